Context: an optimization exercise on an open-source flow, tuned for small area. The choices shown serve that exercise and are no tape-out recipe.
Only simulation tests tie the RTL to the original design; equivalence was not proved.
Order is by start time. A run may have started before the one above it ended, and the first run may already hold edits.
Not every run is shown, and edits may drop behaviour that the tests do not exercise.
No driver is modelled on the clock port, so clocking that relies on it looks cheaper here than on a real chip.
Power is estimated from default activity; no workload was simulated.

## flow/config.mk

```make
export PLATFORM = sky130hd
export DESIGN_NAME = m_spi
export DESIGN_NICKNAME = m_spi
export VERILOG_FILES = /design/flow/design.v
export SDC_FILE = /design/flow/constraint.sdc
export NUM_CORES = 4
export LEC_CHECK = 0
export CAP_MARGIN = 20
export CORE_MARGIN = 2
export CORE_UTILIZATION = 40
export SLEW_MARGIN = 20
```

## flow/constraint.sdc

```tcl
create_clock -name core_clock -period 5.0 [get_ports {user_clk}]
set_input_delay 1.0000 -clock core_clock [delete_from_list [all_inputs] [get_ports {user_clk}]]
set_output_delay 1.0000 -clock core_clock [all_outputs]
set_load 0.01 [all_outputs]
```

## flow/run.sh

```bash
#!/bin/bash
# synth_recipe.tcl (not shown) runs the flow's synth.tcl, then flattens the netlist and writes it again
# the make line also repeats each setting of config.mk as NAME=value (left out here)
make -C /OpenROAD-flow-scripts/flow DESIGN_CONFIG=/design/flow/config.mk WORK_HOME=/design/flow/orfs CLKGATE_MAP_FILE= SYNTH_SCRIPT=/design/flow/synth_recipe.tcl finish
```

## flow/design.v

```verilog
module m_spi # (
    parameter   [31:00]         USER_CLK_RATE    = 32'd100_000_000  ,  
    parameter   [31:00]         SPI_CLK_RATE     = 32'd2_500_000    ,  
    parameter   [00:00]         MCS_VALID_LEVEL  = 0                , 
    parameter   [01:00]         SCK_MODE         = 2'b01            , 
    parameter   [15:00]         AWIDTH           = 16               , 
    parameter   [15:00]         DWIDTH           = 8                  
) ( 
    input                       user_clk                            ,  
    input                       user_rst                            ,  
    input                       i_rd_evt                            ,  
    input                       i_wr_evt                            ,  
    input       [DWIDTH-1:0]    i_wr_data                           ,  
    input       [AWIDTH-1:0]    i_addr                              ,  
    output reg                  o_rd_evt                            ,  
    output reg  [DWIDTH-1:0]    o_rd_data                           ,  
    output reg                  o_rw_done_evt                       ,  
    output reg                  mcs                                 ,  
    output reg                  sclk                                ,  
    output reg                  mosi                                ,  
    input                       miso                                   
);
    localparam  SCK_DIV         = USER_CLK_RATE/SPI_CLK_RATE/2  ;
    localparam  PAYLOAD_WIDTH   = AWIDTH + DWIDTH + 1           ;
    localparam  IDLE            = 3'b001                        ;
    localparam  BUSY            = 3'b010                        ;
    localparam  MASTER_OUT      = 3'b100                        ;
    reg         [04:00]             c_state                     ;
    reg         [04:00]             n_state                     ;
    reg         [PAYLOAD_WIDTH-1:0] tx_payload                  ;
    reg                             rd_en                       ;
    reg         [31:00]             cnt_mbusy                   ;
    reg         [31:00]             cnt_bit                     ;
    reg                             rw_mode                     ;  
    reg                             read_evt                    ;
    reg         [PAYLOAD_WIDTH-1:0] rx_payload                  ;
    always@(posedge user_clk or posedge user_rst) begin
        if(user_rst) begin
            c_state <=  IDLE;
        end else begin
            c_state <=  n_state;
        end
    end
    always@(*) begin
        case(c_state)
        IDLE       :
        begin
            if(i_wr_evt || i_rd_evt) begin
                n_state = BUSY;
            end else begin
                n_state = IDLE;
            end
        end
        BUSY        :
        begin
            if( (cnt_mbusy == (SCK_DIV - 1)) && (cnt_bit == (PAYLOAD_WIDTH - 1)) && (sclk == SCK_MODE[0])) begin
                n_state = MASTER_OUT;
            end else begin
                n_state = BUSY;
            end
        end
        MASTER_OUT :
        begin
            n_state = IDLE;
        end
        default:n_state = IDLE;
        endcase
    end
    always@(posedge user_clk or posedge user_rst) begin
        if(user_rst) begin
            tx_payload    <= 'h0;
            rd_en         <= 'd0;
            cnt_mbusy     <= 'h0;
            cnt_bit       <= 'h0;
            rw_mode       <= 'b0;
            read_evt      <= 'b0;
            rx_payload    <= 'h0;
            o_rd_evt      <= 'b0;
            o_rd_data     <= 'h0;
            o_rw_done_evt <= 'b0;
            mcs           <= 'b0;
            sclk          <= 'b0;
            mosi          <= 'b0;
        end else begin
            read_evt      <= 0;
            o_rd_evt      <= read_evt;
            o_rw_done_evt <= 0;
            case(c_state)
            IDLE        : 
            begin
                mcs     <= ~MCS_VALID_LEVEL;
                sclk    <=  SCK_MODE[1];
                cnt_bit <= 0;
                if(i_wr_evt) begin
                    tx_payload <= {1'b0,i_addr,i_wr_data};
                    mosi       <= 1'b0;  
                    if(MCS_VALID_LEVEL) begin
                        mcs <= 1;
                    end else begin
                        mcs <= 0; 
                    end
                    if(SCK_MODE[0]) begin  
                        sclk <= 0;
                    end else begin  
                        sclk <= 1; 
                    end
                end
                if(i_rd_evt) begin
                    rw_mode    <= 1;
                    tx_payload <= {1'b1,i_addr,{DWIDTH{1'b0}}};
                    mosi       <= 1'b1;  
                    if(SCK_MODE[0]) begin
                        sclk <= 0;
                    end else begin
                        sclk <= 1;
                    end
                end
            end
            BUSY : 
            begin
                mcs <= MCS_VALID_LEVEL; 
                if(cnt_mbusy == (SCK_DIV - 1)) begin
                    cnt_mbusy <= 'h0;
                end else begin
                    cnt_mbusy <= cnt_mbusy + 1; 
                end
                if (cnt_mbusy == (SCK_DIV - 1)) begin
                    sclk <=  ~sclk;
                    if(sclk == SCK_MODE[0]) begin
                        if(cnt_bit == (PAYLOAD_WIDTH - 1)) begin
                            cnt_bit <=  0;
                            mcs     <= ~MCS_VALID_LEVEL;
                            sclk    <=  SCK_MODE[1];
                        end else begin
                            cnt_bit <=  cnt_bit + 1; 
                        end
                    end
                    if(sclk == SCK_MODE[0]) begin 
                        mosi       <= tx_payload[PAYLOAD_WIDTH-1]; 
                    end else begin
                        tx_payload <= {tx_payload[PAYLOAD_WIDTH-2:0],1'b0};
                    end
                end
                if (rw_mode) begin
                    if (cnt_mbusy == (SCK_DIV - 2)) begin
                        rd_en   <=  ~rd_en;
                    end
                end
                if(cnt_mbusy == 0 && rd_en) begin 
                    rx_payload <= {rx_payload[PAYLOAD_WIDTH-2:0],miso}; 
                end
            end
            MASTER_OUT  : 
            begin
                mcs     <= ~MCS_VALID_LEVEL;
                sclk    <=  SCK_MODE[1];
                rw_mode <=  0;
                o_rw_done_evt <= 1;
                if(rw_mode) begin
                    read_evt  <= 1;
                    o_rd_data <= rx_payload[DWIDTH-1:0];
                end
            end
            default:
            begin
                tx_payload <= 'h0;
                rd_en      <= 'd0;
                cnt_mbusy  <= 'h0;
                cnt_bit    <= 'h0;
                rw_mode    <= 'b0;
                read_evt   <= 'b0;
                o_rd_evt   <= 'b0;
                o_rd_data  <= 'h0;
                mcs        <= 'b0;
                sclk       <= 'b0;
                mosi       <= 'b0;
            end
            endcase 
        end
    end 
endmodule
```

==> results of run 1 <==
cells by family (layout without fill, tap and decap cells):
| kind of cell | count (synthesis) | count (layout) | share of synthesized area |
|---|---|---|---|
| and+or+nand+nor | 269 | 269 | 0.2278 |
| xor gates and xnor gates | 13 | 13 | 0.01763 |
| DFF | 116 | 116 | 0.4496 |
| AOI/OAI and AO/OA | 165 | 165 | 0.1879 |
| muxes | 37 | 37 | 0.06374 |
| buffers and inverters | 66 | 94 | 0.04359 |
| adders and majority gates | 5 | 5 | 0.009686 |
power breakdown:
group / total, mW / internal (mW) / switching [mW]
Sequential: 1.13 / 1.04 / 0.0900
Combinational: 0.827 / 0.327 / 0.501
Clock: 1.12 / 0.718 / 0.400
Total: 3.08 / 2.09 / 0.991
placed cells by master, fill, tap and decap left out, types with 11 or more instances in the layout:
cell             synthesis  layout
clkbuf_16                0      17
and3_1                  22      22
nand3_1                 32      32
and4_1                  13      13
nand4_1                 14      14
nor3_1                  19      17
nand2_1                 62      62
o21ai_0                 30      29
a31oi_1                 29      29
nor4_1                  25      24
clkdlybuf4s50_1          0      41
a22o_1                  32      32
inv_1                   16      15
a21oi_1                 13      12
mux2_2                  33      33
nor2_1                  36      36
xnor2_1                 11      11
dfrtp_1                115     115
cell type report:
class	instances	area, sq um	share of cell area
Multi-Input combinational cell	489	3298	0.4360
Sequential cell	116	2904	0.3839
Timing Repair Buffer	50	490.5	0.06484
Clock buffer	22	484.2	0.06401
Tap cell	216	270.3	0.03573
Inverter	16	62.56	0.008270
Clock inverter	6	55.05	0.007278
metrics by stage:
| step | cells | hold slack [ps] | util |
|---|---|---|---|
| floorplan | 671 | 433.4 | - |
| global placement | 886 | 449.6 | 0.4434 |
| detailed placement | 886 | 440.1 | 0.4434 |
| CTS | 914 | 453.1 | 0.4775 |
| global route | 915 | 496.4 | 0.4779 |
| finish | 915 | 452.3 | 0.4779 |
sequential cells by signal, summed over array words and instances (netlist names):
name and count:
c_state 3, cnt_bit 32, cnt_mbusy 32, mcs 1, mosi 1, o_rd_data 8
o_rd_evt 1, o_rw_done_evt 1, rd_en 1, read_evt 1, rw_mode 1, rx_payload 8
sclk 1, tx_payload 25
per-layer routing:
metal	global-route usage	vias to the layer above
met5	0	-
met4	0.07947	0
met3	0.03774	25
met2	0.2978	171
met1	0.2731	2674
li1	-	2592
path summary, 6_finish.rpt:
path                               start             to  slack (ps)  cells after the start
max reg2reg                cnt_mbusy[12]  cnt_mbusy[15]        1880                      5
min in group asynchronous       user_rst  tx_payload[0]        1080                      3
max                        cnt_mbusy[12]  cnt_mbusy[15]        1880                      5
max in group asynchronous       user_rst  cnt_mbusy[19]        3430                      3
min                             read_evt       o_rd_evt         450                      1
min reg2reg                     read_evt       o_rd_evt         450                      1
worst max-delay path: stages, from the launching register on:
cell     delay [ps]
dfrtp_1         440
nor4_2          380
nand4_1         340
or4_1           890
a21oi_1         790
nor2_1          120
==> out/summary.log, run 1 <==
qor: critical_path.cp-start-kind flop
qor: clock_tree.cts_max_path_bufs 2
qor: power_and_ir_drop.power_leakage 3.196 nW
qor: route.dr_wl_met2 7233 um
qor: timing.timing.final.hold_violations 0
qor: timing.tightestPinTransition 1044 ps
qor: grt.number_of_antenna_violations_at_the_first_check_in_global_routing 0
qor: route.route.met3.wl 783 um
qor: critical_path.worst-endpoint-required 5260 ps
qor: route.route.detailed.wl_per_inst 17.31 um
qor: clock_tree.cts_hold_buffers 0
qor: synthesis.syn_avg_cell_area 9.625 sq um
qor: power_and_ir_drop.post-layout-total-power 3.077 mW
qor: timing.max_slew_violations 0
qor: synthesis.netlist_top_cells_count dfrtp_1, nand2_1, clkbuf_1
qor: grt.grt_util_all_layers 0.1949
qor: clock_tree.tritoncts yes
qor: synthesis.synth_warnings 1
qor: place.post-place-ws 1938 ps
qor: min_path.hold_path.class flop to flop
qor: synthesis.synthDominantCellAreaShare 0.4456
qor: route.drtPass1Iterations 5
qor: job.max_cap_viols 0
qor: route.drt-initial-drc-count 413
qor: place.placement.cell_area 7018 sq um
qor: route.detail_route.wirelength.met1 7545 um
qor: die.core_area 15830 sq um
qor: route.antenna_left 0
qor: timing.fmax 320.2 MHz
qor: route.vias_per_cell 5.969
qor: clock_tree.number_of_setup_buffers_added_after_cts 0
qor: timing.report.final.setup_viol 0
qor: grt.grt_pass1_vias 5240
qor: synthesis.async_reset_ff_frac 1.000
qor: die.dieHeight 131.1 um
qor: place.port_buffers 41
qor: route.top_layer_used met4
qor: timing.finalWorstSetupSlack 1877 ps
qor: synthesis.fraction_of_the_yosys_area_taken_by_sequential_cells 0.4496
qor: timing.post-route-period-util 0.6247
qor: run_status.outcome timing/DRC/antenna clean
qor: clock_tree.cts_inserted_buffers 17
qor: timing.grt_setup_unrepaired false
qor: synthesis.yosys.cell_types.count 61
qor: layout.drive_above_1_share 0.1259
qor: synthesis.mappedNetlistNets 705
qor: layout.antennaDiodeCount 0
qor: place.gp_congestion 0.8173
qor: timing.finClkSkew 4.470 ps
qor: synthesis.synth.most_common_cell dfrtp_1
qor: clock_tree.htree_num_levels 4
qor: die.die_w 131.1 um
qor: power_and_ir_drop.worst_vdd_rail_ir_drop 0.0002731 V
qor: synthesis.synth_cells 671
qor: clock_tree.clkSlewWorstSetupHoldPaths 50 ps
qor: grt.grt_pass1_wl 26280 um
qor: critical_path.critical_path_arrival 3380 ps
qor: die.floorplan.initialDensity 0.4081
qor: clock_tree.clock-root-buffer clkbuf_16
qor: clock_tree.clock-sinks 116
qor: synthesis.synth_edf_count 0
qor: route.detailroute.via_count 5462
qor: route.routed_wirelength 15840 um
qor: die.top_ports 42
qor: layout.final_nets 724
qor: grt.overflow 0
qor: power_and_ir_drop.power_density 406.8 nW/um^2
qor: synthesis.synth.cell_area 6459 sq um
qor: timing.max_slew_margin 0.3001
qor: die.placementRows 46
qor: place.dp.final_hpwl 10550 um
qor: timing.final_period_minus_worst_setup_slack 3123 ps
qor: synthesis.synth_flop_cell dfrtp_1
qor: layout.final.fill_count 1471
qor: synthesis.synth.top_cells.by_area dfrtp_1, mux2_2, a22o_1
qor: clock_tree.cts_repair_resized_insts 0
qor: critical_path.worst_setup_path_end_kind flop
qor: timing.finalSetupTns 0 ps
qor: critical_path.cp_max_fo 16
qor: layout.synthToLayoutAreaGrowth 17.13%
qor: route.drc_errors 0
qor: grt.grt_start_max_net_pins 117
qor: clock_tree.clock_latency 410 ps
qor: critical_path.critPathKind flop to flop
qor: layout.post-route-cell-area 7565 sq um
qor: die.design.die.area 17180 sq um
qor: synthesis.number_of_synthesized_register_bits 116
qor: synthesis.synth_largest_area_cell dfrtp_1
==> inputs of run 2 (changes only) <==
==> flow/design.v (replaced) <==
module m_spi # (
    parameter   [31:00]         USER_CLK_RATE    = 32'd100_000_000  ,
    parameter   [31:00]         SPI_CLK_RATE     = 32'd2_500_000    ,
    parameter   [00:00]         MCS_VALID_LEVEL  = 0                ,
    parameter   [01:00]         SCK_MODE         = 2'b01            ,
    parameter   [15:00]         AWIDTH           = 16               ,
    parameter   [15:00]         DWIDTH           = 8
) (
    input                       user_clk                            ,
    input                       user_rst                            ,
    input                       i_rd_evt                            ,
    input                       i_wr_evt                            ,
    input       [DWIDTH-1:0]    i_wr_data                           ,
    input       [AWIDTH-1:0]    i_addr                              ,
    output reg                  o_rd_evt                            ,
    output reg  [DWIDTH-1:0]    o_rd_data                           ,
    output reg                  o_rw_done_evt                       ,
    output reg                  mcs                                 ,
    output reg                  sclk                                ,
    output reg                  mosi                                ,
    input                       miso
);
    reg                 busy     ;  
    reg     [4:0]       cnt_div  ;  
    reg     [4:0]       cnt_bit  ;  
    reg                 rw_mode  ;  
    reg     [23:0]      sreg     ;  
    wire    idle     = ~busy;
    wire    half_end = busy & (cnt_div == 5'd19);
    wire    fall     = half_end & sclk;
    wire    closing  = busy & cnt_bit[4] & cnt_bit[3] & cnt_bit[0];    
    wire    sample   = busy & sclk & (cnt_div == 5'd0) & (cnt_bit != 5'd0);
    wire    req      = i_wr_evt | i_rd_evt;
    always @(posedge user_clk) begin
        if (idle) begin
            cnt_div <= 5'd0;
            cnt_bit <= 5'd0;
            rw_mode <= i_rd_evt;
            sreg    <= {i_addr, i_wr_data};
        end else begin
            cnt_div <= (cnt_div == 5'd19) ? 5'd0 : cnt_div + 5'd1;
            if (fall)
                cnt_bit <= cnt_bit + 5'd1;
            if (sample)
                sreg <= {sreg[22:0], miso};
        end
    end
    always @(posedge user_clk or posedge user_rst) begin
        if (user_rst) begin
            busy          <= 1'b0;
            sclk          <= 1'b0;
            mcs           <= 1'b0;
            mosi          <= 1'b0;
            o_rw_done_evt <= 1'b0;
            o_rd_evt      <= 1'b0;
            o_rd_data     <= 8'h0;
        end else begin
            busy          <= idle ? req : ~closing;
            sclk          <= sclk ^ half_end;
            mcs           <= idle ? ~i_wr_evt : (cnt_bit[4] & cnt_bit[3] & (cnt_bit[0] | fall));
            if (idle)
                mosi <= i_rd_evt;
            else if (fall)
                mosi <= sreg[23] & ~(cnt_bit[4] & (rw_mode | cnt_bit[3]));
            o_rw_done_evt <= closing;
            o_rd_evt      <= o_rw_done_evt & rw_mode;
            if (closing & rw_mode)
                o_rd_data <= sreg[7:0];
        end
    end
endmodule
==> run 2 against run 1 <==
Still clean on timing, DRC and antenna. Non-clock buffer count fell by 8. Register-to-register slack improved by 1300 ps. Synthesized cell count decreased by 79%. Final area fell by 64%. Clock-buffer cell count shrank 15. Combinational power down 81%. Critical path type is now flop to primary output.
==> out/summary.log, run 2 <==
qor: run_status.outcome timing/DRC/antenna clean
qor: layout.synthToLayoutAreaGrowth 27.96%
qor: route.routed_wirelength 3640 um [-77%]
qor: layout.post-route-cell-area 2691 sq um [-64%]
qor: critical_path.cp_max_fo 3 [-13]
qor: die.design.die.area 5855 sq um [-66%]
qor: critical_path.cp_slowest_stage_delay 550 ps [-340 ps]
qor: die.die_w 76.52 um [-42%]
qor: grt.grt_pass1_vias 1333 [-75%]
qor: layout.largestRegisters sreg: 24 flops, o_rd_data: 8 flops
qor: timing.max_slew_margin 0.4874 [+0.1873]
qor: layout.layout.cells.most_common_list clkdlybuf4s50_1, edfxtp_1, mux2_2
qor: clock_tree.htree_num_levels 2 [-2]
qor: route.route.met3.wl 184 um [-77%]
qor: synthesis.synth.cell_area 2103 sq um [-67%]
qor: synthesis.async_reset_ff_frac 0.2857 [-0.7143]
qor: place.port_buffers 41 [unchanged]
qor: synthesis.synthDominantCellAreaShare 0.3569 [-0.08863]
qor: timing.finalWorstSetupSlack 2752 ps [+875.5 ps]
qor: route.route.detailed.wl_per_inst 14.05 um [-19%]
qor: critical_path.cp-start-kind flop
qor: critical_path.path_delay_family buffers and inverters
qor: synthesis.yosys.cell_types.count 32 [-48%]
qor: timing.timing.final.hold_violations 0 [unchanged]
qor: power_and_ir_drop.post-layout-total-power 0.9215 mW [-70%]
qor: layout.regMostFlops sreg
qor: route.drtPass1Iterations 4 [-1]
qor: clock_tree.cts_inserted_buffers 5 [-12]
qor: grt.grt_start_max_net_pins 33 [-72%]
qor: route.antenna_left 0 [unchanged]
qor: timing.finClkSkew 7.659 ps [+3.189 ps]
qor: synthesis.number_of_synthesized_register_bits 49 [-58%]
qor: timing.report.final.setup_viol 0 [unchanged]
qor: synthesis.mappedNetlistNets 178 [-75%]
qor: critical_path.critical_path_arrival 1250 ps [-2130 ps]
qor: route.drt-initial-drc-count 42 [-90%]
qor: clock_tree.number_of_setup_buffers_added_after_cts 0 [unchanged]
qor: die.dieHeight 76.52 um [-42%]
qor: place.gp_congestion 0.6770 [-17%]
qor: synthesis.synth_flop_cell edfxtp_1
qor: power_and_ir_drop.power_leakage 1.050 nW [-67%]
qor: synthesis.synth_warnings 1 [unchanged]
qor: critical_path.critPathKind flop to primary output
qor: critical_path.worst-endpoint-required 4000 ps [-1260 ps]
qor: clock_tree.tritoncts yes
qor: timing.tightestPinTransition 766.0 ps [-278.1 ps]
qor: layout.final.fill_count 445 [-70%]
qor: clock_tree.cts_hold_buffers 0 [unchanged]
qor: die.placementRows 26 [-43%]
qor: synthesis.fraction_of_the_yosys_area_taken_by_sequential_cells 0.6187 [+0.1690]
qor: grt.number_of_antenna_violations_at_the_first_check_in_global_routing 0 [unchanged]
qor: timing.finalSetupTns 0 ps [unchanged]
qor: layout.number_of_flip_flops_under_the_largest_register_name 24
qor: timing.grt_setup_unrepaired false
qor: clock_tree.cts_max_path_bufs 2 [unchanged]
qor: die.floorplan.initialDensity 0.4144 [+0.006384]
qor: clock_tree.clkSlewWorstSetupHoldPaths 90 ps [+40 ps]
qor: power_and_ir_drop.worst_vdd_rail_ir_drop 0.0001709 V [-37%]
qor: place.post-place-ws 3039 ps [+1101 ps]
qor: route.top_layer_used met4
qor: critical_path.path_buf_inv 1 [+1]
qor: route.detailroute.via_count 1242 [-77%]
qor: clock_tree.clock-root-buffer clkbuf_8
qor: timing.post-route-period-util 0.4496 [-0.1751]
qor: synthesis.synth_cells 144 [-79%]
qor: layout.antennaDiodeCount 0 [unchanged]
qor: place.dp.final_hpwl 2621 um [-75%]
qor: grt.overflow 0 [unchanged]
qor: critical_path.worst_setup_path_end_kind primary output
qor: route.vias_per_cell 4.795 [-20%]
qor: synthesis.synth_largest_area_cell edfxtp_1
qor: layout.final_nets 222 [-69%]
qor: synthesis.synth.top_cells.by_area edfxtp_1, dfrtp_1, mux2_2
qor: timing.fmax 444.9 MHz [+39%]
qor: min_path.hold_path.class flop to flop
qor: layout.layout_commonest_cell clkdlybuf4s50_1
qor: die.top_ports 42 [unchanged]
qor: clock_tree.cts_repair_resized_insts 0 [unchanged]
qor: grt.grt_pass1_wl 6051 um [-77%]
qor: layout.drive_above_1_share 0.2275 [+0.1016]
qor: die.core_area 5075 sq um [-68%]
qor: synthesis.syn_avg_cell_area 14.61 sq um [+52%]
qor: timing.final_period_minus_worst_setup_slack 2248 ps [-875.5 ps]
qor: synthesis.synth.most_common_cell edfxtp_1
qor: route.detail_route.wirelength.met1 1595 um [-79%]
qor: clock_tree.clock_latency 290 ps [-120 ps]
qor: grt.grt_util_all_layers 0.1317 [-0.06325]
qor: place.placement.cell_area 2590 sq um [-63%]
qor: job.max_cap_viols 0 [unchanged]
qor: route.drc_errors 0 [unchanged]
qor: synthesis.synth_edf_count 25 [+25]
qor: critical_path.critPathSlowestCell clkdlybuf4s50_1
qor: synthesis.netlist_top_cells_count edfxtp_1, mux2_2, dfrtp_1
qor: layout.final_core_util 0.5303 [+0.05238]
qor: clock_tree.clock-sinks 49 [-58%]
qor: critical_path.critical_path.cell_chain clkdlybuf4s50_1
qor: route.dr_wl_met2 1806 um [-75%]
qor: timing.max_slew_violations 0 [unchanged]
qor: power_and_ir_drop.power_density 342.4 nW/um^2 [-16%]
run 2: changes by cell type in the layout (fill, tap and decap cells not counted), sizes merged, moves of 25 or more:
| cell | previous run | this run |
|---|---|---|
| a31oi | 29 | 2 |
| nor4 | 28 | 0 |
| edfxtp | 0 | 25 |
| nand2 | 62 | 2 |
| nor2 | 36 | 11 |
| a22o | 32 | 0 |
| dfrtp | 115 | 14 |
| o21ai | 30 | 4 |
| nand3 | 32 | 2 |
run 2: area by class of cell:
cell class                      instances  area [sq um]  area share
Sequential cell                        49          1301      0.4835
Clock inverter                          1         3.754    0.001395
Multi-Input combinational cell         83         757.0      0.2813
Inverter                                7         26.28    0.009763
Tap cell                               70         87.58     0.03254
Timing Repair Buffer                   42         417.9      0.1553
Clock buffer                            7         97.59     0.03626
run 2: through the flow:
stage / hold slack [ps] / cells
5_1_grt: 519.9 / 259
3_5_place_dp: 489.0 / 251
2_1_floorplan: 477.9 / 144
3_3_place_gp: 464.6 / 251
6_report: 504.2 / 259
4_1_cts: 500.2 / 259
run 2: final timing paths:
| path | start | endpoint | slack [ps] | depth (start not counted) |
|---|---|---|---|---|
| setup / recovery | sclk | sclk | 2750 | 1 |
| max in group asynchronous | user_rst | o_rd_data[1] | 3580 | 2 |
| hold reg to reg | sreg[0] | o_rd_data[0] | 500 | 1 |
| hold / removal | sreg[0] | o_rd_data[0] | 500 | 1 |
| min in group asynchronous | user_rst | o_rw_done_evt | 1050 | 2 |
| setup reg to reg | cnt_bit[0] | sreg[12] | 3140 | 4 |
run 2: metal layers:
layer  global-route usage  vias up
met3              0.04028        6
li1                     -      603
met2               0.2310       35
met1               0.1509      598
met4              0.04909        0
met5                    0        -
run 2: logic make-up (layout without fill, tap and decap cells):
kind of cell / after synthesis / after routing / synth area share
AO/OA/AOI/OAI: 9 / 9 / 0.02439
XOR/XNOR: 5 / 5 / 0.02082
adder cells (fa/ha/maj): 5 / 5 / 0.02974
buffers and inverters: 12 / 57 / 0.02676
flip-flops: 49 / 49 / 0.6187
multiplexers: 33 / 33 / 0.1904
AND/OR/NAND/NOR: 31 / 31 / 0.08923
run 2: power by group:
group | leakage (nW) | switching [mW] | internal [mW]
combinational | 0.504 | 0.0702 | 0.0845
clock | 0.0510 | 0.124 | 0.128
sequential | 0.496 | 0.0458 | 0.470
==> inputs of run 3 (changes only) <==
--- a/flow/design.v
+++ b/flow/design.v
@@ -16,3 +16,3 @@
     output reg  [DWIDTH-1:0]    o_rd_data                           ,
-    output reg                  o_rw_done_evt                       ,
+    output                      o_rw_done_evt                       ,
     output reg                  mcs                                 ,
@@ -24,5 +24,7 @@
     reg     [4:0]       cnt_div  ;  
-    reg     [4:0]       cnt_bit  ;  
+    reg     [4:1]       cnt_bit_h;  
+    reg                 cnt_bit_l;  
     reg                 rw_mode  ;  
     reg     [23:0]      sreg     ;  
+    wire    [4:0]       cnt_bit  = {cnt_bit_h, cnt_bit_l};
     wire    idle     = ~busy;
@@ -30,19 +32,22 @@
     wire    fall     = half_end & sclk;
-    wire    closing  = busy & cnt_bit[4] & cnt_bit[3] & cnt_bit[0];    
+    wire    at_end   = cnt_bit[4] & cnt_bit[3] & cnt_bit[0];     
+    wire    closing  = busy & at_end;
     wire    sample   = busy & sclk & (cnt_div == 5'd0) & (cnt_bit != 5'd0);
     wire    req      = i_wr_evt | i_rd_evt;
+    wire    [4:0] cnt_bit_nx = idle ? 5'd0 : cnt_bit + {4'd0, fall};
+    assign  o_rw_done_evt = idle & at_end;
     always @(posedge user_clk) begin
+        cnt_bit_h <= cnt_bit_nx[4:1];
         if (idle) begin
             cnt_div <= 5'd0;
-            cnt_bit <= 5'd0;
             rw_mode <= i_rd_evt;
-            sreg    <= {i_addr, i_wr_data};
         end else begin
             cnt_div <= (cnt_div == 5'd19) ? 5'd0 : cnt_div + 5'd1;
-            if (fall)
-                cnt_bit <= cnt_bit + 5'd1;
-            if (sample)
-                sreg <= {sreg[22:0], miso};
         end
     end
+    wire    hold = busy & ~sample;
+    always @(posedge user_clk)
+        sreg <= ({24{idle}} & {i_addr, i_wr_data})
+              | ({24{sample}} & {sreg[22:0], miso})
+              | ({24{hold}} & sreg);
     always @(posedge user_clk or posedge user_rst) begin
@@ -50,2 +55,3 @@
             busy          <= 1'b0;
+            cnt_bit_l     <= 1'b0;
             sclk          <= 1'b0;
@@ -53,3 +59,2 @@
             mosi          <= 1'b0;
-            o_rw_done_evt <= 1'b0;
             o_rd_evt      <= 1'b0;
@@ -57,3 +62,4 @@
         end else begin
-            busy          <= idle ? req : ~closing;
+            busy          <= idle ? req : ~at_end;
+            cnt_bit_l     <= cnt_bit_nx[0];
             sclk          <= sclk ^ half_end;
@@ -64,3 +70,2 @@
                 mosi <= sreg[23] & ~(cnt_bit[4] & (rw_mode | cnt_bit[3]));
-            o_rw_done_evt <= closing;
             o_rd_evt      <= o_rw_done_evt & rw_mode;
==> flow/flow/run.sh (new file) <==
#!/bin/bash
# Layout flow: the standard ORFS flow (standard.sh) with two changes that only affect
# cell area:
#  * synthesis uses the standard synthesis script, except that ABC maps the combinational
#    logic with an area-oriented script (flow/abc_area.script); flip-flop mapping
#    (dfflibmap) and everything else is unchanged, so the registers are the same;
#  * ports are buffered with sky130_fd_sc_hd__buf_1 instead of the default buffer.
set -euo pipefail
here=$(pwd)
sed 's#log_cmd abc {\*}\$abc_args#log_cmd abc {*}[lreplace $abc_args 1 1 '"$here"'/flow/abc_area.script]#' \
    "$FLOW_HOME/scripts/synth.tcl" > "$here/area_synth_core.tcl"
grep -q 'abc_area.script' "$here/area_synth_core.tcl"
sed "s#\$::env(SCRIPTS_DIR)/synth.tcl#$here/area_synth_core.tcl#" synth_recipe.tcl > "$here/area_synth.tcl"
grep -q 'area_synth_core.tcl' "$here/area_synth.tcl"
bash standard.sh SYNTH_SCRIPT="$here/area_synth.tcl" \
    "BUFFER_PORTS_ARGS=-buffer_cell sky130_fd_sc_hd__buf_1" \
    finish > "$here/flow_make.log" 2>&1
test -f out/final.def
==> flow/flow/abc_area.script (new file) <==
strash
dch
amap
==> flow/standard.sh (new file) <==
#!/bin/bash
# synth_recipe.tcl (not shown) runs the flow's synth.tcl, then flattens the netlist and writes it again
# the make line also repeats each setting of config.mk as NAME=value (left out here)
make -C /OpenROAD-flow-scripts/flow DESIGN_CONFIG=/design/flow/config.mk WORK_HOME=/design/flow/orfs CLKGATE_MAP_FILE= SYNTH_SCRIPT=/design/flow/synth_recipe.tcl "${@:-finish}"
removed: flow/run.sh
==> run 3 against run 2 <==
Maximum frequency fell by 16%. Sequential share of layout area rose by 0.65 points. First-iteration DRC count rose to 4.4 times the previous value. Worst hold slack got worse by 39 ps. Via count rose by 13%. Utilization fell by 3.9 points. Synthesized cell count rose by 15%. Critical path depth rose by 8. Critical path type is now flop to flop.
==> out/summary.log, run 3 <==
qor: run_status.outcome timing/DRC/antenna clean
qor: timing.grt_setup_unrepaired false
qor: power_and_ir_drop.worst_vdd_rail_ir_drop 0.0002108 V [+23%]
qor: die.die_w 70.88 um [-7.4%]
qor: critical_path.r2r_end cnt_bit_h[4]
qor: layout.antennaDiodeCount 0 [unchanged]
qor: route.drt-initial-drc-count 185 [+340%]
qor: timing.finalSetupTns 0 ps [unchanged]
qor: route.drc_errors 0 [unchanged]
qor: place.place.detailed.instances 260 [+3.6%]
qor: synthesis.synth_warnings 1 [unchanged]
qor: critical_path.worst-r2r-setup-slack 2320 ps [-820 ps]
qor: route.routed_wirelength 3486 um [-4.2%]
qor: min_path.hold_path.startpoint sreg[9]
qor: critical_path.crit_end cnt_bit_h[4]
qor: grt.grt_pass1_wl 5975 um [-1.3%]
qor: timing.fmax 372.7 MHz [-16%]
qor: clock_tree.clkSlewWorstSetupHoldPaths 90 ps [about the same]
qor: route.vias_per_cell 5.216 [+8.8%]
qor: clock_tree.clock-root-buffer clkbuf_8
qor: synthesis.synth.top_cells.by_area dfxtp_1, dfrtp_1, a222oi_1
qor: timing.max_slew_violations 0 [unchanged]
qor: timing.post-route-period-util 0.5366 [+0.08704]
qor: route.detail_route.wirelength.met1 1685 um [+5.6%]
qor: clock_tree.tritoncts yes
qor: clock_tree.clock-sinks 48 [-2.0%]
qor: route.top_layer_used met4
qor: job.max_cap_viols 0 [unchanged]
qor: clock_tree.clock_latency 300 ps [about the same]
qor: timing.max_slew_margin 0.3656 [-0.1218]
qor: grt.grt_pass1_vias 1319 [-1.1%]
qor: route.detailroute.via_count 1398 [+13%]
qor: layout.post_layout_nonfiller_instances 268 [+3.5%]
qor: critical_path.cp-start-kind flop
qor: timing.finClkSkew 7.655 ps [-0.003640 ps]
qor: synthesis.netlist_top_cells_count clkinv_1, dfxtp_1, a222oi_1
qor: timing.final_period_minus_worst_setup_slack 2683 ps [+435.2 ps]
qor: die.top_ports 42 [unchanged]
qor: layout.final_nets 250 [+13%]
qor: critical_path.worst_setup_path_end_kind flop
qor: timing.report.final.setup_viol 0 [unchanged]
qor: place.dp.final_hpwl 2400 um [-8.4%]
qor: synthesis.synthDominantCellAreaShare 0.3692 [+0.01230]
qor: layout.drive_above_1_share 0.05093 [-0.1766]
qor: power_and_ir_drop.power_density 454.9 nW/um^2 [+33%]
qor: place.gp_congestion 0.7587 [+12%]
qor: layout.largestRegisters sreg: 24 flops, o_rd_data: 8 flops, cnt_div: 5 flops
qor: route.dr_wl_met2 1543 um [-15%]
qor: clock_tree.cts_inserted_buffers 5 [unchanged]
qor: layout.regMostFlops sreg
qor: critical_path.cp-startpoint busy
qor: clock_tree.cts_hold_buffers 0 [unchanged]
qor: critical_path.worst-r2r-cell-count 9 [+5]
qor: route.route.met3.wl 225 um [+22%]
qor: place.port_buffers 41 [unchanged]
qor: critical_path.cp_common_cell ha_1
qor: synthesis.synth.cell_area 1789 sq um [-15%]
qor: synthesis.syn_avg_cell_area 10.84 sq um [-26%]
qor: grt.overflow 0 [unchanged]
qor: die.placementRows 24 [-7.7%]
qor: grt.grt_start_max_net_pins 38 [+15%]
qor: critical_path.worst-endpoint-required 5190 ps [+1190 ps]
qor: critical_path.critical_path_arrival 2880 ps [+1630 ps]
qor: synthesis.synth.most_common_cell clkinv_1
qor: layout.layout.cells.most_common_list buf_1, clkinv_1, dfxtp_1
qor: clock_tree.cts_max_path_bufs 2 [unchanged]
qor: route.antenna_left 0 [unchanged]
qor: synthesis.yosys.cell_types.count 21 [-34%]
qor: die.design.die.area 5024 sq um [-14%]
qor: critical_path.cp_max_fo 37 [+34]
qor: critical_path.critical_path.cell_chain clkinv_1 > nor2b_1 > ha_1 > ha_1 > ha_1 > nand2_1 > nor2_1 > nor2_1 > a211oi_1
qor: synthesis.mappedNetlistNets 200 [+12%]
qor: die.core_area 4324 sq um [-15%]
qor: die.floorplan.initialDensity 0.4138 [-0.0006745]
qor: synthesis.number_of_synthesized_register_bits 48 [-2.0%]
qor: layout.final.fill_count 412 [-7.4%]
qor: synthesis.async_reset_ff_frac 0.2917 [+0.005952]
qor: route.route.detailed.wl_per_inst 13.01 um [-7.4%]
qor: synthesis.synth_flop_cell dfxtp_1
qor: grt.number_of_antenna_violations_at_the_first_check_in_global_routing 0 [unchanged]
qor: layout.synthToLayoutAreaGrowth 18.74%
qor: timing.timing.final.hold_violations 0 [unchanged]
qor: critical_path.critPathSlowestCell clkinv_1
qor: clock_tree.cts_repair_resized_insts 0 [unchanged]
qor: synthesis.synth_largest_area_cell dfxtp_1
qor: critical_path.cp_slowest_stage_delay 750 ps [+200 ps]
qor: clock_tree.number_of_setup_buffers_added_after_cts 0 [unchanged]
qor: layout.layout_commonest_cell buf_1
qor: die.dieHeight 70.88 um [-7.4%]
qor: layout.number_of_flip_flops_under_the_largest_register_name 24 [unchanged]
qor: min_path.hold_path.class flop to flop
qor: grt.grt_util_all_layers 0.1485 [+0.01685]
qor: clock_tree.htree_num_levels 2 [unchanged]
qor: synthesis.fraction_of_the_yosys_area_taken_by_sequential_cells 0.5818 [-0.03686]
qor: route.drtPass1Iterations 8 [+4]
qor: timing.tightestPinTransition 945.8 ps [+179.7 ps]
qor: critical_path.r2r-start busy
qor: synthesis.synth_cells 165 [+15%]
qor: power_and_ir_drop.power_leakage 0.8653 nW [-18%]
qor: critical_path.critPathKind flop to flop
qor: synthesis.synth_edf_count 1 [-96%]
## run 3: kinds of logic (layout without fill, tap and decap cells)
logic type | Yosys count | count (layout) | synth area share
buffers and inverters | 37 | 88 | 0.07762
AOI/OAI and AO/OA | 44 | 44 | 0.2203
and+or+nand+nor | 30 | 30 | 0.07832
DFF | 48 | 48 | 0.5818
adders and majority gates | 6 | 6 | 0.04196
## run 3: through the flow
step	util	worst slack [ps]	area, sq um	hold slack (ps)	power (mW)
finish	0.4913	2317	2125	465.0	0.9664
global route	0.4913	1984	2125	492.8	1.036
CTS	0.4913	2302	2125	472.3	0.9782
detailed placement	0.4690	2372	2028	449.2	0.7363
global placement	0.4690	2461	2028	434.9	0.7320
floorplan	-	1793	1789	421.2	0.6760
## run 3: area by class of cell
cell class	instances	area (sq um)	area share
clock buffer	6	82.58	0.03887
timing repair buffer	43	168.9	0.07951
tap	52	65.06	0.03062
multi-input combinational	80	614.3	0.2892
inverter	37	138.9	0.06537
sequential	48	1041	0.4900
clock inverter	2	13.76	0.006478
## run 3: how the worst min path moves through the flow
stage                 endpoint  slack (ps)  cells after the start
global placement    cnt_div[0]         430                      1
global route          sreg[20]         490                      2
CTS                    sreg[9]         470                      2
detailed placement     sreg[9]         450                      2
finish                 sreg[9]         460                      2
floorplan           cnt_div[0]         420                      1
## run 3: critical path, delay by kind of cell, from the launching register on
family                   cells  cell delay (ps)
buffers and inverters        1              750
adder cells (fa/ha/maj)      3              590
AO/OA/AOI/OAI                1              200
AND/OR/NAND/NOR              4              640
flip-flops                   1              400
## run 3: power by group
group	leakage, nW	internal (mW)	total (mW)	switching [mW]
Combinational	0.352	0.0878	0.187	0.0994
Sequential	0.466	0.479	0.539	0.0609
Clock	0.0477	0.112	0.240	0.127
## run 3: routing by layer
layer | vias to the layer above | GRT usage
met4 | 0 | 0.03774
met2 | 42 | 0.2233
li1 | 716 | -
met3 | 4 | 0.05413
met1 | 636 | 0.2045
met5 | - | 0
==> inputs of run 4 (changes only) <==
--- a/flow/design.v
+++ b/flow/design.v
@@ -30,3 +30,5 @@
     wire    idle     = ~busy;
-    wire    half_end = busy & (cnt_div == 5'd19);
+    wire    div_last  = cnt_div[4] & ~cnt_div[1] & ~cnt_div[0];              
+    wire    div_first = ~cnt_div[2] & ~cnt_div[1] & ~cnt_div[0];             
+    wire    half_end = busy & div_last;
     wire    fall     = half_end & sclk;
@@ -34,3 +36,3 @@
     wire    closing  = busy & at_end;
-    wire    sample   = busy & sclk & (cnt_div == 5'd0) & (cnt_bit != 5'd0);
+    wire    sample   = busy & sclk & div_first & (cnt_bit != 5'd0);
     wire    req      = i_wr_evt | i_rd_evt;
@@ -44,3 +46,3 @@
         end else begin
-            cnt_div <= (cnt_div == 5'd19) ? 5'd0 : cnt_div + 5'd1;
+            cnt_div <= div_last ? 5'd0 : {cnt_div[3:0], ~(cnt_div[4] ^ cnt_div[1])};
         end
@@ -49,3 +51,3 @@
     always @(posedge user_clk)
-        sreg <= ({24{idle}} & {i_addr, i_wr_data})
+        sreg <= ({{16{idle}}, {8{idle & ~i_rd_evt}}} & {i_addr, i_wr_data})
               | ({24{sample}} & {sreg[22:0], miso})
@@ -69,3 +71,3 @@
             else if (fall)
-                mosi <= sreg[23] & ~(cnt_bit[4] & (rw_mode | cnt_bit[3]));
+                mosi <= sreg[23] & ~(cnt_bit[4] & cnt_bit[3]);
             o_rd_evt      <= o_rw_done_evt & rw_mode;
--- a/flow/flow/run.sh
+++ b/flow/flow/run.sh
@@ -1,3 +1,3 @@
 #!/bin/bash
-# Layout flow: the standard ORFS flow (standard.sh) with two changes that only affect
+# Layout flow: the standard ORFS flow (standard.sh) with changes that only affect
 # cell area:
@@ -6,3 +6,5 @@
 #    (dfflibmap) and everything else is unchanged, so the registers are the same;
-#  * ports are buffered with sky130_fd_sc_hd__buf_1 instead of the default buffer.
+#  * ports are buffered with sky130_fd_sc_hd__buf_1 instead of the default buffer;
+#  * the clock tree is 4 balanced sky130_fd_sc_hd__clkbuf_4, each driving the flip-flops
+#    of one quadrant, inserted before CTS (flow/clkins_hook.tcl), in place of the H-tree.
 set -euo pipefail
@@ -16,2 +18,3 @@
     "BUFFER_PORTS_ARGS=-buffer_cell sky130_fd_sc_hd__buf_1" \
+    PRE_CTS_TCL="$here/flow/clkins_hook.tcl" \
     finish > "$here/flow_make.log" 2>&1
==> flow/flow/clkins_hook.tcl (new file) <==
# PRE_CTS hook: drive the clock sinks through NK buffers of type BUF, one per group of
# nearby sinks, in place of TritonCTS's H-tree; the clock port then drives only those
# buffers. clock_tree_synthesis is then told to skip these nets.
set K [expr {[info exists ::env(CLK_NK)] ? $::env(CLK_NK) : 4}]
set BUF [expr {[info exists ::env(CLK_BUF)] ? $::env(CLK_BUF) : "sky130_fd_sc_hd__clkbuf_4"}]
set block [ord::get_db_block]
set net [$block findNet user_clk]
set pts {}
foreach it [$net getITerms] {
  set bb [[$it getInst] getBBox]
  lappend pts [list "[[$it getInst] getName]/[[$it getMTerm] getName]" [expr {([$bb xMin]+[$bb xMax])/2}] [expr {([$bb yMin]+[$bb yMax])/2}]]
}
proc split2 {pts idx} {
  set s [lsort -integer -index $idx $pts]
  set h [expr {[llength $s]/2}]
  return [list [lrange $s 0 [expr {$h-1}]] [lrange $s $h end]]
}
if {$K == 1} { set groups [list $pts]
} elseif {$K == 2} { set groups [split2 $pts 1]
} elseif {$K == 3} {
  set s [lsort -integer -index 1 $pts]; set n [llength $s]; set a [expr {$n/3}]; set b [expr {2*$n/3}]
  set groups [list [lrange $s 0 [expr {$a-1}]] [lrange $s $a [expr {$b-1}]] [lrange $s $b end]]
} else {
  set groups {}
  foreach g [split2 $pts 1] { foreach h [split2 $g 2] { lappend groups $h } }
}
set dbu [$block getDbUnitsPerMicron]
set gi 0
foreach g $groups {
  set sx 0; set sy 0; set pins {}
  foreach p $g { lappend pins [get_pins [lindex $p 0]]; set sx [expr {$sx+[lindex $p 1]}]; set sy [expr {$sy+[lindex $p 2]}] }
  set n [llength $g]
  insert_buffer -buffer_cell $BUF -net user_clk -load_pins $pins \
    -location [list [expr {$sx/$n/double($dbu)}] [expr {$sy/$n/double($dbu)}]] \
    -buffer_name clkbuf_leaf_$gi -net_name clknet_leaf_$gi
  incr gi
}
set skip {}
foreach it [$net getITerms] {
  set onet [[[$it getInst] findITerm X] getNet]
  $onet setSigType CLOCK
  lappend skip [$onet getName]
}
$net setSigType CLOCK
lappend skip user_clk
puts "clock buffers: $gi x $BUF; nets $skip"
set_cts_config -skip_nets $skip
==> run 4 against run 3 <==
Register-to-register slack improved by 670 ps. Combinational power increased by 41%. Worst hold slack got worse by 22 ps. Synthesized area decreased by 3.1%. Clock skew decreased by 2.5 ps. Total power increased by 3.0%. Utilization decreased by 0.17 points. Critical path type is now flop to primary output. Critical endpoint is now o_rw_done_evt. Highest routed layer unchanged.
==> out/summary.log, run 4 <==
qor: place.port_buffers 41 [unchanged]
qor: layout.final_nets 241 [-3.6%]
qor: layout.synthToLayoutAreaGrowth 15.45%
qor: run_status.outcome timing/DRC/antenna clean
qor: place.gp_congestion 0.7372 [-2.8%]
qor: timing.post-route-period-util 0.4660 [-0.07060]
qor: synthesis.synth.top_cells.by_area dfxtp_1, dfrtp_1, a222oi_1
qor: synthesis.synth_edf_count 1 [unchanged]
qor: route.drt-initial-drc-count 119 [-36%]
qor: route.routed_wirelength 3579 um [+2.7%]
qor: route.drc_errors 0 [unchanged]
qor: die.top_ports 42 [unchanged]
qor: route.antenna_left 0 [unchanged]
qor: layout.area.sequential 1041 sq um [unchanged]
qor: timing.max_slew_margin 0.5594 [+0.1938]
qor: layout.antennaDiodeCount 0 [unchanged]
qor: critical_path.worst_setup_path_end_kind primary output
qor: synthesis.number_of_synthesized_register_bits 48 [unchanged]
qor: synthesis.yosys.cell_types.count 18 [-14%]
qor: synthesis.async_reset_ff_frac 0.2917 [unchanged]
qor: power_and_ir_drop.power_density 497.7 nW/um^2 [+9.4%]
qor: critical_path.cp-start-kind flop
qor: grt.grt_pass1_wl 6058 um [+1.4%]
qor: synthesis.synth_largest_area_cell dfxtp_1
qor: grt.overflow 0 [unchanged]
qor: place.dp.final_hpwl 2716 um [+13%]
qor: die.placementRows 23 [-4.2%]
qor: place.place.detailed.instances 251 [-3.5%]
qor: synthesis.synth.cell_area 1733 sq um [-3.1%]
qor: layout.regMostFlops sreg
qor: route.drtPass1Iterations 5 [-3]
qor: timing.final_period_minus_worst_setup_slack 2330 ps [-353.0 ps]
qor: layout.layout.cells.most_common_list buf_1, clkinv_1, dfxtp_1
qor: power_and_ir_drop.power_leakage 0.8187 nW [-5.4%]
qor: layout.multi_input_area 566.8 sq um [-7.7%]
qor: layout.drive_above_1_share 0.03415 [-0.01678]
qor: critical_path.worst-r2r-setup-slack 2990 ps [+670 ps]
qor: timing.timing.final.hold_violations 0 [unchanged]
qor: die.core_area 4086 sq um [-5.5%]
qor: synthesis.synth_cells 158 [-4.2%]
qor: min_path.hold_path.class flop to flop
qor: die.die_w 69.82 um [-1.5%]
qor: timing.max_slew_violations 0 [unchanged]
qor: critical_path.worst-endpoint-required 4000 ps [-1190 ps]
qor: timing.fmax 429.2 MHz [+15%]
qor: synthesis.synth.most_common_cell clkinv_1
qor: grt.grt_util_all_layers 0.1451 [-0.003409]
qor: power_and_ir_drop.worst_vdd_rail_ir_drop 0.0001794 V [-15%]
qor: timing.finClkSkew 5.166 ps [-2.489 ps]
qor: route.detailroute.via_count 1397 [-0.072%]
qor: layout.post_layout_nonfiller_instances 255 [-4.9%]
qor: job.max_cap_viols 0 [unchanged]
qor: synthesis.synthDominantCellAreaShare 0.3812 [+0.01200]
qor: timing.grt_setup_unrepaired false
qor: die.floorplan.initialDensity 0.4241 [+0.01029]
qor: synthesis.fraction_of_the_yosys_area_taken_by_sequential_cells 0.6007 [+0.01890]
qor: critical_path.cp_max_fo 4 [-89%]
qor: die.dieHeight 69.82 um [-1.5%]
qor: route.route.detailed.wl_per_inst 14.04 um [+7.9%]
qor: critical_path.critPathKind flop to primary output
qor: route.vias_per_cell 5.478 [+5.0%]
qor: grt.grt_pass1_vias 1316 [-0.23%]
qor: clock_tree.cts_hold_buffers 0 [unchanged]
qor: critical_path.critical_path_arrival 1330 ps [-1550 ps]
qor: grt.grt_start_max_net_pins 27 [-29%]
qor: synthesis.netlist_top_cells_count clkinv_1, dfxtp_1, a222oi_1
qor: die.design.die.area 4875 sq um [-3.0%]
qor: timing.report.final.setup_viol 0 [unchanged]
qor: timing.finalSetupTns 0 ps [unchanged]
qor: layout.number_of_flip_flops_under_the_largest_register_name 24 [unchanged]
qor: synthesis.synth_warnings 1 [unchanged]
qor: timing.tightestPinTransition 656.9 ps [-288.9 ps]
qor: layout.final.fill_count 413 [+0.24%]
qor: clock_tree.clock_latency 170 ps [-130 ps]
qor: layout.layout_commonest_cell buf_1
qor: synthesis.synth_flop_cell dfxtp_1
qor: clock_tree.number_of_setup_buffers_added_after_cts 0 [unchanged]
qor: grt.number_of_antenna_violations_at_the_first_check_in_global_routing 0 [unchanged]
qor: synthesis.syn_avg_cell_area 10.97 sq um [+1.1%]
qor: clock_tree.clkSlewWorstSetupHoldPaths 110 ps [+20 ps]
qor: layout.largestRegisters sreg: 24 flops, o_rd_data: 8 flops, cnt_div: 5 flops
qor: synthesis.mappedNetlistNets 192 [-4.0%]
qor: clock_tree.cts_repair_resized_insts 0 [unchanged]
run 4: cell types whose count changed after synthesis, sizes merged:
cell	before	now
ha	6	5
clkinv	37	35
nand4	1	0
nor3	3	2
a221oi	1	0
or2	1	0
nor4	1	0
nor2	12	15
and2	1	2
a2111oi	0	1
a211oi	7	3
run 4: cells by family after synthesis:
group / synth area share
DFF: 0.6007
AOI/OAI and AO/OA: 0.2101
and+or+nand+nor: 0.07725
adders and majority gates: 0.03610
buffers and inverters: 0.07581
run 4: worst paths after layout:
path                            cells past startpoint             to          from
worst max-delay path                                5  o_rw_done_evt  cnt_bit_h[3]
worst min register to register                      2     cnt_div[1]    cnt_div[0]
min in group asynchronous                           2      cnt_bit_l      user_rst
worst max register to register                      5   o_rd_data[6]          busy
worst min-delay path                                2     cnt_div[1]    cnt_div[0]
max in group asynchronous                           2   o_rd_data[0]      user_rst
run 4: area by class of cell, clock buffers not listed:
class	instances	share of cell area
sequential	48	0.5203
timing repair buffer	43	0.08443
inverter	35	0.06567
multi-input combinational	75	0.2833
tap	50	0.03127
run 4: power by group:
part	total [mW]	leakage [nW]	switching, mW	internal (mW)
Combinational	0.263	0.333	0.146	0.117
Sequential	0.605	0.467	0.0893	0.515
Clock	0.128	0.0184	0.0893	0.0385
run 4: metal layers:
layer	share of wire	track usage	vias to the layer above	routed length [um]
li1	-	-	675	-
met1	0.47	0.2052	676	1669
met2	0.46	0.2392	42	1637
met3	0.065	0.02762	4	232
met4	0.011	0.01709	0	40
met5	0	0	-	0
run 4: per-stage QoR:
step	hold slack, ps	instance area (sq um)	power [mW]	utilization	setup slack [ps]
after CTS	425.6	2001	0.9802	0.4896	2872
after global routing	485.5	2001	1.076	0.4896	2565
after floorplan	403.4	1734	0.7793	-	997.5
after detailed placement	424.5	1971	0.8799	0.4822	2880
final	443.0	2001	0.9958	0.4896	2670
after global placement	424.6	1971	0.8525	0.4822	2954
run 4: critical path, stage by stage (launching register included):
cell	delay, ps
dfxtp_1	380
clkinv_1	120
nor2b_1	250
nand2_1	110
nor2_1	130
buf_1	170
==> inputs of run 5 (changes only) <==
--- a/flow/flow/run.sh
+++ b/flow/flow/run.sh
@@ -6,2 +6,3 @@
 #    (dfflibmap) and everything else is unchanged, so the registers are the same;
+#  * global placement is not timing-driven (the design has several ns of slack);
 #  * ports are buffered with sky130_fd_sc_hd__buf_1 instead of the default buffer;
@@ -18,3 +19,3 @@
     "BUFFER_PORTS_ARGS=-buffer_cell sky130_fd_sc_hd__buf_1" \
-    PRE_CTS_TCL="$here/flow/clkins_hook.tcl" \
+    PRE_CTS_TCL="$here/flow/clkins_hook.tcl" GPL_TIMING_DRIVEN=0 \
     finish > "$here/flow_make.log" 2>&1
==> flow/flow/abc_area.script (replaced) <==
strash
dc2
dch -f
amap -F 4 -A 4
==> run 5 against run 4 <==
Via count down 0.50%. Worst hold slack better by 4.9 ps. Final area down 0.63%. Still clean. Cell count down 2.7%. First-iteration DRC count up 73%. Clock power about the same. Sequential cell count unchanged. Clock skew up 1.6 ps. Maximum frequency down 28%. Routed wire length up 1.4%.
==> out/summary.log, run 5 <==
qor: run_status.outcome timing/DRC/antenna clean
qor: timing.finClkSkew 6.806 ps [+1.639 ps]
qor: grt.global_route.usage.met3 0.02616 [-0.001453]
qor: synthesis.synthDominantCellAreaShare 0.3837 [+0.002493]
qor: critical_path.critical_path.cell_chain clkinv_1 > nor3_1 > nand3_1 > a31oi_2 > buf_6 > nor2_2 > a222oi_1 > clkinv_1
qor: grt.number_of_antenna_violations_at_the_first_check_in_global_routing 0 [unchanged]
qor: layout.post_layout_nonfiller_instances 248 [-2.7%]
qor: timing.grt_setup_unrepaired false
qor: critical_path.cp_common_cell clkinv_1
qor: min_path.min_delay_worst_endpoint cnt_div[4]
qor: synthesis.netlist_top_cells_count clkinv_1, dfxtp_1, a222oi_1
qor: grt.global_route.peak_usage_layer met2
qor: layout.number_of_flip_flops_under_the_largest_register_name 24 [unchanged]
qor: synthesis.number_of_synthesized_register_bits 48 [unchanged]
qor: timing.tightestPinTransition 990.5 ps [+333.6 ps]
qor: grt.met2_global_route_usage 0.2468 [+0.007641]
qor: grt.grt_start_max_net_pins 27 [unchanged]
qor: power_and_ir_drop.power_density 481.4 nW/um^2 [-3.3%]
qor: synthesis.synth_flop_cell dfxtp_1
qor: grt.overflow 0 [unchanged]
qor: layout.largestRegisters sreg: 24 flops, o_rd_data: 8 flops, cnt_div: 5 flops
qor: layout.synthToLayoutAreaGrowth 15.48% [about the same]
qor: layout.layout.cells.most_common_list buf_1, clkinv_1, dfxtp_1
qor: critical_path.worst_setup_path_end_kind flop
qor: route.drtPass1Iterations 5 [unchanged]
qor: timing.finalSetupTns 0 ps [unchanged]
qor: route.route.detailed.wl_per_inst 14.64 um [+4.3%]
qor: die.top_ports 42 [unchanged]
qor: timing.hold-worst-slack 447.9 ps [+4.938 ps]
qor: critical_path.worst-endpoint-required 5060 ps [+1060 ps]
qor: synthesis.syn_avg_cell_area 11.33 sq um [+3.3%]
qor: timing.max_slew_violations 0 [unchanged]
qor: critical_path.worst-r2r-setup-slack 1780 ps [-1210 ps]
qor: place.place.detailed.instances 244 [-2.8%]
qor: synthesis.synth_warnings 1 [unchanged]
qor: layout.final_core_util 0.4900 [about the same]
qor: grt.grt_util_met1 0.2043 [-0.0009242]
qor: critical_path.r2r-start busy
qor: min_path.hold_path.class flop to flop
qor: synthesis.synth_edf_count 1 [unchanged]
qor: job.max_cap_viols 0 [unchanged]
qor: critical_path.critical_path_arrival 3280 ps [+1950 ps]
qor: route.vias_per_cell 5.605 [+2.3%]
qor: min_path.holdPathStages 1 [-1]
qor: layout.antennaDiodeCount 0 [unchanged]
qor: die.dieHeight 69.61 um [-0.31%]
qor: synthesis.mappedNetlistNets 186 [-3.1%]
qor: synthesis.yosys.cell_types.count 19 [+1]
qor: grt.grt_util_all_layers 0.1469 [+0.001724]
qor: layout.regMostFlops sreg
qor: synthesis.synth.cell_area 1722 sq um [-0.65%]
qor: clock_tree.clkSlewWorstSetupHoldPaths 110 ps [about the same]
qor: layout.final.fill_count 381 [-7.7%]
qor: layout.layout_commonest_cell buf_1
qor: timing.max_slew_margin 0.3390 [-0.2204]
qor: clock_tree.clock_latency 180 ps [about the same]
qor: critical_path.cp-start-kind flop
qor: route.routed_wirelength 3630 um [+1.4%]
qor: clock_tree.cts_hold_buffers 0 [unchanged]
qor: die.die_w 69.61 um [-0.31%]
qor: grt.grt_pass1_wl 6147 um [+1.5%]
qor: place.dp.final_hpwl 2610 um [-3.9%]
qor: clock_tree.number_of_setup_buffers_added_after_cts 0 [unchanged]
qor: die.design.die.area 4845 sq um [-0.61%]
qor: die.placementRows 23 [unchanged]
qor: timing.post-route-period-util 0.6441 [+0.1781]
qor: synthesis.synth_largest_area_cell dfxtp_1
qor: route.drc_errors 0 [unchanged]
qor: timing.report.final.setup_viol 0 [unchanged]
qor: power_and_ir_drop.power_leakage 0.7808 nW [-4.6%]
qor: grt.grt_pass1_vias 1329 [+0.99%]
qor: critical_path.cp_slowest_stage_delay 650 ps [+270 ps]
qor: timing.final_period_minus_worst_setup_slack 3220 ps [+890.4 ps]
qor: power_and_ir_drop.worst_vdd_rail_ir_drop 0.0002488 V [+39%]
qor: critical_path.r2r_end sreg[13]
qor: route.drt-initial-drc-count 206 [+73%]
qor: layout.drive_above_1_share 0.03535 [+0.001207]
qor: die.core_area 4058 sq um [-0.70%]
qor: synthesis.synth_cells 152 [-3.8%]
qor: route.antenna_left 0 [unchanged]
qor: min_path.hold_path.startpoint cnt_div[3]
qor: critical_path.cp_max_fo 26 [+22]
qor: place.gp_congestion 0.7671 [+4.1%]
qor: clock_tree.cts_repair_resized_insts 0 [unchanged]
qor: timing.fmax 310.5 MHz [-28%]
qor: timing.timing.final.hold_violations 0 [unchanged]
qor: route.detailroute.via_count 1390 [-0.50%]
qor: layout.final_nets 234 [-2.9%]
qor: synthesis.fraction_of_the_yosys_area_taken_by_sequential_cells 0.6047 [+0.003929]
qor: die.floorplan.initialDensity 0.4243 [about the same]
qor: synthesis.synth.top_cells.by_area dfxtp_1, dfrtp_1, a222oi_1
qor: critical_path.critPathSlowestCell clkinv_1
qor: place.port_buffers 41 [unchanged]
qor: critical_path.worst-r2r-cell-count 8 [+3]
qor: critical_path.critPathKind flop to flop
qor: synthesis.async_reset_ff_frac 0.2917 [unchanged]
==> run 5: logic make-up (layout without fill, tap and decap cells) <==
kind of cell,after synthesis,count (layout),share of synthesized area
adder cells (fa/ha/maj),5,5,0.03634
flip-flops,48,48,0.6047
AND/OR/NAND/NOR,23,23,0.06759
AO/OA/AOI/OAI,43,43,0.2195
buffers and inverters,33,79,0.07195
==> run 5: routing by layer <==
metal | share of wire | vias up
met5 | 0 | -
met4 | 0.0069 | 0
met3 | 0.075 | 4
met2 | 0.46 | 51
met1 | 0.46 | 664
li1 | - | 671
==> run 5: stage by stage <==
stage	setup WS (ps)	total power, mW	area (sq um)
2_1_floorplan	1684	0.7496	1722
3_3_place_gp	416.9	0.8031	1938
3_5_place_dp	1782	0.8343	1958
4_1_cts	1771	0.9341	1988
5_1_grt	1396	1.028	1988
6_report	1780	0.9571	1988
==> run 5: final cells by class, clock buffers not listed <==
type	instances	area, sq um	share of cell area
repair buffers	42	165.2	0.08307
well taps	50	62.56	0.03147
flip-flops and latches	48	1041	0.5236
inverters	33	123.9	0.06230
multi-input cells	71	565.5	0.2845
==> run 5: critical path, delay by kind of cell, from the launching register on <==
| family | cells | cell delay (ps) |
|---|---|---|
| buffers and inverters | 3 | 1030 |
| AO/OA/AOI/OAI | 2 | 900 |
| AND/OR/NAND/NOR | 3 | 680 |
| flip-flops | 1 | 500 |
==> run 5: how the worst max path moves through the flow <==
stage                     depth (start not counted)  endpoint  startpoint  slack (ps)
after CTS                                         8  sreg[13]        busy        1770
after global routing                              8  sreg[11]        busy        1400
after detailed placement                          8  sreg[12]        busy        1780
after global placement                            7  sreg[19]        busy         420
final                                             8  sreg[13]        busy        1780
after floorplan                                   7   sreg[0]        busy        1680
==> run 5: power breakdown <==
part	switching, mW	total (mW)	internal, mW
Combinational	0.137	0.246	0.109
Clock	0.0907	0.129	0.0385
Sequential	0.0768	0.582	0.505
==> inputs of run 6 (changes only) <==
--- a/flow/design.v
+++ b/flow/design.v
@@ -19,3 +19,3 @@
     output reg                  sclk                                ,
-    output reg                  mosi                                ,
+    output                      mosi                                ,
     input                       miso
@@ -27,3 +27,3 @@
     reg                 rw_mode  ;  
-    reg     [23:0]      sreg     ;  
+    reg     [23:0]      sreg     ;
     wire    [4:0]       cnt_bit  = {cnt_bit_h, cnt_bit_l};
@@ -36,3 +36,5 @@
     wire    closing  = busy & at_end;
-    wire    sample   = busy & sclk & div_first & (cnt_bit != 5'd0);
+    wire    bit_zero = (cnt_bit == 5'd0);
+    wire    shift    = fall & ~bit_zero;
+    wire    sample   = busy & sclk & div_first & (cnt_bit[4:1] != 4'd0);
     wire    req      = i_wr_evt | i_rd_evt;
@@ -40,2 +42,3 @@
     assign  o_rw_done_evt = idle & at_end;
+    assign  mosi = busy & ~at_end & (bit_zero ? rw_mode : sreg[23]);
     always @(posedge user_clk) begin
@@ -49,7 +52,12 @@
     end
-    wire    hold = busy & ~sample;
-    always @(posedge user_clk)
-        sreg <= ({{16{idle}}, {8{idle & ~i_rd_evt}}} & {i_addr, i_wr_data})
-              | ({24{sample}} & {sreg[22:0], miso})
-              | ({24{hold}} & sreg);
+    wire    hold_hi = busy & ~shift;
+    wire    hold_lo = busy & ~sample;
+    always @(posedge user_clk) begin
+        sreg[23:1] <= ({{16{idle}}, {7{idle & ~i_rd_evt}}} & {i_addr, i_wr_data[7:1]})
+                    | ({23{shift}} & sreg[22:0])
+                    | ({23{hold_hi}} & sreg[23:1]);
+        sreg[0]    <= (idle & ~i_rd_evt & i_wr_data[0])
+                    | (sample & miso)
+                    | (hold_lo & sreg[0]);
+    end
     always @(posedge user_clk or posedge user_rst) begin
@@ -60,3 +68,2 @@
             mcs           <= 1'b0;
-            mosi          <= 1'b0;
             o_rd_evt      <= 1'b0;
@@ -68,9 +75,5 @@
             mcs           <= idle ? ~i_wr_evt : (cnt_bit[4] & cnt_bit[3] & (cnt_bit[0] | fall));
-            if (idle)
-                mosi <= i_rd_evt;
-            else if (fall)
-                mosi <= sreg[23] & ~(cnt_bit[4] & cnt_bit[3]);
             o_rd_evt      <= o_rw_done_evt & rw_mode;
             if (closing & rw_mode)
-                o_rd_data <= sreg[7:0];
+                o_rd_data <= sreg[8:1];
         end
==> flow/flow/run.sh (replaced) <==
#!/bin/bash
# Layout flow: the standard ORFS flow (standard.sh) with changes that only affect
# cell area:
#  * synthesis uses the standard synthesis script, except that ABC maps the combinational
#    logic with an area-oriented script (flow/abc_area.script) and adders are left to ABC
#    (ADDER_MAP_FILE empty); flip-flop mapping (dfflibmap) and everything else is
#    unchanged, so the registers are the same;
#  * ports are buffered with sky130_fd_sc_hd__buf_1 instead of the default buffer;
#  * the clock tree is NK balanced clock buffers, each driving the flip-flops of one
#    group of nearby flip-flops, inserted before CTS (flow/clkins_hook.tcl), in place
#    of TritonCTS's H-tree.
set -euo pipefail
here=$(pwd)
sed 's#log_cmd abc {\*}\$abc_args#log_cmd abc {*}[lreplace $abc_args 1 1 '"$here"'/flow/abc_area.script]#' \
    "$FLOW_HOME/scripts/synth.tcl" > "$here/area_synth_core.tcl"
grep -q 'abc_area.script' "$here/area_synth_core.tcl"
sed "s#\$::env(SCRIPTS_DIR)/synth.tcl#$here/area_synth_core.tcl#" synth_recipe.tcl > "$here/area_synth.tcl"
grep -q 'area_synth_core.tcl' "$here/area_synth.tcl"
bash standard.sh SYNTH_SCRIPT="$here/area_synth.tcl" ADDER_MAP_FILE= \
    "BUFFER_PORTS_ARGS=-buffer_cell sky130_fd_sc_hd__buf_1" \
    PRE_CTS_TCL="$here/flow/clkins_hook.tcl" \
    finish > "$here/flow_make.log" 2>&1
test -f out/final.def
==> flow/flow/abc_area.script (replaced) <==
strash
dch
amap
==> run 6 against run 5 <==
Final area is 3.0% lower. Sequential cell count fell by 1. Worst hold slack improved by 15 ps. Combinational power up 6%. Setup slack lost 150 ps. Register-to-register slack worse by 150 ps. Clock skew is 3.3 ps higher. Critical path type unchanged. Critical endpoint is now sreg[7]. Largest power group unchanged.
==> out/summary.log, run 6 <==
qor: run_status.outcome timing/DRC/antenna clean
qor: power_and_ir_drop.worst_vdd_rail_ir_drop 0.0002585 V [+3.9%]
qor: route.route.detailed.wl_per_inst 14.40 um [-1.6%]
qor: layout.final.fill_count 396 [+3.9%]
qor: layout.antennaDiodeCount 0 [unchanged]
qor: grt.grt_pass1_wl 5747 um [-6.5%]
qor: min_path.hold_path.class flop to flop
qor: synthesis.synth_cells 158 [+3.9%]
qor: synthesis.fraction_of_the_yosys_area_taken_by_sequential_cells 0.6096 [+0.004958]
qor: layout.largestRegisters sreg: 24 flops, o_rd_data: 8 flops, cnt_div: 5 flops
qor: synthesis.synth_top_family_by_area compound AO/OA/AOI/OAI gates
qor: critical_path.cp-start-kind flop
qor: layout.regMostFlops sreg
qor: synthesis.synthDominantCellAreaShare 0.3964 [+0.01268]
qor: timing.finalWorstSetupSlack 1628 ps [-151.5 ps]
qor: synthesis.mappedNetlistNets 187 [+0.54%]
qor: clock_tree.number_of_setup_buffers_added_after_cts 0 [unchanged]
qor: critical_path.critical_path_cell_count 10 [+2]
qor: layout.drive_above_1_share 0.02927 [-0.006085]
qor: layout.final_nets 236 [+0.85%]
qor: synthesis.synth.most_common_cell clkinv_1
qor: synthesis.async_reset_ff_frac 0.2766 [-0.01507]
qor: critical_path.critical_path_arrival 3430 ps [+150 ps]
qor: critical_path.cp_max_fo 26 [unchanged]
qor: route.drt-initial-drc-count 217 [+5.3%]
qor: power_and_ir_drop.power_leakage 0.7568 nW [-3.1%]
qor: route.detailroute.via_count 1400 [+0.72%]
qor: layout.layout_commonest_cell buf_1
qor: clock_tree.cts_repair_resized_insts 0 [unchanged]
qor: synthesis.netlist_top_cells_count clkinv_1, dfxtp_1, a222oi_1
qor: route.drtPass1Iterations 7 [+2]
qor: timing.report.final.setup_viol 0 [unchanged]
qor: layout.layout.cells.most_common_list buf_1, clkinv_1, dfxtp_1
qor: die.core_area 4000 sq um [-1.4%]
qor: synthesis.syn_avg_cell_area 10.55 sq um [-6.9%]
qor: synthesis.synth_compound_area_frac 0.2207 [+0.001244]
qor: timing.fmax 296.6 MHz [-4.5%]
qor: timing.grt_setup_unrepaired false
qor: job.max_cap_viols 0 [unchanged]
qor: route.antenna_left 0 [unchanged]
qor: synthesis.synth.cell_area 1667 sq um [-3.2%]
qor: clock_tree.clkSlewWorstSetupHoldPaths 120 ps [about the same]
qor: clock_tree.cts_hold_buffers 0 [unchanged]
qor: grt.grt_pass1_vias 1299 [-2.3%]
qor: power_and_ir_drop.p_sw 0.3042 mW [-0.12%]
qor: layout.final_core_util 0.4820 [-0.007964]
qor: layout.area.sequential 1016 sq um [-2.4%]
qor: timing.tightestPinTransition 679.7 ps [-310.8 ps]
qor: synthesis.synth_flop_cell dfxtp_1
qor: route.vias_per_cell 5.490 [-2.0%]
qor: synthesis.yosys.cell_types.count 20 [+1]
qor: layout.post-route-cell-area 1928 sq um [-3.0%]
qor: synthesis.number_of_synthesized_register_bits 47 [-2.1%]
qor: timing.finalSetupTns 0 ps [unchanged]
qor: timing.timing.final.hold_violations 0 [unchanged]
qor: grt.grt_util_all_layers 0.1576 [+0.01074]
qor: die.top_ports 42 [unchanged]
qor: route.routed_wirelength 3672 um [+1.2%]
qor: grt.grt_start_max_net_pins 27 [unchanged]
qor: grt.number_of_antenna_violations_at_the_first_check_in_global_routing 0 [unchanged]
qor: critical_path.critPathKind flop to flop
qor: route.drc_errors 0 [unchanged]
qor: critical_path.critical_path.cell_chain clkinv_1 > or3_1 > nor2_1 > clkinv_1 > nor2_1 > buf_4 > nor2_1 > buf_4 > a222oi_1 > clkinv_1
qor: critical_path.worst_setup_path_end_kind flop
qor: clock_tree.clock_latency 180 ps [about the same]
qor: power_and_ir_drop.share_comb_of_total_power 0.270 [+0.013]
qor: critical_path.cp_slowest_stage_delay 580 ps [-70 ps]
qor: synthesis.synth_warnings 1 [unchanged]
qor: critical_path.worst-endpoint-required 5060 ps [about the same]
qor: grt.overflow 0 [unchanged]
qor: power_and_ir_drop.power_density 499.4 nW/um^2 [+3.7%]
qor: synthesis.post_synth_mux_area_share 0 [unchanged]
qor: critical_path.worst-r2r-cell-count 10 [+2]
qor: critical_path.path_buf_inv 5 [+2]
qor: critical_path.path_delay_family buffers and inverters
qor: timing.max_slew_margin 0.5452 [+0.2062]
qor: synthesis.adder_cell_share_of_the_synthesized_area 0 [-0.03634]
qor: power_and_ir_drop.pwr-share-clk 0.134 [about the same]
qor: place.post-place-ws 1659 ps [-122.1 ps]
qor: layout.multi_input_area 523.0 sq um [-7.5%]
qor: place.place.detailed.instances 251 [+2.9%]
qor: timing.max_slew_violations 0 [unchanged]
qor: power_and_ir_drop.sequentialPowerShare 0.596 [-0.012]
qor: place.port_buffers 41 [unchanged]
qor: place.gp_congestion 0.8742 [+14%]
qor: place.dp.final_hpwl 2738 um [+4.9%]
qor: place.placement.cell_area 1898 sq um [-3.1%]
qor: die.placementRows 23 [unchanged]
qor: synthesis.synth.top_cells.by_area dfxtp_1, dfrtp_1, a222oi_1
qor: power_and_ir_drop.switching_share_of_power 0.3159 [-0.002285]
qor: layout.number_of_flip_flops_under_the_largest_register_name 24 [unchanged]
qor: synthesis.synth_largest_area_cell dfxtp_1
qor: power_and_ir_drop.internal_power 0.6588 mW [+0.94%]
qor: layout.synthToLayoutAreaGrowth 15.69%
qor: min_path.holdPathStages 1 [unchanged]
qor: synthesis.yosys.area_share.simple 0.09309 [+0.02551]
qor: critical_path.critPathSlowestCell clkinv_1
qor: synthesis.synth_edf_count 1 [unchanged]
qor: die.design.die.area 4699 sq um [-3.0%]
qor: timing.final_period_minus_worst_setup_slack 3372 ps [+151.5 ps]
qor: die.die_w 68.55 um [-1.5%]
qor: synthesis.synth_xor_area_frac 0 [unchanged]
qor: timing.finClkSkew 10.07 ps [+3.267 ps]
qor: die.dieHeight 68.55 um [-1.5%]
qor: timing.post-route-period-util 0.6744 [+0.03030]
qor: layout.post_layout_nonfiller_instances 255 [+2.8%]
qor: die.floorplan.initialDensity 0.4166 [-0.007658]
-- run 6: changes by cell type after synthesis, sizes merged, moves of 2 or more --
| cell | previous run | this run |
|---|---|---|
| nor2 | 4 | 17 |
| and2 | 2 | 0 |
| and3 | 0 | 2 |
| nand2 | 3 | 6 |
| a211oi | 0 | 2 |
| nor3 | 6 | 4 |
| nor2b | 6 | 3 |
| ha | 5 | 0 |
-- run 6: per-layer routing --
metal	up-vias	GRT usage	share of wire
li1	677	-	-
met1	670	0.2191	0.46
met2	51	0.2656	0.47
met3	2	0.02110	0.063
met4	0	0.02500	0.0025
met5	-	0	0
-- run 6: worst paths after layout --
path                            start          to  slack (ps)
min in group asynchronous    user_rst   cnt_bit_l         740
min                        cnt_div[3]  cnt_div[4]         460
max reg2reg                      busy     sreg[7]        1630
max                              busy     sreg[7]        1630
min reg2reg                cnt_div[3]  cnt_div[4]         460
max in group asynchronous    user_rst        busy        3980
-- run 6: kinds of logic (layout without fill, tap and decap cells) --
group / Yosys count / in the layout
AOI/OAI and AO/OA: 42 / 42
DFF: 47 / 47
buffers and inverters: 34 / 81
and+or+nand+nor: 35 / 35
-- run 6: power groups by stage --
| stage | combinational, mW | clock [mW] | sequential (mW) |
|---|---|---|---|
| after floorplan | 0.200 | 0 | 0.559 |
| after global placement | 0.253 | 0 | 0.575 |
| after detailed placement | 0.263 | 0 | 0.578 |
| after CTS | 0.263 | 0.0953 | 0.580 |
| after global routing | 0.294 | 0.151 | 0.586 |
| final | 0.260 | 0.129 | 0.574 |
-- run 6: worst reg2reg max path, stage by stage, from the launching register on --
cell and delay [ps]:
dfrtp_1 510, clkinv_1 580, or3_1 540, nor2_1 190
clkinv_1 120, nor2_1 100, buf_4 260, nor2_1 220
buf_4 250, a222oi_1 390, clkinv_1 110
-- run 6: stage by stage --
step                      hold slack, ps  power, mW
after CTS                          446.7     0.9387
after global routing               478.7      1.032
after detailed placement           446.0     0.8408
final                              462.5     0.9629
after global placement             429.1     0.8277
after floorplan                    413.8     0.7596
-- run 6: layout make-up, clock buffers not listed --
| cell class | instances | share of cell area |
|---|---|---|
| inverter | 34 | 0.06619 |
| multi-input combinational | 77 | 0.2713 |
| sequential | 47 | 0.5269 |
| timing repair buffer | 43 | 0.08761 |
| tap | 50 | 0.03245 |
==> inputs of run 7 (changes only) <==
--- a/flow/flow/clkins_hook.tcl
+++ b/flow/flow/clkins_hook.tcl
@@ -3,4 +3,4 @@
 # buffers. clock_tree_synthesis is then told to skip these nets.
-set K [expr {[info exists ::env(CLK_NK)] ? $::env(CLK_NK) : 4}]
-set BUF [expr {[info exists ::env(CLK_BUF)] ? $::env(CLK_BUF) : "sky130_fd_sc_hd__clkbuf_4"}]
+set K [expr {[info exists ::env(CLK_NK)] ? $::env(CLK_NK) : 3}]
+set BUF [expr {[info exists ::env(CLK_BUF)] ? $::env(CLK_BUF) : "sky130_fd_sc_hd__clkbuf_8"}]
 set block [ord::get_db_block]
==> run 7 against run 6 <==
Register-to-register slack got worse by 40 ps. Sequential share of layout area decreased by 0.31 points. Critical path depth unchanged. Clock skew decreased by 3.2 ps. Maximum frequency decreased by 1.1%. Setup slack got worse by 37 ps. Die area unchanged. Sequential power about the same. Sequential cell count unchanged. Critical endpoint unchanged. Largest cell class unchanged. Largest power group unchanged. Highest routed layer unchanged.
==> out/summary.log, run 7 <==
qor: layout.layout.cells.most_common_list buf_1, clkinv_1, dfxtp_1
qor: power_and_ir_drop.power_leakage 0.7600 nW [+0.42%]
qor: timing.post-route-period-util 0.6818 [+0.007424]
qor: grt.grt_util_all_layers 0.1545 [-0.003103]
qor: grt.overflow 0 [unchanged]
qor: route.routed_wirelength 3680 um [+0.22%]
qor: timing.grt_setup_unrepaired false
qor: timing.max_slew_margin 0.5295 [-0.01573]
qor: layout.final_core_util 0.4848 [+0.002816]
qor: critical_path.worst-endpoint-required 5030 ps [-30 ps]
qor: place.port_buffers 41 [unchanged]
qor: synthesis.synth_warnings 1 [unchanged]
qor: die.placementRows 23 [unchanged]
qor: grt.number_of_antenna_violations_at_the_first_check_in_global_routing 0 [unchanged]
qor: clock_tree.number_of_setup_buffers_added_after_cts 0 [unchanged]
qor: die.core_area 4000 sq um [unchanged]
qor: die.dieHeight 68.55 um [unchanged]
qor: timing.report.final.setup_viol 0 [unchanged]
qor: synthesis.synth_edf_count 1 [unchanged]
qor: place.post-place-ws 1659 ps [unchanged]
qor: critical_path.cp_slowest_stage_delay 580 ps [about the same]
qor: timing.timing.final.hold_violations 0 [unchanged]
qor: layout.number_of_flip_flops_under_the_largest_register_name 24 [unchanged]
qor: critical_path.worst_setup_path_end_kind flop
qor: die.die_w 68.55 um [unchanged]
qor: route.drtPass1Iterations 5 [-2]
qor: critical_path.cp-start-kind flop
qor: synthesis.synth_largest_area_cell dfxtp_1
qor: layout.post_layout_nonfiller_instances 254 [-0.39%]
qor: synthesis.synth_cells 158 [unchanged]
qor: layout.drive_above_1_share 0.02451 [-0.004758]
qor: layout.final.fill_count 393 [-0.76%]
qor: critical_path.critPathSlowestCell clkinv_1
qor: synthesis.mappedNetlistNets 187 [unchanged]
qor: power_and_ir_drop.worst_vdd_rail_ir_drop 0.0002568 V [-0.63%]
qor: synthesis.fraction_of_the_yosys_area_taken_by_sequential_cells 0.6096 [unchanged]
qor: timing.finClkSkew 6.911 ps [-3.162 ps]
qor: clock_tree.cts_hold_buffers 0 [unchanged]
qor: critical_path.critPathKind flop to flop
qor: critical_path.cp_max_fo 26 [unchanged]
qor: timing.finalWorstSetupSlack 1591 ps [-37.12 ps]
qor: synthesis.async_reset_ff_frac 0.2766 [unchanged]
qor: route.detailroute.via_count 1404 [+0.29%]
qor: die.top_ports 42 [unchanged]
qor: power_and_ir_drop.power_density 504.9 nW/um^2 [+1.1%]
qor: layout.largestRegisters sreg: 24 flops, o_rd_data: 8 flops, cnt_div: 5 flops
qor: synthesis.synthDominantCellAreaShare 0.3964 [unchanged]
qor: timing.tightestPinTransition 703.2 ps [+23.50 ps]
qor: place.dp.final_hpwl 2738 um [unchanged]
qor: layout.post-route-cell-area 1939 sq um [+0.58%]
qor: route.route.detailed.wl_per_inst 14.49 um [+0.61%]
qor: grt.grt_start_max_net_pins 27 [unchanged]
qor: layout.synthToLayoutAreaGrowth 16.37%
qor: place.gp_congestion 0.8742 [unchanged]
qor: critical_path.critical_path_arrival 3440 ps [about the same]
qor: timing.finalSetupTns 0 ps [unchanged]
qor: route.antenna_left 0 [unchanged]
qor: grt.grt_pass1_wl 5699 um [-0.84%]
qor: synthesis.synth.most_common_cell clkinv_1
qor: route.drt-initial-drc-count 193 [-11%]
qor: synthesis.yosys.cell_types.count 20 [unchanged]
qor: layout.antennaDiodeCount 0 [unchanged]
qor: clock_tree.cts_repair_resized_insts 0 [unchanged]
qor: place.placement.cell_area 1898 sq um [unchanged]
qor: critical_path.critical_path.cell_chain clkinv_1 > or3_1 > nor2_1 > clkinv_1 > nor2_1 > buf_4 > nor2_1 > buf_4 > a222oi_1 > clkinv_1
qor: job.max_cap_viols 0 [unchanged]
qor: route.vias_per_cell 5.528 [+0.68%]
qor: synthesis.number_of_synthesized_register_bits 47 [unchanged]
qor: clock_tree.clock_latency 150 ps [-30 ps]
qor: synthesis.netlist_top_cells_count clkinv_1, dfxtp_1, a222oi_1
qor: synthesis.synth_flop_cell dfxtp_1
qor: die.floorplan.initialDensity 0.4166 [unchanged]
qor: layout.layout_commonest_cell buf_1
qor: synthesis.synth.top_cells.by_area dfxtp_1, dfrtp_1, a222oi_1
qor: run_status.outcome timing/DRC/antenna clean
qor: place.place.detailed.instances 251 [unchanged]
qor: timing.max_slew_violations 0 [unchanged]
qor: timing.final_period_minus_worst_setup_slack 3409 ps [+37.12 ps]
qor: timing.fmax 293.3 MHz [-1.1%]
qor: grt.grt_pass1_vias 1301 [+0.15%]
qor: die.design.die.area 4699 sq um [unchanged]
qor: layout.regMostFlops sreg
qor: synthesis.synth.cell_area 1667 sq um [unchanged]
qor: clock_tree.clkSlewWorstSetupHoldPaths 90 ps [-30 ps]
qor: layout.final_nets 235 [-0.42%]
qor: min_path.hold_path.class flop to flop
qor: route.drc_errors 0 [unchanged]
qor: synthesis.syn_avg_cell_area 10.55 sq um [unchanged]
[run 7: cell counts after synthesis]
Identical to the previous run, type by type.
[run 7: layout make-up, clock buffers not listed]
cell class,instances,area (sq um),area share
Sequential cell,47,1016,0.5239
Multi-Input combinational cell,77,523.0,0.2697
Inverter,34,127.6,0.06581
Timing Repair Buffer,43,168.9,0.08710
Tap cell,50,62.56,0.03226
[run 7: worst max-delay path: cells and delay by family, from the launching register on]
kind                   cells  cell delay, ps
buffers and inverters      5            1330
AO/OA/AOI/OAI              1             400
flip-flops                 1             500
AND/OR/NAND/NOR            4            1060
[run 7: power by group]
part           switching [mW]  total (mW)  internal [mW]
clock                  0.0890       0.144         0.0555
combinational           0.139       0.261          0.122
sequential             0.0756       0.574          0.498
[run 7: routing by layer]
metal	vias up	GRT usage	share of wire
li1	674	-	-
met1	667	0.2109	0.45
met2	56	0.2656	0.47
met3	7	0.01461	0.066
met4	0	0.03250	0.015
met5	-	0	0
[run 7: kinds of logic (layout without fill, tap and decap cells)]
kind of cell / count (synthesis) / in the layout / synth area share
flip-flops: 47 / 47 / 0.6096
buffers and inverters: 34 / 80 / 0.07658
AND/OR/NAND/NOR: 35 / 35 / 0.09309
AO/OA/AOI/OAI: 42 / 42 / 0.2207
[run 7: path summary, 6_finish.rpt]
path                            startpoint            to  slack (ps)  depth (start not counted)
worst max-delay path                  busy       sreg[7]        1590                         10
worst min-delay path            cnt_div[3]    cnt_div[4]         460                          1
worst max register to register        busy       sreg[7]        1590                         10
worst min register to register  cnt_div[3]    cnt_div[4]         460                          1
max in group asynchronous         user_rst          busy        3960                          2
min in group asynchronous         user_rst  o_rd_data[0]         770                          2
[run 7: through the flow]
stage | hold slack, ps | power (mW)
after floorplan | 413.8 | 0.7596
after global placement | 429.1 | 0.8277
after detailed placement | 446.0 | 0.8408
after CTS | 446.7 | 0.9551
after global routing | 475.3 | 1.042
final | 459.5 | 0.9792
==> inputs of run 8 (changes only) <==
--- a/flow/design.v
+++ b/flow/design.v
@@ -24,7 +24,5 @@
     reg     [4:0]       cnt_div  ;  
-    reg     [4:1]       cnt_bit_h;  
-    reg                 cnt_bit_l;  
+    reg     [4:0]       cnt_bit  ;  
     reg                 rw_mode  ;  
     reg     [23:0]      sreg     ;
-    wire    [4:0]       cnt_bit  = {cnt_bit_h, cnt_bit_l};
     wire    idle     = ~busy;
@@ -41,12 +39,9 @@
     wire    [4:0] cnt_bit_nx = idle ? 5'd0 : cnt_bit + {4'd0, fall};
-    assign  o_rw_done_evt = idle & at_end;
+    assign  o_rw_done_evt = idle & mcs & at_end;
     assign  mosi = busy & ~at_end & (bit_zero ? rw_mode : sreg[23]);
     always @(posedge user_clk) begin
-        cnt_bit_h <= cnt_bit_nx[4:1];
-        if (idle) begin
-            cnt_div <= 5'd0;
+        cnt_bit <= cnt_bit_nx;
+        cnt_div <= idle | div_last ? 5'd0 : {cnt_div[3:0], ~(cnt_div[4] ^ cnt_div[1])};
+        if (idle)
             rw_mode <= i_rd_evt;
-        end else begin
-            cnt_div <= div_last ? 5'd0 : {cnt_div[3:0], ~(cnt_div[4] ^ cnt_div[1])};
-        end
     end
@@ -65,3 +60,2 @@
             busy          <= 1'b0;
-            cnt_bit_l     <= 1'b0;
             sclk          <= 1'b0;
@@ -72,3 +66,2 @@
             busy          <= idle ? req : ~at_end;
-            cnt_bit_l     <= cnt_bit_nx[0];
             sclk          <= sclk ^ half_end;
--- a/flow/flow/run.sh
+++ b/flow/flow/run.sh
@@ -8,3 +8,3 @@
 #  * ports are buffered with sky130_fd_sc_hd__buf_1 instead of the default buffer;
-#  * the clock tree is NK balanced clock buffers, each driving the flip-flops of one
+#  * the clock tree is 4 balanced buffers (buf_4), each driving the flip-flops of one
 #    group of nearby flip-flops, inserted before CTS (flow/clkins_hook.tcl), in place
--- a/flow/flow/clkins_hook.tcl
+++ b/flow/flow/clkins_hook.tcl
@@ -3,4 +3,4 @@
 # buffers. clock_tree_synthesis is then told to skip these nets.
-set K [expr {[info exists ::env(CLK_NK)] ? $::env(CLK_NK) : 3}]
-set BUF [expr {[info exists ::env(CLK_BUF)] ? $::env(CLK_BUF) : "sky130_fd_sc_hd__clkbuf_8"}]
+set K [expr {[info exists ::env(CLK_NK)] ? $::env(CLK_NK) : 4}]
+set BUF [expr {[info exists ::env(CLK_BUF)] ? $::env(CLK_BUF) : "sky130_fd_sc_hd__buf_4"}]
 set block [ord::get_db_block]
--- a/flow/config.mk
+++ b/flow/config.mk
@@ -10,2 +10,3 @@
 export CORE_UTILIZATION = 40
+export PLACE_DENSITY = 0.9
 export SLEW_MARGIN = 20
==> run 8 against run 7 <==
Sequential share of layout area grew 0.18 points. Highest routed layer unchanged. Die area is the same. Total power grew 3.8%. Global-route usage shrank 0.42 points. Utilization shrank 0.41 points. Critical path type unchanged. Register-to-register slack gained 96 ps. Sequential power grew 4.4%. Largest cell class unchanged. Worst hold slack lost 1.5 ps. Via count shrank 1.0%. First-iteration DRC count shrank 2.1%.
==> out/summary.log, run 8 <==
qor: synthesis.synthDominantCellAreaShare 0.4084 [+0.01201]
qor: grt.number_of_antenna_violations_at_the_first_check_in_global_routing 0 [unchanged]
qor: critical_path.critPathKind flop to flop
qor: critical_path.cp_max_fo 28 [+7.7%]
qor: layout.drive_above_1_share 0.02941 [+0.004902]
qor: power_and_ir_drop.worst_vdd_rail_ir_drop 0.0002332 V [-9.2%]
qor: layout.final.fill_count 378 [-3.8%]
qor: power_and_ir_drop.power_leakage 0.7406 nW [-2.5%]
qor: synthesis.synth.cell_area 1667 sq um [unchanged]
qor: route.drtPass1Iterations 6 [+1]
qor: route.drt-initial-drc-count 189 [-2.1%]
qor: synthesis.synth_largest_area_cell dfxtp_1
qor: min_path.hold_path.startpoint sreg[22]
qor: die.floorplan.initialDensity 0.4166 [unchanged]
qor: place.dp.final_hpwl 2647 um [-3.3%]
qor: place.place.detailed.instances 250 [-0.40%]
qor: layout.layout_commonest_cell buf_1
qor: timing.max_slew_violations 0 [unchanged]
qor: layout.layout.cells.most_common_list buf_1, clkinv_1, dfxtp_1
qor: clock_tree.clkSlewWorstSetupHoldPaths 110 ps [+20 ps]
qor: grt.grt_pass1_vias 1255 [-3.5%]
qor: timing.fmax 301.8 MHz [+2.9%]
qor: clock_tree.clock_latency 150 ps [about the same]
qor: timing.finClkSkew 12.71 ps [+5.801 ps]
qor: timing.hold-worst-slack 458.0 ps [-1.531 ps]
qor: timing.finalSetupTns 0 ps [unchanged]
qor: route.routed_wirelength 3406 um [-7.4%]
qor: timing.max_slew_margin 0.4409 [-0.08858]
qor: critical_path.worst_setup_path_end_kind flop
qor: power_and_ir_drop.power_density 528.6 nW/um^2 [+4.7%]
qor: die.dieHeight 68.55 um [unchanged]
qor: timing.post-route-period-util 0.6626 [-0.01922]
qor: place.gp_congestion 0.8156 [-6.7%]
qor: route.route.detailed.wl_per_inst 13.41 um [-7.4%]
qor: layout.regMostFlops sreg
qor: critical_path.critical_path_arrival 3340 ps [-100 ps]
qor: layout.synthToLayoutAreaGrowth 15.39%
qor: layout.largestRegisters sreg: 24 flops, o_rd_data: 8 flops
qor: synthesis.synth.top_cells.by_area dfxtp_1, dfrtp_1, a222oi_1
qor: critical_path.cp-start-kind flop
qor: die.design.die.area 4699 sq um [unchanged]
qor: synthesis.number_of_synthesized_register_bits 47 [unchanged]
qor: grt.grt_start_max_net_pins 29 [+7.4%]
qor: timing.grt_setup_unrepaired false
qor: grt.grt_util_all_layers 0.1503 [-0.004224]
qor: place.port_buffers 41 [unchanged]
qor: clock_tree.cts_repair_resized_insts 0 [unchanged]
qor: critical_path.worst-r2r-cell-count 9 [-1]
qor: critical_path.r2r-start busy
qor: layout.final_nets 235 [unchanged]
qor: synthesis.netlist_top_cells_count clkinv_1, dfxtp_1, a222oi_1
qor: synthesis.async_reset_ff_frac 0.2553 [-0.02128]
qor: grt.grt_pass1_wl 5561 um [-2.4%]
qor: synthesis.fraction_of_the_yosys_area_taken_by_sequential_cells 0.6066 [-0.003003]
qor: synthesis.synth_cells 158 [unchanged]
qor: min_path.min_delay_worst_endpoint sreg[23]
qor: timing.report.final.setup_viol 0 [unchanged]
qor: route.antenna_left 0 [unchanged]
qor: critical_path.worst-endpoint-required 5020 ps [about the same]
qor: timing.final_period_minus_worst_setup_slack 3313 ps [-96.08 ps]
qor: clock_tree.cts_hold_buffers 0 [unchanged]
qor: synthesis.synth_edf_count 1 [unchanged]
qor: min_path.hold_path.class flop to flop
qor: power_and_ir_drop.post-layout-total-power 1.016 mW [+3.8%]
qor: die.die_w 68.55 um [unchanged]
qor: timing.timing.final.hold_violations 0 [unchanged]
qor: critical_path.worst-r2r-setup-slack 1690 ps [+100 ps]
qor: layout.antennaDiodeCount 0 [unchanged]
qor: clock_tree.number_of_setup_buffers_added_after_cts 0 [unchanged]
qor: synthesis.synth_flop_cell dfxtp_1
qor: run_status.outcome timing/DRC/antenna clean
qor: route.detailroute.via_count 1390 [-1.0%]
qor: route.vias_per_cell 5.472 [-1.0%]
qor: layout.number_of_flip_flops_under_the_largest_register_name 24 [unchanged]
qor: place.post-place-ws 1786 ps [+126.4 ps]
qor: timing.finalWorstSetupSlack 1687 ps [+96.08 ps]
qor: timing.tightestPinTransition 837.7 ps [+134.6 ps]
qor: layout.post_layout_nonfiller_instances 254 [unchanged]
qor: critical_path.r2r_end sreg[5]
qor: synthesis.mappedNetlistNets 187 [unchanged]
qor: job.max_cap_viols 0 [unchanged]
qor: synthesis.syn_avg_cell_area 10.55 sq um [unchanged]
qor: route.drc_errors 0 [unchanged]
qor: die.core_area 4000 sq um [unchanged]
qor: min_path.holdPathStages 2 [+1]
qor: die.placementRows 23 [unchanged]
qor: synthesis.synth_warnings 1 [unchanged]
qor: die.top_ports 42 [unchanged]
qor: synthesis.yosys.cell_types.count 19 [-5.0%]
qor: grt.overflow 0 [unchanged]
[run 8: critical path, cell delays in order (launching register included)]
cell	delay, ps
dfrtp_1	470
clkinv_1	630
or3_1	580
nor2_1	190
clkinv_1	140
nor2_1	150
buf_4	280
nor2_2	220
a222oi_1	430
clkinv_1	110
[run 8: worst max-delay path by stage]
stage               start       end  slack, ps  depth (start not counted)
floorplan            busy  sreg[10]       1520                          8
CTS                  busy   sreg[5]       1780                          9
global route         busy  sreg[19]       1370                          9
detailed placement   busy   sreg[5]       1790                          9
finish               busy   sreg[5]       1690                          9
global placement     busy  sreg[10]       1850                          9
[run 8: report_power, final]
part           internal (mW)  switching, mW  total (mW)
clock                 0.0422         0.0865       0.129
combinational          0.140          0.148       0.288
sequential             0.515         0.0841       0.599
[run 8: layer usage]
metal / global-route usage / wire length (um) / vias up
met5: 0 / 0 / -
met4: 0.04500 / 99 / 0
met3: 0.01623 / 177 / 13
met2: 0.2404 / 1626 / 55
met1: 0.2141 / 1502 / 642
li1: - / - / 680
[run 8: cell families after synthesis]
kind of cell | share of synthesized area
compound gates | 0.2185
flops | 0.6066
buf+inv | 0.07658
simple gates | 0.09835
[run 8: cell type report, clock buffers not listed]
type / instances / area (sq um) / share of cell area
tap: 50 / 62.56 / 0.03253
sequential: 47 / 1011 / 0.5257
inverter: 34 / 127.6 / 0.06636
multi-input combinational: 77 / 530.5 / 0.2759
timing repair buffer: 42 / 161.4 / 0.08393
[run 8: metrics by stage]
stage / utilization / instance area, sq um
floorplan: - / 1667
global placement: 0.4726 / 1891
detailed placement: 0.4733 / 1893
CTS: 0.4808 / 1923
global route: 0.4808 / 1923
finish: 0.4808 / 1923
==> inputs of run 9 (changes only) <==
==> flow/flow/abc_area.script (replaced) <==
strash
drw
dch
amap
==> run 9 against run 8 <==
Setup slack better by 760 ps. Clock skew shrank 2.6 ps. Final area grew 0.13%. Clock power barely moved. Worst hold slack worse by 2.9 ps. Global-route usage down 0.48 points. Routed wire length down 2.6%. Sequential share of layout area decreased by 0.069 points. Synthesized cell count is 2.5% lower. Critical endpoint is now mosi. Largest cell class unchanged.
==> out/summary.log, run 9 <==
qor: run_status.outcome timing/DRC/antenna clean
qor: critical_path.critPathKind flop to primary output
qor: timing.finalSetupTns 0 ps [unchanged]
qor: power_and_ir_drop.power_density 519.4 nW/um^2 [-1.7%]
qor: timing.fmax 391.3 MHz [+30%]
qor: critical_path.worst-endpoint-required 4000 ps [-1020 ps]
qor: power_and_ir_drop.sequentialPowerShare 0.600 [+0.010]
qor: grt.grt_pass1_wl 5313 um [-4.5%]
qor: die.placementRows 23 [unchanged]
qor: min_path.hold_path.class flop to flop
qor: layout.number_of_flip_flops_under_the_largest_register_name 24 [unchanged]
qor: die.die_w 68.36 um [-0.28%]
qor: critical_path.cp_max_fo 5 [-82%]
qor: timing.tightestPinTransition 569.2 ps [-268.5 ps]
qor: grt.number_of_antenna_violations_at_the_first_check_in_global_routing 0 [unchanged]
qor: route.drc_errors 0 [unchanged]
qor: grt.overflow 0 [unchanged]
qor: clock_tree.clock_latency 140 ps [about the same]
qor: die.top_ports 42 [unchanged]
qor: layout.final.fill_count 389 [+2.9%]
qor: layout.multi_input_area 540.5 sq um [+1.9%]
qor: synthesis.synth.cell_area 1657 sq um [-0.60%]
qor: synthesis.synth_flop_cell dfxtp_1
qor: synthesis.yosys.cell_types.count 20 [+1]
qor: power_and_ir_drop.p_sw 0.3035 mW [-4.8%]
qor: clock_tree.cts_repair_resized_insts 0 [unchanged]
qor: route.antenna_left 0 [unchanged]
qor: synthesis.synth_edf_count 1 [unchanged]
qor: job.max_cap_viols 0 [unchanged]
qor: synthesis.synth_cells 154 [-2.5%]
qor: layout.synthToLayoutAreaGrowth 16.24%
qor: timing.post-route-period-util 0.5111 [-0.1515]
qor: timing.max_slew_margin 0.6191 [+0.1782]
qor: timing.report.final.setup_viol 0 [unchanged]
qor: synthesis.synth_warnings 1 [unchanged]
qor: place.port_buffers 41 [unchanged]
qor: synthesis.async_reset_ff_frac 0.2553 [unchanged]
qor: grt.grt_util_all_layers 0.1455 [-0.004779]
qor: route.routed_wirelength 3316 um [-2.6%]
qor: synthesis.synth.top_cells.by_area dfxtp_1, dfrtp_1, a222oi_1
qor: timing.final_period_minus_worst_setup_slack 2555 ps [-757.5 ps]
qor: layout.antennaDiodeCount 0 [unchanged]
qor: synthesis.fraction_of_the_yosys_area_taken_by_sequential_cells 0.6103 [+0.003665]
qor: layout.layout_commonest_cell buf_1
qor: synthesis.number_of_synthesized_register_bits 47 [unchanged]
qor: synthesis.mappedNetlistNets 183 [-2.1%]
qor: die.dieHeight 68.36 um [-0.28%]
qor: layout.post-route-cell-area 1926 sq um [+0.13%]
qor: layout.area.sequential 1011 sq um [unchanged]
qor: route.detailroute.via_count 1311 [-5.7%]
qor: place.dp.final_hpwl 2542 um [-4.0%]
qor: layout.regMostFlops sreg
qor: timing.grt_setup_unrepaired false
qor: synthesis.synthDominantCellAreaShare 0.4109 [+0.002468]
qor: timing.max_slew_violations 0 [unchanged]
qor: die.core_area 4000 sq um [unchanged]
qor: critical_path.cp-startpoint cnt_bit[3]
qor: route.route.detailed.wl_per_inst 13.16 um [-1.9%]
qor: place.gp_congestion 0.8540 [+4.7%]
qor: route.drtPass1Iterations 5 [-1]
qor: power_and_ir_drop.switching_share_of_power 0.3034 [-0.01025]
qor: synthesis.synth_largest_area_cell dfxtp_1
qor: synthesis.syn_avg_cell_area 10.76 sq um [+2.0%]
qor: clock_tree.clkSlewWorstSetupHoldPaths 100 ps [about the same]
qor: power_and_ir_drop.power_leakage 0.7383 nW [-0.31%]
qor: layout.layout.cells.most_common_list buf_1, dfxtp_1, clkinv_1
qor: place.placement.cell_area 1896 sq um [+0.13%]
qor: synthesis.synth.most_common_cell dfxtp_1
qor: min_path.hold_path.startpoint cnt_div[3]
qor: critical_path.critical_path_arrival 1560 ps [-1780 ps]
qor: power_and_ir_drop.post-layout-total-power 1.000 mW [-1.6%]
qor: grt.grt_pass1_vias 1161 [-7.5%]
qor: layout.drive_above_1_share 0.03465 [+0.005242]
qor: layout.largestRegisters sreg: 24 flops, o_rd_data: 8 flops
qor: critical_path.r2r-start busy
qor: critical_path.cp-start-kind flop
qor: power_and_ir_drop.internal_power 0.6967 mW [-0.14%]
qor: route.vias_per_cell 5.202 [-4.9%]
qor: timing.finClkSkew 10.10 ps [-2.610 ps]
qor: power_and_ir_drop.share_comb_of_total_power 0.272 [-0.012]
qor: synthesis.netlist_top_cells_count dfxtp_1, clkinv_1, a222oi_1
qor: die.floorplan.initialDensity 0.4141 [-0.002502]
qor: critical_path.worst_setup_path_end_kind primary output
qor: grt.grt_start_max_net_pins 28 [-3.4%]
qor: die.design.die.area 4672 sq um [-0.57%]
qor: power_and_ir_drop.worst_vdd_rail_ir_drop 0.0001670 V [-28%]
qor: clock_tree.number_of_setup_buffers_added_after_cts 0 [unchanged]
qor: power_and_ir_drop.pwr-share-clk 0.128 [about the same]
qor: layout.final_nets 233 [-0.85%]
qor: timing.timing.final.hold_violations 0 [unchanged]
qor: clock_tree.cts_hold_buffers 0 [unchanged]
qor: route.drt-initial-drc-count 142 [-25%]
## run 9: cell families after synthesis
group | Yosys count | share of synthesized area
buffers and inverters | 28 | 0.06344
and+or+nand+nor | 38 | 0.1080
DFF | 47 | 0.6103
AOI/OAI and AO/OA | 41 | 0.2183
## run 9: final cells by class, clock buffers not listed
cell class                      count  area share
Multi-Input combinational cell     79      0.2807
Inverter                           28     0.05458
Tap cell                           50     0.03249
Timing Repair Buffer               44     0.09162
Sequential cell                    47      0.5250
## run 9: through the flow
stage	utilization	std cells	hold slack, ps	setup WS, ps
2_1_floorplan	-	154	413.8	1719
3_3_place_gp	0.4739	248	417.7	2598
3_5_place_dp	0.4739	248	440.6	2606
4_1_cts	0.4814	252	440.6	2608
5_1_grt	0.4814	252	483.0	2288
6_report	0.4814	252	455.1	2445
## run 9: power groups by stage
stage | Sequential [mW] | Clock [mW] | Combinational [mW]
CTS | 0.607 | 0.0988 | 0.276
detailed placement | 0.605 | 0 | 0.276
finish | 0.600 | 0.128 | 0.272
floorplan | 0.582 | 0 | 0.218
global placement | 0.602 | 0 | 0.264
global route | 0.618 | 0.145 | 0.318
## run 9: path summary, 6_finish.rpt
path,end,slack [ps],depth (start not counted)
min in group asynchronous,o_rd_data[2],750,2
worst max-delay path,mosi,2440,5
worst max register to register,sreg[9],2590,9
max in group asynchronous,busy,4000,2
worst min register to register,cnt_div[4],460,1
worst min-delay path,cnt_div[4],460,1
## run 9: worst max-delay path, cell delays in order, from the launching register on
cell and delay (ps):
dfxtp_1 360, nor4_1 350, nor2b_1 280, a21oi_1 70, a211oi_1 170, buf_1 180
## run 9: per-layer routing
| metal | global-route usage | wire length, um |
|---|---|---|
| met1 | 0.2103 | 1538 |
| met4 | 0.03000 | 44 |
| met5 | 0 | 0 |
| met3 | 0.01151 | 218 |
| met2 | 0.2379 | 1515 |
==> inputs of run 10 (changes only) <==
--- a/flow/design.v
+++ b/flow/design.v
@@ -19,5 +19,8 @@
     output reg                  sclk                                ,
-    output                      mosi                                ,
+    output reg                  mosi                                ,
     input                       miso
 );
+    localparam integer RING_N = 23;
+    localparam integer RING_T = 22;
+    localparam integer RING_W = 21;
     reg                 busy     ;  
@@ -26,3 +29,4 @@
     reg                 rw_mode  ;  
-    reg     [23:0]      sreg     ;
+    reg     [RING_N-1:0] ring    ;
+    reg                 bit0     ;  
     wire    idle     = ~busy;
@@ -34,5 +38,5 @@
     wire    closing  = busy & at_end;
-    wire    bit_zero = (cnt_bit == 5'd0);
-    wire    shift    = fall & ~bit_zero;
-    wire    sample   = busy & sclk & div_first & (cnt_bit[4:1] != 4'd0);
+    wire    fall_24  = cnt_bit[4] & cnt_bit[2] & cnt_bit[1] & cnt_bit[0];   
+    wire    fall_25  = cnt_bit[4] & cnt_bit[3];                              
+    wire    sample   = busy & sclk & div_first & (cnt_bit != 5'd0);
     wire    req      = i_wr_evt | i_rd_evt;
@@ -40,3 +44,11 @@
     assign  o_rw_done_evt = idle & mcs & at_end;
-    assign  mosi = busy & ~at_end & (bit_zero ? rw_mode : sreg[23]);
+    wire    [23:0]  frame = {i_addr, i_wr_data & {8{~i_rd_evt}}};    
+    reg     [RING_N-1:0] ring_ld;
+    integer k;
+    always @(*) begin
+        ring_ld = {RING_N{1'b0}};
+        for (k = 1; k <= 23; k = k + 1)
+            ring_ld[(RING_T + 1 + 40 * RING_N - 40 * k) % RING_N] = frame[24 - k];
+    end
+    integer p;
     always @(posedge user_clk) begin
@@ -44,14 +56,13 @@
         cnt_div <= idle | div_last ? 5'd0 : {cnt_div[3:0], ~(cnt_div[4] ^ cnt_div[1])};
-        if (idle)
+        if (idle) begin
             rw_mode <= i_rd_evt;
-    end
-    wire    hold_hi = busy & ~shift;
-    wire    hold_lo = busy & ~sample;
-    always @(posedge user_clk) begin
-        sreg[23:1] <= ({{16{idle}}, {7{idle & ~i_rd_evt}}} & {i_addr, i_wr_data[7:1]})
-                    | ({23{shift}} & sreg[22:0])
-                    | ({23{hold_hi}} & sreg[23:1]);
-        sreg[0]    <= (idle & ~i_rd_evt & i_wr_data[0])
-                    | (sample & miso)
-                    | (hold_lo & sreg[0]);
+            bit0    <= frame[0];
+        end
+        for (p = 0; p < RING_N; p = p + 1)
+            if (idle)
+                ring[p] <= ring_ld[p];
+            else if (p == RING_W && sample)
+                ring[p] <= miso;
+            else
+                ring[p] <= ring[(p + RING_N - 1) % RING_N];
     end
@@ -62,2 +73,3 @@
             mcs           <= 1'b0;
+            mosi          <= 1'b0;
             o_rd_evt      <= 1'b0;
@@ -68,5 +80,10 @@
             mcs           <= idle ? ~i_wr_evt : (cnt_bit[4] & cnt_bit[3] & (cnt_bit[0] | fall));
+            if (idle)
+                mosi <= i_rd_evt;
+            else if (fall)
+                mosi <= ~fall_25 & (fall_24 ? bit0 : ring[RING_T]);
             o_rd_evt      <= o_rw_done_evt & rw_mode;
             if (closing & rw_mode)
-                o_rd_data <= sreg[8:1];
+                for (k = 18; k <= 25; k = k + 1)
+                    o_rd_data[25 - k] <= ring[(RING_W + 1019 + 40 * RING_N - 40 * k) % RING_N];
         end
==> flow/flow/abc_area.script (replaced) <==
strash
dch
amap
==> run 10 against run 9 <==
Still clean. Synthesized cell count is 4.5% lower. First-iteration DRC count fell by 77%. Setup slack got worse by 81 ps. Register-to-register slack got worse by 230 ps. Die area decreased by 2.4%. Global-route usage shrank 0.14 points. Maximum frequency decreased by 3.1%. Largest cell class unchanged.
==> out/summary.log, run 10 <==
qor: run_status.outcome timing/DRC/antenna clean
qor: route.detailroute.via_count 1238 [-5.6%]
qor: clock_tree.number_of_setup_buffers_added_after_cts 0 [unchanged]
qor: layout.final_core_util 0.4741 [-0.007254]
qor: synthesis.synth.top_cells.by_area dfxtp_1, dfrtp_1, a22o_1
qor: timing.post-route-period-util 0.5274 [+0.01628]
qor: min_path.holdPathStages 2 [+1]
qor: grt.number_of_antenna_violations_at_the_first_check_in_global_routing 0 [unchanged]
qor: job.max_cap_viols 0 [unchanged]
qor: critical_path.worst-r2r-cell-count 10 [+1]
qor: die.floorplan.initialDensity 0.4097 [-0.004427]
qor: synthesis.synth_edf_count 2 [+1]
qor: power_and_ir_drop.power_leakage 0.7261 nW [-1.7%]
qor: critical_path.critical_path_arrival 2710 ps [+1150 ps]
qor: route.drc_errors 0 [unchanged]
qor: critical_path.cp_max_fo 37 [+32]
qor: synthesis.synth_flop_cell dfxtp_1
qor: synthesis.synth_warnings 1 [unchanged]
qor: synthesis.async_reset_ff_frac 0.2708 [+0.01551]
qor: grt.grt_pass1_wl 5181 um [-2.5%]
qor: timing.finalSetupTns 0 ps [unchanged]
qor: critical_path.r2r_end cnt_bit[4]
qor: die.dieHeight 67.55 um [-1.2%]
qor: layout.layout.cells.most_common_list buf_1, dfxtp_1, a22o_1
qor: route.vias_per_cell 5.095 [-2.1%]
qor: layout.largestRegisters ring: 23 flops, o_rd_data: 8 flops
qor: min_path.hold_path.startpoint cnt_div[2]
qor: layout.final_nets 224 [-3.9%]
qor: die.top_ports 42 [unchanged]
qor: timing.timing.final.hold_violations 0 [unchanged]
qor: min_path.min_delay_worst_endpoint cnt_div[3]
qor: power_and_ir_drop.power_density 529.4 nW/um^2 [+1.9%]
qor: clock_tree.cts_repair_resized_insts 0 [unchanged]
qor: synthesis.synth.most_common_cell dfxtp_1
qor: timing.fmax 379.2 MHz [-3.1%]
qor: clock_tree.cts_hold_buffers 0 [unchanged]
qor: route.drt-initial-drc-count 33 [-77%]
qor: clock_tree.clock_latency 140 ps [about the same]
qor: power_and_ir_drop.worst_vdd_rail_ir_drop 0.0002310 V [+38%]
qor: route.routed_wirelength 3195 um [-3.6%]
qor: die.die_w 67.55 um [-1.2%]
qor: synthesis.mappedNetlistNets 176 [-3.8%]
qor: layout.drive_above_1_share 0.02591 [-0.008747]
qor: synthesis.synth.cell_area 1615 sq um [-2.5%]
qor: synthesis.fraction_of_the_yosys_area_taken_by_sequential_cells 0.6476 [+0.03729]
qor: grt.grt_start_max_net_pins 38 [+36%]
qor: place.dp.final_hpwl 2357 um [-7.3%]
qor: synthesis.yosys.cell_types.count 20 [unchanged]
qor: timing.final_period_minus_worst_setup_slack 2637 ps [+81.38 ps]
qor: synthesis.syn_avg_cell_area 10.99 sq um [+2.2%]
qor: critical_path.worst_setup_path_end_kind flop
qor: layout.layout_commonest_cell buf_1
qor: synthesis.number_of_synthesized_register_bits 48 [+2.1%]
qor: critical_path.r2r-start busy
qor: route.antenna_left 0 [unchanged]
qor: grt.grt_util_all_layers 0.1441 [-0.001358]
qor: timing.finClkSkew 5.659 ps [-4.443 ps]
qor: layout.regMostFlops ring
qor: synthesis.netlist_top_cells_count dfxtp_1, a22o_1, clkinv_1
qor: route.route.detailed.wl_per_inst 13.15 um [about the same]
qor: timing.hold-worst-slack 450.8 ps [-4.221 ps]
qor: die.core_area 3943 sq um [-1.4%]
qor: clock_tree.clkSlewWorstSetupHoldPaths 110 ps [about the same]
qor: synthesis.synth_cells 147 [-4.5%]
qor: grt.grt_pass1_vias 1148 [-1.1%]
qor: layout.synthToLayoutAreaGrowth 15.72%
qor: timing.report.final.setup_viol 0 [unchanged]
qor: synthesis.synthDominantCellAreaShare 0.4090 [-0.001891]
qor: synthesis.synth_largest_area_cell dfxtp_1
qor: place.place.detailed.instances 239 [-3.6%]
qor: layout.antennaDiodeCount 0 [unchanged]
qor: place.port_buffers 41 [unchanged]
qor: die.design.die.area 4562 sq um [-2.4%]
qor: timing.max_slew_margin 0.4485 [-0.1707]
qor: min_path.hold_path.class flop to flop
qor: layout.number_of_flip_flops_under_the_largest_register_name 23 [-4.2%]
qor: route.drtPass1Iterations 4 [-1]
qor: critical_path.worst-r2r-setup-slack 2360 ps [-230 ps]
qor: grt.overflow 0 [unchanged]
qor: place.gp_congestion 0.7625 [-11%]
qor: critical_path.worst-endpoint-required 5070 ps [+1070 ps]
qor: timing.max_slew_violations 0 [unchanged]
qor: timing.tightestPinTransition 827.3 ps [+258.1 ps]
qor: timing.grt_setup_unrepaired false
qor: die.placementRows 23 [unchanged]
qor: critical_path.cp-start-kind flop
qor: layout.final.fill_count 366 [-5.9%]
qor: critical_path.critPathKind flop to flop
qor: layout.post_layout_nonfiller_instances 243 [-3.6%]
[run 10: how the worst max path moves through the flow]
| stage | startpoint | endpoint | depth (start not counted) |
|---|---|---|---|
| global route | busy | cnt_bit[4] | 10 |
| detailed placement | busy | cnt_bit[4] | 10 |
| CTS | busy | cnt_bit[4] | 10 |
| floorplan | busy | o_rw_done_evt | 3 |
| finish | busy | cnt_bit[4] | 10 |
| global placement | busy | cnt_bit[4] | 10 |
[run 10: kinds of logic after synthesis]
logic type | count (synthesis) | synth area share
AO/OA/AOI/OAI | 45 | 0.2107
flip-flops | 48 | 0.6476
buffers and inverters | 16 | 0.03718
AND/OR/NAND/NOR | 38 | 0.1046
[run 10: layer usage]
layer  global-route usage  vias up  routed length (um)
li1                     -      626                   -
met1               0.1923      557                1395
met2               0.2537       50                1511
met3              0.01833        5                 249
met4              0.02296        0                  39
met5                    0        -                   0
[run 10: worst max-delay path: stages, from the launching register on]
cell and delay (ps):
dfrtp_1 900, clkinv_1 210, buf_4 300, nor3_1 220, nand2_1 120, clkinv_1 100, and3_1 210, nand2_1 90
nor2_1 170, nor2_1 60, a211oi_1 190
[run 10: area by class of cell, clock buffers not listed]
class / count / area, sq um / area share
flip-flops and latches: 48 / 1046 / 0.5596
multi-input cells: 83 / 509.2 / 0.2724
repair buffers: 42 / 161.4 / 0.08635
well taps: 50 / 62.56 / 0.03347
inverters: 16 / 60.06 / 0.03213
[run 10: stage by stage]
stage | power [mW] | instance area [sq um] | worst slack, ps
2_1_floorplan | 0.7818 | 1615 | 2179
3_3_place_gp | 0.8519 | 1839 | 2514
3_5_place_dp | 0.8674 | 1839 | 2385
4_1_cts | 0.9707 | 1869 | 2399
5_1_grt | 1.061 | 1869 | 2078
6_report | 0.9896 | 1869 | 2363
[run 10: power by group]
part | total (mW) | switching [mW] | internal [mW]
sequential | 0.613 | 0.0851 | 0.528
clock | 0.132 | 0.0895 | 0.0422
combinational | 0.245 | 0.121 | 0.124
total | 0.990 | 0.296 | 0.694
==> inputs of run 11 (changes only) <==
--- a/flow/design.v
+++ b/flow/design.v
@@ -19,3 +19,3 @@
     output reg                  sclk                                ,
-    output reg                  mosi                                ,
+    output                      mosi                                ,
     input                       miso
@@ -30,3 +30,3 @@
     reg     [RING_N-1:0] ring    ;
-    reg                 bit0     ;  
+    reg                 mosi_q   ;
     wire    idle     = ~busy;
@@ -38,5 +38,5 @@
     wire    closing  = busy & at_end;
-    wire    fall_24  = cnt_bit[4] & cnt_bit[2] & cnt_bit[1] & cnt_bit[0];   
     wire    fall_25  = cnt_bit[4] & cnt_bit[3];                              
-    wire    sample   = busy & sclk & div_first & (cnt_bit != 5'd0);
+    wire    bit_zero = (cnt_bit == 5'd0);
+    wire    sample   = busy & sclk & div_first & (cnt_bit[4:1] != 4'd0);
     wire    req      = i_wr_evt | i_rd_evt;
@@ -44,2 +44,3 @@
     assign  o_rw_done_evt = idle & mcs & at_end;
+    assign  mosi = busy & (bit_zero ? rw_mode : mosi_q);
     wire    [23:0]  frame = {i_addr, i_wr_data & {8{~i_rd_evt}}};    
@@ -49,6 +50,7 @@
         ring_ld = {RING_N{1'b0}};
-        for (k = 1; k <= 23; k = k + 1)
-            ring_ld[(RING_T + 1 + 40 * RING_N - 40 * k) % RING_N] = frame[24 - k];
+        for (k = 2; k <= 24; k = k + 1)
+            ring_ld[(RING_T + 1 + 80 * RING_N - 40 * k) % RING_N] = frame[24 - k];
     end
     integer p;
+    integer j;
     always @(posedge user_clk) begin
@@ -56,6 +58,8 @@
         cnt_div <= idle | div_last ? 5'd0 : {cnt_div[3:0], ~(cnt_div[4] ^ cnt_div[1])};
-        if (idle) begin
+        if (idle)
             rw_mode <= i_rd_evt;
-            bit0    <= frame[0];
-        end
+        if (idle)
+            mosi_q <= frame[23];
+        else if (fall & ~bit_zero)
+            mosi_q <= ~fall_25 & ring[RING_T];
         for (p = 0; p < RING_N; p = p + 1)
@@ -73,3 +77,2 @@
             mcs           <= 1'b0;
-            mosi          <= 1'b0;
             o_rd_evt      <= 1'b0;
@@ -80,10 +83,6 @@
             mcs           <= idle ? ~i_wr_evt : (cnt_bit[4] & cnt_bit[3] & (cnt_bit[0] | fall));
-            if (idle)
-                mosi <= i_rd_evt;
-            else if (fall)
-                mosi <= ~fall_25 & (fall_24 ? bit0 : ring[RING_T]);
             o_rd_evt      <= o_rw_done_evt & rw_mode;
             if (closing & rw_mode)
-                for (k = 18; k <= 25; k = k + 1)
-                    o_rd_data[25 - k] <= ring[(RING_W + 1019 + 40 * RING_N - 40 * k) % RING_N];
+                for (j = 18; j <= 25; j = j + 1)
+                    o_rd_data[25 - j] <= ring[(RING_W + 1019 + 80 * RING_N - 40 * j) % RING_N];
         end
==> run 11 against run 10 <==
Register-to-register slack got worse by 270 ps. Critical path type is now flop to primary output. Routed wire length rose by 1.0%. Utilization rose by 1.6 points. Combinational power barely moved. Total power fell by 3.5%. Largest power group unchanged. Sequential share of layout area fell by 0.26 points. Highest routed layer unchanged.
==> out/summary.log, run 11 <==
qor: critical_path.path_buf_inv 3 [unchanged]
qor: critical_path.critical_path.cell_chain clkinv_1 > buf_4 > nor2_1 > buf_1
qor: timing.grt_setup_unrepaired false
qor: timing.timing.final.hold_violations 0 [unchanged]
qor: critical_path.cp_slowest_stage_delay 840 ps [-60 ps]
qor: place.dp.final_hpwl 2403 um [+1.9%]
qor: job.max_cap_viols 0 [unchanged]
qor: grt.number_of_antenna_violations_at_the_first_check_in_global_routing 0 [unchanged]
qor: layout.final_core_util 0.4896 [+0.01550]
qor: grt.grt_start_max_net_pins 25 [-34%]
qor: timing.post-route-period-util 0.6627 [+0.1354]
qor: layout.synthToLayoutAreaGrowth 15.90%
qor: route.drc_errors 0 [unchanged]
qor: synthesis.mappedNetlistNets 173 [-1.7%]
qor: clock_tree.cts_repair_resized_insts 0 [unchanged]
qor: timing.fmax 301.8 MHz [-20%]
qor: run_status.outcome timing/DRC/antenna clean
qor: critical_path.critPathKind flop to primary output
qor: power_and_ir_drop.power_density 520.7 nW/um^2 [-1.6%]
qor: synthesis.yosys.cell_types.count 21 [+5.0%]
qor: synthesis.fraction_of_the_yosys_area_taken_by_sequential_cells 0.6456 [-0.001990]
qor: synthesis.synth_warnings 1 [unchanged]
qor: layout.drive_above_1_share 0.02632 [+0.0004091]
qor: layout.antennaDiodeCount 0 [unchanged]
qor: route.drt-initial-drc-count 46 [+39%]
qor: critical_path.worst-endpoint-required 4000 ps [-1070 ps]
qor: timing.finClkSkew 6.790 ps [+1.131 ps]
qor: place.gp_congestion 0.8684 [+14%]
qor: layout.final.fill_count 377 [+3.0%]
qor: clock_tree.clkSlewWorstSetupHoldPaths 110 ps [about the same]
qor: synthesis.syn_avg_cell_area 10.98 sq um [about the same]
qor: layout.multi_input_area 500.5 sq um [-1.7%]
qor: critical_path.critical_path_arrival 2310 ps [-400 ps]
qor: synthesis.synth.most_common_cell dfxtp_1
qor: grt.overflow 0 [unchanged]
qor: synthesis.synth_cells 144 [-2.0%]
qor: layout.final_nets 221 [-1.3%]
qor: critical_path.critPathSlowestCell dfrtp_1
qor: critical_path.critical_path_cell_count 4 [-6]
qor: grt.grt_pass1_wl 5195 um [+0.27%]
qor: layout.regMostFlops ring
qor: route.detailroute.via_count 1214 [-1.9%]
qor: route.antenna_left 0 [unchanged]
qor: synthesis.synthDominantCellAreaShare 0.4177 [+0.008736]
qor: die.top_ports 42 [unchanged]
qor: synthesis.async_reset_ff_frac 0.2553 [-0.01551]
qor: timing.max_slew_margin 0.5057 [+0.05728]
qor: critical_path.worst-r2r-cell-count 9 [-1]
qor: synthesis.synth.cell_area 1582 sq um [-2.1%]
qor: power_and_ir_drop.power_leakage 0.7169 nW [-1.3%]
qor: die.placementRows 22 [-4.3%]
qor: die.die_w 66.88 um [-0.98%]
qor: route.route.detailed.wl_per_inst 13.56 um [+3.2%]
qor: die.dieHeight 66.88 um [-0.98%]
qor: critical_path.cp_max_fo 24 [-35%]
qor: min_path.holdPathStages 2 [unchanged]
qor: timing.report.final.setup_viol 0 [unchanged]
qor: grt.grt_util_all_layers 0.1474 [+0.003296]
qor: timing.finalSetupTns 0 ps [unchanged]
qor: clock_tree.number_of_setup_buffers_added_after_cts 0 [unchanged]
qor: power_and_ir_drop.worst_vdd_rail_ir_drop 0.0002340 V [+1.3%]
qor: synthesis.netlist_top_cells_count dfxtp_1, a22o_1, clkinv_1
qor: die.floorplan.initialDensity 0.4225 [+0.01275]
qor: grt.grt_pass1_vias 1117 [-2.7%]
qor: layout.layout_commonest_cell buf_1
qor: synthesis.synth_flop_cell dfxtp_1
qor: layout.area.sequential 1021 sq um [-2.4%]
qor: critical_path.worst_setup_path_end_kind primary output
qor: synthesis.number_of_synthesized_register_bits 47 [-2.1%]
qor: layout.largestRegisters ring: 23 flops, o_rd_data: 8 flops
qor: critical_path.cp-start-kind flop
qor: synthesis.synth_largest_area_cell dfxtp_1
qor: critical_path.path_delay_family buffers and inverters
qor: synthesis.synth_edf_count 2 [unchanged]
qor: timing.final_period_minus_worst_setup_slack 3314 ps [+676.9 ps]
qor: die.core_area 3744 sq um [-5.0%]
qor: layout.number_of_flip_flops_under_the_largest_register_name 23 [unchanged]
qor: route.vias_per_cell 5.101 [+0.12%]
qor: min_path.hold_path.class flop to flop
qor: synthesis.synth.top_cells.by_area dfxtp_1, dfrtp_1, a22o_1
qor: place.port_buffers 41 [unchanged]
qor: timing.max_slew_violations 0 [unchanged]
qor: route.drtPass1Iterations 4 [unchanged]
qor: route.routed_wirelength 3228 um [+1.0%]
qor: clock_tree.clock_latency 140 ps [about the same]
qor: clock_tree.cts_hold_buffers 0 [unchanged]
qor: layout.layout.cells.most_common_list buf_1, dfxtp_1, a22o_1
qor: die.design.die.area 4473 sq um [-2.0%]
qor: timing.tightestPinTransition 741.4 ps [-85.92 ps]
-- run 11: area by class of cell, clock buffers not listed --
cell class / instances / share of cell area
multi-input cells: 81 / 0.2730
inverters: 16 / 0.03276
repair buffers: 42 / 0.08805
well taps: 48 / 0.03276
flip-flops and latches: 47 / 0.5570
-- run 11: worst min-delay path, cell delays in order, from the launching register on --
cell and delay (ps):
dfxtp_1 310, clkinv_1 50, o21ai_0 60
-- run 11: routing by layer --
metal | wire (um) | part of all wire | track usage
met1 | 1487 | 0.46 | 0.2167
met2 | 1441 | 0.45 | 0.2388
met3 | 271 | 0.084 | 0.01520
met4 | 27 | 0.0084 | 0.02296
met5 | 0 | 0 | 0
-- run 11: where the power goes --
part / internal [mW] / leakage, nW / switching, mW
Sequential: 0.515 / 0.453 / 0.0669
Clock: 0.0422 / 0.0192 / 0.0872
Combinational: 0.122 / 0.245 / 0.122
Total: 0.679 / 0.717 / 0.276
-- run 11: final timing paths --
check                               from      endpoint  slack, ps
worst max-delay path                busy          mosi       1690
worst min-delay path            ring[17]      ring[18]        450
worst max register to register      busy    cnt_bit[4]       2090
worst min register to register  ring[17]      ring[18]        450
max in group asynchronous       user_rst  o_rd_data[3]       3980
min in group asynchronous       user_rst          sclk        770
-- run 11: through the flow --
stage	total power, mW	area, sq um	setup slack, ps	hold slack (ps)	cells
2_1_floorplan	0.7569	1582	2198	413.8	144
3_3_place_gp	0.8163	1803	1935	421.2	234
3_5_place_dp	0.8340	1803	1859	429.7	234
4_1_cts	0.9349	1833	1841	429.7	238
5_1_grt	1.027	1833	1426	477.1	238
6_report	0.9545	1833	1686	452.1	238
-- run 11: cell families (layout without fill, tap and decap cells) --
group / Yosys count / in the layout / share of synthesized area
AOI/OAI and AO/OA: 42 / 42 / 0.2057
and+or+nand+nor: 39 / 39 / 0.1108
DFF: 47 / 47 / 0.6456
buffers and inverters: 16 / 62 / 0.03798
==> inputs of run 12 (changes only) <==
==> flow/flow/abc_area.script (replaced) <==
strash
dch -f
amap -F 4 -A 4
==> run 12 against run 11 <==
Critical endpoint is now o_rw_done_evt. Still clean. Synthesized cell count decreased by 7.6%. Largest power group unchanged. Sequential cell count unchanged. Highest routed layer unchanged. Clock skew decreased by 2.6 ps. Routed wire length decreased by 4.2%.
==> out/summary.log, run 12 <==
qor: place.gp_congestion 0.8108 [-6.6%]
qor: grt.number_of_antenna_violations_at_the_first_check_in_global_routing 0 [unchanged]
qor: critical_path.worst-r2r-cell-count 6 [-3]
qor: timing.max_slew_margin 0.4116 [-0.09416]
qor: route.drt-initial-drc-count 30 [-35%]
qor: synthesis.synth_cells 133 [-7.6%]
qor: synthesis.post_synth_mux_area_share 0 [unchanged]
qor: critical_path.critical_path_arrival 1690 ps [-620 ps]
qor: synthesis.synth_warnings 1 [unchanged]
qor: timing.final_period_minus_worst_setup_slack 2685 ps [-628.3 ps]
qor: synthesis.synth_compound_area_frac 0.2263 [+0.02060]
qor: timing.timing.final.hold_violations 0 [unchanged]
qor: layout.layout_commonest_cell buf_1
qor: grt.grt_pass1_vias 1182 [+5.8%]
qor: min_path.holdPathStages 1 [-1]
qor: layout.number_of_flip_flops_under_the_largest_register_name 23 [unchanged]
qor: synthesis.synth_xor_area_frac 0 [unchanged]
qor: critical_path.worst-endpoint-required 4000 ps [about the same]
qor: critical_path.worst_setup_path_end_kind primary output
qor: route.antenna_left 0 [unchanged]
qor: power_and_ir_drop.power_leakage 0.6885 nW [-4.0%]
qor: timing.grt_setup_unrepaired false
qor: power_and_ir_drop.worst_vdd_rail_ir_drop 0.0001657 V [-29%]
qor: grt.grt_pass1_wl 5119 um [-1.5%]
qor: place.port_buffers 41 [unchanged]
qor: grt.grt_util_all_layers 0.1429 [-0.004509]
qor: route.vias_per_cell 5.273 [+3.4%]
qor: power_and_ir_drop.power_density 441.7 nW/um^2 [-15%]
qor: clock_tree.clkSlewWorstSetupHoldPaths 100 ps [about the same]
qor: synthesis.number_of_synthesized_register_bits 47 [unchanged]
qor: die.dieHeight 66.66 um [-0.34%]
qor: synthesis.async_reset_ff_frac 0.2553 [unchanged]
qor: timing.finClkSkew 4.200 ps [-2.590 ps]
qor: timing.tightestPinTransition 882.6 ps [+141.2 ps]
qor: synthesis.synth_flop_cell dfxtp_1
qor: layout.regMostFlops ring
qor: critical_path.cp_max_fo 28 [+17%]
qor: clock_tree.cts_repair_resized_insts 0 [unchanged]
qor: critical_path.cp-start-kind flop
qor: power_and_ir_drop.post-layout-total-power 0.8047 mW [-16%]
qor: layout.multi_input_area 500.5 sq um [unchanged]
qor: timing.max_slew_violations 0 [unchanged]
qor: layout.antennaDiodeCount 0 [unchanged]
qor: synthesis.yosys.area_share.simple 0.09243 [-0.01833]
qor: critical_path.critPathKind flop to primary output
qor: critical_path.critPathSlowestCell dfrtp_1
qor: timing.finalSetupTns 0 ps [unchanged]
qor: synthesis.synth_top_family_by_area compound AO/OA/AOI/OAI gates
qor: critical_path.critical_path.cell_chain clkinv_1 > nand3_1 > clkinv_1 > buf_1
qor: job.max_cap_viols 0 [unchanged]
qor: layout.drive_above_1_share 0.02793 [+0.001617]
qor: layout.area.sequential 1021 sq um [unchanged]
qor: clock_tree.clock_latency 140 ps [about the same]
qor: synthesis.synthDominantCellAreaShare 0.4207 [+0.002996]
qor: synthesis.syn_avg_cell_area 11.81 sq um [+7.5%]
qor: die.floorplan.initialDensity 0.4226 [about the same]
qor: timing.report.final.setup_viol 0 [unchanged]
qor: synthesis.synth.top_cells.by_area dfxtp_1, dfrtp_1, o22a_1
qor: min_path.hold_path.class flop to flop
qor: timing.post-route-period-util 0.5371 [-0.1257]
qor: route.routed_wirelength 3092 um [-4.2%]
qor: layout.largestRegisters ring: 23 flops, o_rd_data: 8 flops
qor: run_status.outcome timing/DRC/antenna clean
qor: synthesis.mappedNetlistNets 162 [-6.4%]
qor: die.top_ports 42 [unchanged]
qor: synthesis.synth.cell_area 1570 sq um [-0.71%]
qor: layout.synthToLayoutAreaGrowth 16.02% [about the same]
qor: layout.final.fill_count 361 [-4.2%]
qor: grt.overflow 0 [unchanged]
qor: grt.grt_start_max_net_pins 38 [+52%]
qor: synthesis.synth_edf_count 2 [unchanged]
qor: die.design.die.area 4443 sq um [-0.67%]
qor: synthesis.synth_largest_area_cell dfxtp_1
qor: synthesis.synth.most_common_cell dfxtp_1
qor: synthesis.adder_cell_share_of_the_synthesized_area 0 [unchanged]
qor: clock_tree.number_of_setup_buffers_added_after_cts 0 [unchanged]
qor: synthesis.fraction_of_the_yosys_area_taken_by_sequential_cells 0.6502 [+0.004630]
qor: layout.layout.cells.most_common_list buf_1, dfxtp_1, o22a_1
qor: clock_tree.cts_hold_buffers 0 [unchanged]
qor: place.dp.final_hpwl 2247 um [-6.5%]
qor: critical_path.cp_slowest_stage_delay 930 ps [+90 ps]
qor: synthesis.netlist_top_cells_count dfxtp_1, o22a_1, clkinv_1
qor: route.drtPass1Iterations 4 [unchanged]
qor: synthesis.yosys.cell_types.count 21 [unchanged]
qor: route.drc_errors 0 [unchanged]
qor: die.die_w 66.66 um [-0.34%]
qor: die.placementRows 22 [unchanged]
qor: layout.final_nets 210 [-5.0%]
qor: timing.fmax 372.4 MHz [+23%]
qor: critical_path.cp_common_cell clkinv_1
qor: route.detailroute.via_count 1197 [-1.4%]
qor: route.route.detailed.wl_per_inst 13.62 um [+0.43%]
qor: die.core_area 3716 sq um [-0.74%]
## run 12: changes by cell type after synthesis, sizes merged, moves of 2 or more
| cell | change |
|---|---|
| nand2 | -5 |
| a22o | -17 |
| o22a | +22 |
| nor2 | -2 |
| nand3 | -2 |
| a32o | +2 |
| clkinv | -3 |
| o21ai | -5 |
## run 12: worst max-delay path, delay by kind of cell, from the launching register on
family / cells / cell delay [ps]
DFF: 1 / 930
buffers and inverters: 3 / 440
and+or+nand+nor: 1 / 160
## run 12: final timing paths
| path | endpoint | slack [ps] | from |
|---|---|---|---|
| min | ring[1] | 440 | ring[0] |
| max reg2reg | o_rd_data[0] | 2530 | busy |
| min in group asynchronous | o_rd_data[0] | 770 | user_rst |
| max | o_rw_done_evt | 2310 | busy |
| max in group asynchronous | busy | 3990 | user_rst |
| min reg2reg | ring[1] | 440 | ring[0] |
## run 12: per-stage QoR
stage / worst slack, ps / utilization / area (sq um) / hold WS, ps / std cells
2_1_floorplan: 2120 / - / 1570 / 413.2 / 133
3_3_place_gp: 2539 / 0.4822 / 1792 / 416.5 / 223
3_5_place_dp: 2470 / 0.4822 / 1792 / 421.5 / 223
4_1_cts: 2474 / 0.4902 / 1822 / 422.7 / 227
5_1_grt: 2123 / 0.4902 / 1822 / 456.4 / 227
6_report: 2315 / 0.4902 / 1822 / 444.6 / 227
## run 12: metal layers
metal,track usage,routed length (um)
met5,0,0
met1,0.1923,1457
met3,0.02365,206
met4,0.02296,31
met2,0.2450,1397
## run 12: cells by family after synthesis
group,after synthesis
compound gates,42
simple gates,31
flops,47
buf+inv,13
## run 12: layout make-up, clock buffers not listed
| cell class | count | share of cell area |
|---|---|---|
| inverters | 13 | 0.02679 |
| multi-input cells | 73 | 0.2747 |
| well taps | 48 | 0.03297 |
| repair buffers | 42 | 0.08860 |
| flip-flops and latches | 47 | 0.5604 |
## run 12: where the power goes
group | leakage [nW] | internal [mW] | switching (mW)
combinational | 0.222 | 0.0799 | 0.0725
sequential | 0.447 | 0.475 | 0.0467
clock | 0.0192 | 0.0422 | 0.0881

[re-timing with driven ports]
Ports are ideal in the flow. The routed layouts listed here were re-timed in OpenROAD. Step 1 (the two cells are an assumption about what drives the block):
set clk [get_ports {user_clk}]
set_driving_cell -lib_cell sky130_fd_sc_hd__clkbuf_16 $clk
set_driving_cell -lib_cell sky130_fd_sc_hd__buf_2 [delete_from_list [all_inputs] $clk]
Step 2 also shifts input and output timing later by t, the mid clock arrival at the registers, as if the neighbouring blocks saw the same clock. a / b / c = no drivers / after step 1 / after step 2; a / b = the first two.
run	t, ns	setup slack, ns	hold WS [ns]	latest minus earliest clock arrival (ns)	cell pins on the clock port's net
run 1	0.446	1.877 / 1.877 / 1.877	0.452 / 0.452 / 0.452	0.005 / 0.004	1
run 2	0.317	2.752 / 2.726 / 3.041	0.504 / 0.504 / 0.504	0.008 / 0.007	1
run 3	0.317	2.317 / 2.317 / 2.317	0.465 / 0.465 / 0.465	0.007 / 0.008	1
run 4	0.212	2.670 / 2.627 / 2.840	0.443 / 0.443 / 0.443	0.005 / 0.005	4
run 5	0.215	1.780 / 1.780 / 1.780	0.448 / 0.448 / 0.448	0.007 / 0.007	4
run 6	0.215	1.628 / 1.628 / 1.628	0.463 / 0.463 / 0.463	0.010 / 0.011	4
run 7	0.196	1.591 / 1.591 / 1.591	0.460 / 0.460 / 0.460	0.007 / 0.007	3
run 8	0.181	1.687 / 1.687 / 1.687	0.458 / 0.458 / 0.458	0.013 / 0.013	4
run 9	0.183	2.445 / 2.399 / 2.582	0.455 / 0.455 / 0.455	0.011 / 0.010	4
run 10	0.190	2.363 / 2.352 / 2.363	0.451 / 0.451 / 0.451	0.006 / 0.005	4
run 11	0.185	1.686 / 1.640 / 1.826	0.452 / 0.452 / 0.452	0.007 / 0.007	4
run 12	0.182	2.315 / 2.272 / 2.454	0.445 / 0.445 / 0.445	0.004 / 0.005	4
After both steps every run listed still meets setup and hold.
